From an optimization exercise on the open Yosys and OpenROAD flow, aimed at small area and a short achievable clock period; shortcuts taken in it are not production practice.
In this exercise RTL edits were held to simulation tests only and were not proved equivalent to the original.
Runs are listed by start time; runs that overlapped did not see each other's results, and the first one shown may already differ from the original design.
Some runs may be left out. An edit can pass the tests and still lose a function that they never use.
Power and IR drop assume default switching activity.

`design/flow/run.sh`:
```
#!/bin/bash
# synth_recipe.tcl (not shown) runs the flow's synth.tcl, then flattens the netlist and writes it again
# the make line also repeats each setting of config.mk as NAME=value (left out here)
make -C /OpenROAD-flow-scripts/flow DESIGN_CONFIG=/design/flow/config.mk WORK_HOME=/design/flow/orfs CLKGATE_MAP_FILE= SYNTH_SCRIPT=/design/flow/synth_recipe.tcl finish
```
`design/flow/config.mk`:
```
export PLATFORM = sky130hd
export DESIGN_NAME = configurable_cache
export DESIGN_NICKNAME = configurable_cache
export VERILOG_FILES = /design/flow/design.v
export SDC_FILE = /design/flow/constraint.sdc
export NUM_CORES = 8
export LEC_CHECK = 0
export CAP_MARGIN = 20
export CORE_MARGIN = 2
export CORE_UTILIZATION = 40
export SLEW_MARGIN = 20
```
`design/flow/constraint.sdc`:
```
create_clock -name core_clock -period 12.0 [get_ports {clk}]
set_input_delay 2.4000 -clock core_clock [delete_from_list [all_inputs] [get_ports {clk}]]
set_output_delay 2.4000 -clock core_clock [all_outputs]
set_load 0.01 [all_outputs]
```
`design/flow/design.v`:
```
module configurable_cache #(
    parameter CACHE_SIZE = 8192,     
    parameter LINE_SIZE = 32,        
    parameter ASSOCIATIVITY = 4,     
    parameter NUM_LINES = CACHE_SIZE/LINE_SIZE,
    parameter NUM_SETS = NUM_LINES/ASSOCIATIVITY,
    parameter OFFSET_BITS = $clog2(LINE_SIZE),
    parameter SET_BITS = $clog2(NUM_SETS),
    parameter TAG_BITS = 32 - SET_BITS - OFFSET_BITS
)(
    input wire clk,
    input wire rst,
    input wire [32-1:0] addr,
    output reg hit,
    output reg miss,
    output reg [31:0] total_hits,
    output reg [31:0] total_misses,
    output wire [31:0] num_sets,
    output wire [31:0] tag_bits
);
    reg [TAG_BITS-1:0] tag_array [0:NUM_LINES-1];
    reg valid_array [0:NUM_LINES-1];
    reg [$clog2(ASSOCIATIVITY)-1:0] lru_counter [0:NUM_LINES-1];
    wire [TAG_BITS-1:0] addr_tag;
    wire [SET_BITS-1:0] set_index;
    wire [OFFSET_BITS-1:0] offset;
    assign num_sets = NUM_SETS;
    assign tag_bits = TAG_BITS;
    assign addr_tag = addr[32-1:32-TAG_BITS];
    assign set_index = addr[32-TAG_BITS-1:32-TAG_BITS-SET_BITS];
    assign offset = addr[OFFSET_BITS-1:0];
    reg [31:0] current_set_base;
    reg found_hit;
    reg [31:0] hit_way;
    reg [31:0] lru_way;
    reg [$clog2(ASSOCIATIVITY)-1:0] min_counter;
    integer i;
    always @(posedge clk or posedge rst) begin
        if (rst) begin
            for (i = 0; i < NUM_LINES; i = i + 1) begin
                valid_array[i] <= 0;
                tag_array[i] <= 0;
                lru_counter[i] <= i % ASSOCIATIVITY;
            end
            total_hits <= 0;
            total_misses <= 0;
            hit <= 0;
            miss <= 0;
        end else begin
            current_set_base = set_index * ASSOCIATIVITY;
            found_hit = 0;
            hit_way = 0;
            hit <= 0;
            miss <= 0;
            for (i = 0; i < ASSOCIATIVITY; i = i + 1) begin
                if (valid_array[current_set_base + i] && 
                    tag_array[current_set_base + i] == addr_tag) begin
                    found_hit = 1;
                    hit_way = i;
                end
            end
            if (found_hit) begin
                hit <= 1;
                total_hits <= total_hits + 1;
                for (i = 0; i < ASSOCIATIVITY; i = i + 1) begin
                    if (lru_counter[current_set_base + i] > 
                        lru_counter[current_set_base + hit_way]) begin
                        lru_counter[current_set_base + i] <= 
                            lru_counter[current_set_base + i] - 1;
                    end
                end
                lru_counter[current_set_base + hit_way] <= ASSOCIATIVITY - 1;
            end else begin
                miss <= 1;
                total_misses <= total_misses + 1;
                min_counter = ASSOCIATIVITY - 1;
                lru_way = 0;
                for (i = 0; i < ASSOCIATIVITY; i = i + 1) begin
                    if (lru_counter[current_set_base + i] < min_counter) begin
                        min_counter = lru_counter[current_set_base + i];
                        lru_way = i;
                    end
                end
                valid_array[current_set_base + lru_way] <= 1;
                tag_array[current_set_base + lru_way] <= addr_tag;
                for (i = 0; i < ASSOCIATIVITY; i = i + 1) begin
                    if (lru_counter[current_set_base + i] > 
                        lru_counter[current_set_base + lru_way]) begin
                        lru_counter[current_set_base + i] <= 
                            lru_counter[current_set_base + i] - 1;
                    end
                end
                lru_counter[current_set_base + lru_way] <= ASSOCIATIVITY - 1;
            end
        end
    end
endmodule
```
==> metrics.md, run 1 <==
| Metric | Value |
|---|---|
| Synth cell types | `101` |
| WL/cell | `41.7 um` |
| Die height | `848 um` |
| Num CTS Buffers | `668` |
| CP Buf/Inv Count | `6` |
| Chip width | `848 um` |
| Filler Cells Inserted | `64,300` |
| Number of synthesized register bits | `6,210` |
| Worst Tran Pin Value | `1.33 ns` |
| Worst skew pair latency | `1.21 ns` |
| Yosys warnings | `4` |
| CTS tree | `built` |
| Slew headroom | `10.5%` |
| Hold Buf Count CTS | `0` |
| Footprint of the multi-input gates | `121,000 um^2` |
| Initial Utilization | `40.1%` |
| 1st-pass router iterations | `6` |
| Final setup vio count | `0` |
| Synth top area share | `52.3%` |
| Ys flop type | `dfrtp_1` |
| Pwr/cell area | `215 nW/um^2` |
| Post_cts resized | `0` |
| LEAKAGE | `156 nW` |
| Vias in the first global route | `210,000` |
| Die ar. | `719,000 um^2` |
| Async set-reset flop share out of synthesis | `100%` |
| Clock sinks | `6,210` |
| WP data arrival | `11.49 ns` |
| Avg Cell Area, Syn | `12.6 um^2` |
| Highest clock rate | `95.7 MHz` |
| Hpwl dp | `717,000 um` |
| IO Pins | `164` |
| DRC viols | `0` |
| Period minus WS final | `10.45 ns` |
| Sequential-to-total area share from yosys stat | `54.6%` |
| Antenna violations before repair | `184` |
| Final worst-path cycle share | `87.1%` |
| Fin nets | `21,900` |
| Post-synthesis cell area | `285,000 um^2` |
| Worst Skew | `0.0706 ns` |
| Routed WL | `1,340,000 um` |
| CTS H-tree lvls | `6` |
| Clk slew on worst S/H paths | `0.06 ns` |
| Number of synthesized flops with an enable pin | `0` |
| Initial DRC Count | `40,200` |
| Setup Buffers After CTS | `0` |
| Most Frequent Cell on Critical Path | `ha_1` |
| DP Worst Slack | `0.766 ns` |
| Setup TNS | `0 ns` |
| Maximum VDD drop | `0.580 mV` |
| CP startpoint kind | `input port` |
| Status | `no timing/DRC/antenna violations` |
| Worst Hold Class | `reg -> reg` |
| Post-synthesis instance total | `22,600` |
| Root buf cell | `clkbuf_16` |
| CP top delay family | `simple AND/OR/NAND/NOR gates` |
| Worst Path Required | `13.05 ns` |
| Deepest clock path buffer count | `4` |
| PortBufs | `94` |
| RSZ-0062 raised after global routing | `no` |
| Synth area leader | `dfrtp_1` |
| Final WS setup | `1.55 ns` |
| Final Util | `45.2%` |
| Vias per cell | `7.06` |
| Worst hold slack | `0.459 ns` |
| Share of post-route cells with drive strength above 1 | `31.1%` |
| GP Congestion | `0.962` |
| Post-synth top cells | `dfrtp_1 (5,954), mux2_2 (4,015), and3_1 (2,005)` |
| Synthesis-to-layout area growth | `12.9%` |
| Tot Pwr | `69.1 mW` |
| Max-cap violations | `0` |
| Via count | `227,000` |
| Core area | `711,000 um^2` |
| Fin. Hold Viols | `0` |
| R2R Setup Slk | `3.91 ns` |
| Synth top area cells | `dfrtp_1 (52%), mux2_2 (16%), mux2_1 (6.6%)` |
| Max Slew Vio Count | `0` |
| Remaining Overflow, GRT | `0` |
| Critical path's slowest cell | `or4b_1` |
| Floorplan row count | `310` |
| Final ANT Viol Nets | `0` |
| All-Layer GR Usage | `36.0%` |
| Slowest stage delay, CP | `0.75 ns` |
| Register area | `156,000 um^2` |
| Pin count of the biggest net entering global routing | `182` |
| Most numerous cell in the Yosys netlist | `dfrtp_1` |
| Worst setup path category | `in -> reg` |
| First-pass GRT wire length | `1,810,000 um` |
| Worst setup EP type | `flop` |
| Worst Path Max Fanout | `48` |
## power breakdown
part | internal (mW) | switching [mW]
Clock | 11.9 | 9.10
Combinational | 6.90 | 9.54
Sequential | 28.1 | 3.58
Total | 46.9 | 22.2
## per-layer routing
layer  vias up  GRT usage (%)  share of wire, %
met4        26           22.8               7.2
li1      82700              -                 -
met3      5106           12.1                14
met2     20600           50.9                42
met5         -          0.159             0.019
met1    119000           47.3                37
## stage by stage
step / instance area [um^2] / instances
floorplan: 285000 / 22600
global route: 321000 / 31900
global placement: 299000 / 30700
finish: 322000 / 32200
CTS: 321000 / 31900
detailed placement: 299000 / 30700
## cell usage in the layout, fill, tap and decap left out, drive strengths merged, types with 256 or more instances in the layout
cell type	Yosys	layout
a221oi	271	271
a2111oi	624	624
nor2	425	425
a22oi	755	755
nand2	365	365
and3	2005	2005
clkbuf	1476	1050
mux2	5713	5713
or2	265	265
dfrtp	5954	5954
nand3	1028	1028
buf	1009	979
dfstp	256	256
nand4	618	618
## cell families after synthesis
group | count (synthesis) | synth area share, %
adders and majority gates | 23 | 0.0983
muxes | 5724 | 22.6
buffers and inverters | 2527 | 3.95
DFF | 6210 | 54.6
xor gates and xnor gates | 142 | 0.436
and+or+nand+nor | 5305 | 10.7
other | 2 | 0.00263
AOI/OAI and AO/OA | 2620 | 7.58
## final timing paths
| check | endpoint | depth (start not counted) | start |
|---|---|---|---|
| hold / removal | total_misses[31] | 1 | total_misses[31] |
| hold reg to reg | total_misses[31] | 1 | total_misses[31] |
| setup reg to reg | lru_counter[244][0] | 27 | lru_counter[216][1] |
| max in group asynchronous | tag_array[74][16] | 5 | rst |
| setup / recovery | lru_counter[244][0] | 31 | addr[8] |
| min in group asynchronous | tag_array[150][12] | 3 | rst |
## registers in the layout (all words and copies together), names as in the netlist
signal	cells
hit	1
lru_counter	512
miss	1
tag_array	5376
total_hits	32
total_misses	32
valid_array	256
## final cells by class
type	count	share of cell area, %
sequential	6210	48.4
multi-input combinational	13900	37.6
clock buffer	1036	6.20
tap	9516	3.70
timing repair buffer	1060	3.33
clock inverter	162	0.573
antenna	249	0.194
inverter	42	0.0502
==> inputs of run 2 (changes only) <==
==> design/flow/design.v (replaced) <==
module configurable_cache #(
    parameter CACHE_SIZE = 8192,     
    parameter LINE_SIZE = 32,        
    parameter ASSOCIATIVITY = 4,     
    parameter NUM_LINES = CACHE_SIZE/LINE_SIZE,
    parameter NUM_SETS = NUM_LINES/ASSOCIATIVITY,
    parameter OFFSET_BITS = $clog2(LINE_SIZE),
    parameter SET_BITS = $clog2(NUM_SETS),
    parameter TAG_BITS = 32 - SET_BITS - OFFSET_BITS
)(
    input wire clk,
    input wire rst,
    input wire [31:0] addr,
    output reg hit,
    output reg miss,
    output reg [31:0] total_hits,
    output reg [31:0] total_misses,
    output wire [31:0] num_sets,
    output wire [31:0] tag_bits
);
    localparam TB = TAG_BITS;
    assign num_sets = NUM_SETS;
    assign tag_bits = TAG_BITS;
    wire [TB-1:0]       a_tag = addr[31:32-TB];
    wire [SET_BITS-1:0] a_set = addr[32-TB-1:OFFSET_BITS];
    reg                p_v;      
    reg [SET_BITS-1:0] p_set;
    reg [TB-1:0]       p_tag;
    reg [3:1]          p_sh;     
    wire [3:0] rows [0:NUM_SETS-1];
    wire [NUM_SETS-1:0] anys;    
    wire [NUM_SETS-1:0] sel = {{(NUM_SETS-1){1'b0}}, 1'b1} << a_set;
    reg  [3:0] raw;
    integer k;
    always @* begin
        raw = 4'b0;
        for (k = 0; k < NUM_SETS; k = k + 1)
            raw = raw | ({4{sel[k]}} & rows[k]);
    end
    genvar s;
    generate
        for (s = 0; s < NUM_SETS; s = s + 1) begin : S
            reg [TB-1:0] t0, t1, t2, t3;
            reg [3:0]    v;
            wire we = p_v && (p_set == s);
            always @(posedge clk) begin
                if (we) begin
                    t0 <= p_tag;
                    if (p_sh[1]) t1 <= t0;
                    if (p_sh[2]) t2 <= t1;
                    if (p_sh[3]) t3 <= t2;
                end
            end
            always @(posedge clk or posedge rst) begin
                if (rst)
                    v <= 4'b0;
                else if (we) begin
                    v[0] <= 1'b1;
                    if (p_sh[1]) v[1] <= v[0];
                    if (p_sh[2]) v[2] <= v[1];
                    if (p_sh[3]) v[3] <= v[2];
                end
            end
            assign rows[s] = {v[3] && (t3 == a_tag), v[2] && (t2 == a_tag),
                              v[1] && (t1 == a_tag), v[0] && (t0 == a_tag)};
            wire evict3 = we && p_sh[3];
            assign anys[s] = rows[s][0] || rows[s][1] || rows[s][2] ||
                             (rows[s][3] && !evict3);
        end
    endgenerate
    wire same = p_v && (p_set == a_set);
    wire [3:0] em;
    assign em[0] = same ? (p_tag == a_tag) : raw[0];
    assign em[1] = (same && p_sh[1]) ? raw[0] : raw[1];
    assign em[2] = (same && p_sh[2]) ? raw[1] : raw[2];
    assign em[3] = (same && p_sh[3]) ? raw[2] : raw[3];
    wire found = (same && (p_tag == a_tag)) || |(sel & anys);
    always @(posedge clk) begin
        p_set <= a_set;
        p_tag <= a_tag;
        p_sh[1] <= !em[0];
        p_sh[2] <= !(em[0] || em[1]);
        p_sh[3] <= !(em[0] || em[1] || em[2]);
    end
    always @(posedge clk or posedge rst) begin
        if (rst) begin
            p_v <= 1'b0;
            hit <= 1'b0;
            miss <= 1'b0;
            total_hits <= 32'd0;
            total_misses <= 32'd0;
        end else begin
            p_v <= 1'b1;
            hit <= found;
            miss <= !found;
            if (found)
                total_hits <= total_hits + 32'd1;
            else
                total_misses <= total_misses + 32'd1;
        end
    end
endmodule
--- a/design/flow/config.mk
+++ b/design/flow/config.mk
@@ -9,3 +9,5 @@
 export CORE_MARGIN = 2
-export CORE_UTILIZATION = 40
+export CORE_UTILIZATION = 65
+export PLACE_DENSITY = 0.75
+export SETUP_SLACK_MARGIN = 5
 export SLEW_MARGIN = 20
==> run 2 against run 1 <==
  * Critical path type unchanged
  * Still clean on timing, DRC and antenna
  * Hold slack got worse by 0.024 ns
  * Sequential power fell by 31%
  * Largest cell class unchanged
  * Clock power fell by 15%
==> metrics.md, run 2 <==
| Metric | Value |
|---|---|
| Synth top area share | `67.0%` |
| DRC viols | `0` |
| Final setup vio count | `0` |
| CTS H-tree lvls | `6` |
| LEAKAGE | `82.0 nW` |
| Clk slew on worst S/H paths | `0.06 ns` |
| Filler Cells Inserted | `22,300` |
| Async set-reset flop share out of synthesis | `5.64%` |
| Clock sinks | `5,729` |
| Num CTS Buffers | `576` |
| CTS tree | `built` |
| Synthesis-to-layout area growth | `10.8%` |
| R2R Path Start | `p_set[1]` |
| Most numerous cell in the Yosys netlist | `edfxtp_1` |
| Synth area leader | `edfxtp_1` |
| Pwr/cell area | `157 nW/um^2` |
| Period minus WS final | `7.19 ns` |
| Routed WL | `668,000 um` |
| Reg2reg end | `total_misses[7]` |
| Post-synthesis instance total | `14,900` |
| Most Frequent Cell on Critical Path | `nand4_1` |
| WL/cell | `32.2 um` |
| Final WS setup | `4.81 ns` |
| Hpwl dp | `407,000 um` |
| DP Worst Slack | `3.19 ns` |
| GP Congestion | `0.968` |
| Die ar. | `375,000 um^2` |
| Via count | `134,000` |
| Chip width | `613 um` |
| Deepest clock path buffer count | `4` |
| Synth cell types | `62` |
| Worst Tran Pin Value | `1.26 ns` |
| CP startpoint kind | `input port` |
| Yosys warnings | `1` |
| Sequential-to-total area share from yosys stat | `70.6%` |
| Maximum VDD drop | `0.166 mV` |
| Antenna violations before repair | `59` |
| # placed instances | `19,600` |
| Highest clock rate | `139 MHz` |
| RSZ-0062 raised after global routing | `no` |
| Fin nets | `15,300` |
| Setup TNS | `0 ns` |
| Worst setup path endpoint | `total_misses[7]` |
| Floorplan row count | `223` |
| Pin count of the biggest net entering global routing | `87` |
| Core area | `369,000 um^2` |
| Slew headroom | `16.0%` |
| IO Pins | `164` |
| Fin cells | `20,700` |
| All-Layer GR Usage | `35.6%` |
| Most frequent cells in the layout | `edfxtp_1 (5,376), xnor2_1 (4,367), nand4_1 (1,233), xor2_1 (1,097), clkbuf_16 (597)` |
| Worst Skew | `0.0543 ns` |
| Worst Path Max Fanout | `66` |
| Slowest stage delay, CP | `0.93 ns` |
| Critical path's slowest cell | `dlygate4sd2_1` |
| Number of synthesized register bits | `5,729` |
| Synth top area cells | `edfxtp_1 (67%), xnor2_1 (16%), xor2_1 (4.0%)` |
| Final worst-path cycle share | `59.9%` |
| Initial DRC Count | `21,000` |
| Worst setup EP type | `flop` |
| Avg Cell Area, Syn | `16.2 um^2` |
| Root buf cell | `clkbuf_16` |
| Post-synth top cells | `edfxtp_1 (5,376), xnor2_1 (4,367), nand4_1 (1,233)` |
| Remaining Overflow, GRT | `0` |
| Post-synthesis cell area | `241,000 um^2` |
| Max Slew Vio Count | `0` |
| Share of post-route cells with drive strength above 1 | `10.1%` |
| 1st-pass router iterations | `7` |
| Worst setup path start | `addr[9]` |
| Worst Path Required | `12.94 ns` |
| PortBufs | `94` |
| Vias per cell | `6.45` |
| Max-cap violations | `0` |
| Initial Utilization | `65.3%` |
| Worst skew pair latency | `1.08 ns` |
| Commonest non-fill, non-tap cell in the layout | `edfxtp_1` |
| Die height | `613 um` |
| Fin. Hold Viols | `0` |
| WP data arrival | `8.13 ns` |
| R2R Setup Slk | `5.13 ns` |
| Worst setup path category | `in -> reg` |
| Worst Hold Class | `reg -> reg` |
| R2R depth | `13` |
| Worst path cell trace | `dlygate4sd2_1 -> nor4bb_2 -> nand2_1 -> nor4_1 -> a22oi_1 -> nand4_1 -> nor4_2 -> nand4_1 -> nor4_4 -> buf_6 -> nand4_1 -> xnor2_1` |
| Vias in the first global route | `131,000` |
| Final ANT Viol Nets | `0` |
| First-pass GRT wire length | `942,000 um` |
| Worst hold slack | `0.435 ns` |
| Status | `no timing/DRC/antenna violations` |
| Number of synthesized flops with an enable pin | `5,376` |
| Ys flop type | `edfxtp_1` |
## run 2: cell count changes after synthesis, sizes merged, moves of 715 or more
cell,before,now
a22oi,755,40
and3,2005,65
clkbuf,1476,50
dfrtp,5954,323
edfxtp,0,5376
mux2,5713,195
nand3,1028,46
xnor2,107,4367
xor2,35,1097
## run 2: per-stage QoR
| stage | utilization, % | power [mW] | instance area [um^2] |
|---|---|---|---|
| 6_report | 72.3 | 41.9 | 267000 |
| 5_1_grt | 72.3 | 42.7 | 267000 |
| 4_1_cts | 72.2 | 41.8 | 266000 |
| 3_5_place_dp | 67.2 | 24.4 | 248000 |
| 3_3_place_gp | 67.1 | 24.4 | 248000 |
| 2_1_floorplan | - | 23.6 | 241000 |
## run 2: what timing repair did
| item | in CTS | in global routing |
|---|---|---|
| hold buffers | 0 | 0 |
| gates resized for setup | 8 | 6 |
| endpoints found under the setup margin | 66 | 48 |
| cloned | 0 | 0 |
| setup buffers | 0 | 4 |
| pin swaps | 0 | 3 |
## run 2: per-layer routing
layer  wire, um  vias up  GRT usage, %
met4      36200       10          17.0
li1           -    55300             -
met5         68        -             0
met2     297000     9368          52.9
met3      86900     1749          8.31
met1     247000    67300          50.1
## run 2: cell type report
| type | instances | area [um^2] | share of cell area (%) |
|---|---|---|---|
| clock buffers | 795 | 16100 | 6.02 |
| repair buffers | 420 | 4140 | 1.55 |
| clock inverters | 262 | 2580 | 0.966 |
| multi-input cells | 8482 | 67500 | 25.3 |
| inverters | 14 | 56.3 | 0.0211 |
| well taps | 4950 | 6190 | 2.32 |
| flip-flops and latches | 5729 | 170000 | 63.8 |
| diodes | 71 | 178 | 0.0666 |
## run 2: worst max-delay path, delay by kind of cell
kind / cells / cell delay (ns)
AND/OR/NAND/NOR: 8 / 3.58
XOR/XNOR: 1 / 0.25
buffers and inverters: 2 / 1.35
AO/OA/AOI/OAI: 1 / 0.35
## run 2: logic make-up (layout without fill, tap and decap cells)
kind of cell / after synthesis / in the layout / synth area share (%)
flops: 5729 / 5729 / 70.6
xor+xnor: 5464 / 5464 / 19.9
simple gates: 2588 / 2588 / 6.37
buf+inv: 757 / 1491 / 1.70
mux: 197 / 197 / 0.920
compound gates: 166 / 166 / 0.499
fa+ha+maj: 2 / 2 / 0.0104
other cells: 2 / 136 / 0.00312
## run 2: worst min path at each step
stage | from | to | slack (ns) | depth (start not counted)
after floorplan | S[60].t1[15] | S[60].t2[15] | 0.43 | 0
after global placement | S[16].t0[0] | S[16].t1[0] | 0.45 | 0
after detailed placement | S[47].t0[11] | S[47].t1[11] | 0.45 | 0
after CTS | S[52].t0[14] | S[52].t1[14] | 0.44 | 0
after global routing | S[52].t0[14] | S[52].t1[14] | 0.46 | 0
final | S[52].t0[20] | S[52].t1[20] | 0.43 | 0
## run 2: power breakdown
group	switching [mW]	internal [mW]
clock network	7.54	10.3
registers	0.143	21.7
logic	1.47	0.728
total	9.16	32.7
==> inputs of run 3 (changes only) <==
--- a/design/flow/design.v
+++ b/design/flow/design.v
@@ -31,10 +31,3 @@
     wire [NUM_SETS-1:0] anys;    
-    wire [NUM_SETS-1:0] sel = {{(NUM_SETS-1){1'b0}}, 1'b1} << a_set;
-    reg  [3:0] raw;
-    integer k;
-    always @* begin
-        raw = 4'b0;
-        for (k = 0; k < NUM_SETS; k = k + 1)
-            raw = raw | ({4{sel[k]}} & rows[k]);
-    end
+    wire [3:0] raw = rows[a_set];
     genvar s;
@@ -71,3 +64,3 @@
     wire same = p_v && (p_set == a_set);
-    wire [3:0] em;
+    wire [2:0] em;
     assign em[0] = same ? (p_tag == a_tag) : raw[0];
@@ -75,4 +68,3 @@
     assign em[2] = (same && p_sh[2]) ? raw[1] : raw[2];
-    assign em[3] = (same && p_sh[3]) ? raw[2] : raw[3];
-    wire found = (same && (p_tag == a_tag)) || |(sel & anys);
+    wire found = (same && (p_tag == a_tag)) || anys[a_set];
     always @(posedge clk) begin
@@ -84,2 +76,4 @@
     end
+    wire [31:0] hits_inc = total_hits + 32'd1;
+    wire [31:0] misses_inc = total_misses + 32'd1;
     always @(posedge clk or posedge rst) begin
@@ -95,6 +89,4 @@
             miss <= !found;
-            if (found)
-                total_hits <= total_hits + 32'd1;
-            else
-                total_misses <= total_misses + 32'd1;
+            total_hits <= found ? hits_inc : total_hits;
+            total_misses <= found ? total_misses : misses_inc;
         end
==> design/flow/flow/run.sh (new file) <==
#!/bin/bash
# Layout flow: the standard ORFS flow (standard.sh, with config.mk's settings), except
# that repair_timing aims for 9 ns of setup slack rather than config.mk's 5 ns, repairs only
# the worst path each time, and may resize across cell footprints, so that the clock period
# the layout achieves keeps shrinking past the 7 ns point. The constraints
# (constraint.sdc) are the standard flow's, unchanged. Each ORFS step writes its full log under
# orfs/logs/; make's own output goes to standard_flow.log here.
set -euo pipefail
cd "$(dirname "$0")/.."
bash standard.sh SETUP_SLACK_MARGIN=9 TNS_END_PERCENT=0 MATCH_CELL_FOOTPRINT=0 finish > standard_flow.log 2>&1
==> design/flow/standard.sh (new file) <==
#!/bin/bash
# synth_recipe.tcl (not shown) runs the flow's synth.tcl, then flattens the netlist and writes it again
# the make line also repeats each setting of config.mk as NAME=value (left out here)
make -C /OpenROAD-flow-scripts/flow DESIGN_CONFIG=/design/flow/config.mk WORK_HOME=/design/flow/orfs CLKGATE_MAP_FILE= SYNTH_SCRIPT=/design/flow/synth_recipe.tcl "${@:-finish}"
--- a/design/flow/config.mk
+++ b/design/flow/config.mk
@@ -9,4 +9,6 @@
 export CORE_MARGIN = 2
-export CORE_UTILIZATION = 65
-export PLACE_DENSITY = 0.75
+export CORE_UTILIZATION = 70
+export CTS_CLUSTER_DIAMETER = 60
+export CTS_CLUSTER_SIZE = 25
+export PLACE_DENSITY = 0.8
 export SETUP_SLACK_MARGIN = 5
removed: design/flow/run.sh
==> run 3 against run 2 <==
  * Clock power is 21% lower
  * Critical endpoint is now p_sh[3]
  * Non-clock buffer count up 607
  * Power fell by 6.2%
  * First-iteration DRC count up 47%
  * The layout now fails its checks (antenna violations)
==> metrics.md, run 3 <==
| Metric | Value |
|---|---|
| Status | `finished with violations` |
| Layout Check Fails | `antenna violations` |
| 1st-pass router iterations | `17` |
| Synth area leader | `edfxtp_1` |
| Routed WL | `802,000 um` |
| Post-synth top cells | `edfxtp_1 (5,376), xnor2_1 (3,941), xor2_1 (1,522)` |
| Worst setup EP type | `flop` |
| Yosys warnings | `1` |
| IO Pins | `164` |
| All-Layer GR Usage | `45.2%` |
| Hold Buf Count CTS | `0` |
| Tot Pwr | `39.3 mW` |
| Slew headroom | `9.47%` |
| Most numerous cell in the Yosys netlist | `edfxtp_1` |
| Hpwl dp | `443,000 um` |
| Synth cell types | `85` |
| Initial Utilization | `70.1%` |
| Highest clock rate | `175 MHz` |
| Deepest clock path buffer count | `4` |
| Ys flop type | `edfxtp_1` |
| Synth top area cells | `edfxtp_1 (66%), xnor2_1 (14%), xor2_1 (5.5%)` |
| Fin. Hold Viols | `0` |
| Clk slew on worst S/H paths | `0.09 ns` |
| Vias in the first global route | `140,000` |
| Number of synthesized flops with an enable pin | `5,376` |
| Num CTS Buffers | `368` |
| GP Congestion | `0.997` |
| Number of synthesized register bits | `5,729` |
| Core area | `349,000 um^2` |
| Final Util | `78.6%` |
| WL/cell | `38.2 um` |
| Async set-reset flop share out of synthesis | `5.64%` |
| LEAKAGE | `85.8 nW` |
| Most frequent cells in the layout | `edfxtp_1 (5,376), xnor2_1 (3,935), xor2_1 (1,520), nand4_1 (1,167), buf_4 (533)` |
| Max-cap violations | `0` |
| Die height | `595 um` |
| Worst Skew | `0.0838 ns` |
| Period minus WS final | `5.70 ns` |
| Filler Cells Inserted | `18,400` |
| Sequential-to-total area share from yosys stat | `69.6%` |
| Maximum VDD drop | `0.213 mV` |
| Pin count of the biggest net entering global routing | `96` |
| Max Slew Vio Count | `0` |
| Clock sinks | `5,729` |
| Worst Path Max Fanout | `18` |
| WP data arrival | `6.56 ns` |
| CTS tree | `built` |
| Post-synthesis cell area | `244,000 um^2` |
| Worst setup path category | `in -> reg` |
| Setup TNS | `0 ns` |
| Final worst-path cycle share | `47.5%` |
| Vias per cell | `6.99` |
| Final ANT Viol Nets | `2` |
| Pwr/cell area | `143 nW/um^2` |
| Worst skew pair latency | `1.05 ns` |
| DP Worst Slack | `3.74 ns` |
| Worst Path Required | `12.86 ns` |
| Synthesis-to-layout area growth | `12.1%` |
| Final WS setup | `6.30 ns` |
| CTS H-tree lvls | `5` |
| Synth top area share | `66.0%` |
| Initial DRC Count | `30,800` |
| Commonest non-fill, non-tap cell in the layout | `edfxtp_1` |
| DRC viols | `0` |
| Via count | `147,000` |
| Fin nets | `16,000` |
| Antenna violations before repair | `76` |
| Post-synthesis instance total | `15,300` |
| Remaining Overflow, GRT | `0` |
| Worst Tran Pin Value | `1.36 ns` |
| Share of post-route cells with drive strength above 1 | `13.9%` |
| Floorplan row count | `217` |
| Root buf cell | `clkbuf_16` |
| PortBufs | `94` |
| Die ar. | `354,000 um^2` |
| CP startpoint kind | `input port` |
| Final setup vio count | `0` |
| RSZ-0062 raised after global routing | `yes` |
| Chip width | `595 um` |
| Worst Hold Class | `reg -> reg` |
| Avg Cell Area, Syn | `16.0 um^2` |
| First-pass GRT wire length | `1,100,000 um` |
-- run 3: repair_timing --
action | 4_1_cts | 5_1_grt
pin swaps | 145 | 16
buffers inserted | 333 | 33
resized for setup | 668 | 20
gates cloned | 127 | 1
setup endpoints to repair | 2370 | 2196
-- run 3: area by class of cell --
class	count	area, um^2	area share (%)
clock inverters	271	3550	1.29
multi-input cells	8816	70600	25.8
inverters	31	136	0.0498
diodes	133	333	0.121
clock buffers	415	9630	3.51
repair buffers	1027	13800	5.03
flip-flops and latches	5729	170000	62.1
well taps	4599	5750	2.10
-- run 3: per-stage QoR --
step                      area (um^2)  instances  hold WS, ns
final                          274000      21000        0.436
after global routing           274000      20900        0.451
after CTS                      273000      20800        0.437
after detailed placement       250000      19700        0.441
after global placement         250000      19700        0.440
after floorplan                245000      15300        0.426
-- run 3: metal layers --
| metal | GRT usage [%] | vias up | wire length (um) |
|---|---|---|---|
| met5 | 0 | - | 315 |
| met3 | 17.4 | 2858 | 147000 |
| met4 | 30.4 | 36 | 67700 |
| met1 | 59.1 | 72400 | 254000 |
| met2 | 63.2 | 14100 | 334000 |
| li1 | - | 57500 | - |
-- run 3: path summary, 6_finish.rpt --
kind | from | endpoint | slack, ns | depth (start not counted)
max | addr[7] | p_sh[3] | 6.30 | 13
min | S[5].t2[0] | S[5].t3[0] | 0.44 | 0
max reg2reg | p_set[3] | hit | 6.40 | 11
min reg2reg | S[5].t2[0] | S[5].t3[0] | 0.44 | 0
max in group asynchronous | rst | S[31].v[2] | 7.99 | 4
min in group asynchronous | rst | S[54].v[3] | 1.91 | 2
-- run 3: kinds of logic (layout without fill, tap and decap cells) --
group,after synthesis,in the layout,share of synthesized area (%)
compound gates,237,237,0.687
xor+xnor,5463,5463,19.6
fa+ha+maj,2,2,0.0102
buf+inv,795,1744,2.48
flops,5729,5729,69.6
mux,187,187,0.883
other cells,2,198,0.00307
simple gates,2862,2862,6.79
-- run 3: critical path, cell delays in order --
cell and delay [ns]:
buf_2 0.09, clkbuf_8 0.31, clkinvlp_4 0.41, buf_4 0.32
nor2_2 0.25, nand2_2 0.29, buf_4 0.35, o21ai_0 0.73
nor2_1 0.26, o21ai_2 0.53, o21ai_0 0.16, a222oi_1 0.30
nor4_1 0.09
-- run 3: power by group --
group | switching [mW] | internal, mW | leakage [nW]
Clock | 7.63 | 6.51 | 6.33
Combinational | 2.07 | 1.12 | 26.6
Sequential | 0.211 | 21.7 | 52.9
Total | 9.91 | 29.4 | 85.8
==> inputs of run 4 (changes only) <==
--- a/design/flow/design.v
+++ b/design/flow/design.v
@@ -30,4 +30,3 @@
     wire [3:0] rows [0:NUM_SETS-1];
-    wire [NUM_SETS-1:0] anys;    
-    wire [3:0] raw = rows[a_set];
+    wire [NUM_SETS-1:0] c1, c2, c3, c4;
     genvar s;
@@ -58,5 +57,7 @@
                               v[1] && (t1 == a_tag), v[0] && (t0 == a_tag)};
-            wire evict3 = we && p_sh[3];
-            assign anys[s] = rows[s][0] || rows[s][1] || rows[s][2] ||
-                             (rows[s][3] && !evict3);
+            wire [3:0] m = rows[s];
+            assign c1[s] = m[0] && !we;
+            assign c2[s] = m[0] || (m[1] && !(we && p_sh[2]));
+            assign c3[s] = m[0] || m[1] || (m[2] && !(we && p_sh[3]));
+            assign c4[s] = m[0] || m[1] || m[2] || (m[3] && !(we && p_sh[3]));
         end
@@ -64,7 +65,4 @@
     wire same = p_v && (p_set == a_set);
-    wire [2:0] em;
-    assign em[0] = same ? (p_tag == a_tag) : raw[0];
-    assign em[1] = (same && p_sh[1]) ? raw[0] : raw[1];
-    assign em[2] = (same && p_sh[2]) ? raw[1] : raw[2];
-    wire found = (same && (p_tag == a_tag)) || anys[a_set];
+    wire pend_hit = same && (p_tag == a_tag);
+    wire found = pend_hit || c4[a_set];
     always @(posedge clk) begin
@@ -72,5 +70,5 @@
         p_tag <= a_tag;
-        p_sh[1] <= !em[0];
-        p_sh[2] <= !(em[0] || em[1]);
-        p_sh[3] <= !(em[0] || em[1] || em[2]);
+        p_sh[1] <= !(pend_hit || c1[a_set]);
+        p_sh[2] <= !(pend_hit || c2[a_set]);
+        p_sh[3] <= !(pend_hit || c3[a_set]);
     end
==> design/flow/flow/run.sh (replaced) <==
#!/bin/bash
# Layout flow: the standard ORFS flow (standard.sh, with config.mk's settings), except
# that repair_timing aims for 9 ns of setup slack rather than config.mk's 5 ns, repairs only
# the worst path each time and may resize across cell footprints, so that the clock period
# the layout achieves keeps shrinking past the 7 ns point; and antennas left after detailed
# routing get up to 20 rounds of repair instead of 5. The constraints
# (constraint.sdc) are the standard flow's, unchanged. Each ORFS step writes its full log under
# orfs/logs/; make's own output goes to standard_flow.log here.
set -euo pipefail
cd "$(dirname "$0")/.."
bash standard.sh SETUP_SLACK_MARGIN=9 TNS_END_PERCENT=0 MATCH_CELL_FOOTPRINT=0 MAX_REPAIR_ANTENNAS_ITER_DRT=20 finish > standard_flow.log 2>&1
==> run 4 against run 3 <==
  * Now clean on timing, DRC and antenna
  * Power fell by 0.34%
  * Worst setup slack improved by 0.15 ns
  * Critical path depth grew 2
  * Final cell count down 0.93%
  * Hold slack gained 0.0058 ns
  * Clock skew grew 0.0017 ns
  * Utilization grew 0.21 points
  * Combinational power rose by 4%
==> metrics.md, run 4 <==
| Metric | Value |
|---|---|
| Core area | `346,000 um^2` |
| Period minus WS final | `5.56 ns` |
| Worst Path Required | `12.89 ns` |
| Post-synth top cells | `edfxtp_1 (5,376), xnor2_1 (3,786), xor2_1 (1,673)` |
| Worst setup path category | `in -> reg` |
| Final setup vio count | `0` |
| Vias per cell | `7.02` |
| R2R Setup Slk | `6.55 ns` |
| Post-synthesis cell area | `243,000 um^2` |
| Via count | `146,000` |
| Final ANT Viol Nets | `0` |
| IO Pins | `164` |
| Avg Cell Area, Syn | `15.9 um^2` |
| Pwr/cell area | `144 nW/um^2` |
| Final WS setup | `6.44 ns` |
| Deepest clock path buffer count | `4` |
| Share of post-route cells with drive strength above 1 | `12.1%` |
| Remaining Overflow, GRT | `0` |
| Grt met3 use | `15.4%` |
| DP Worst Slack | `3.90 ns` |
| Status | `no timing/DRC/antenna violations` |
| Synthesis-to-layout area growth | `12.2%` |
| Chip width | `593 um` |
| Clk slew on worst S/H paths | `0.09 ns` |
| Tot Pwr | `39.1 mW` |
| Routed WL | `790,000 um` |
| Worst Hold Class | `reg -> reg` |
| Synth area leader | `edfxtp_1` |
| Highest clock rate | `180 MHz` |
| Num CTS Buffers | `350` |
| Initial DRC Count | `28,800` |
| All-Layer GR Usage | `45.1%` |
| Most used routing layer in global routing | `met2` |
| Max-cap violations | `0` |
| Floorplan row count | `216` |
| Sequential-to-total area share from yosys stat | `70.1%` |
| CTS tree | `built` |
| GRT met2 Usage | `64.2%` |
| Vias in the first global route | `140,000` |
| Worst Path Max Fanout | `16` |
| 1st-pass router iterations | `8` |
| Synth top area cells | `edfxtp_1 (67%), xnor2_1 (14%), xor2_1 (6.0%)` |
| Die height | `593 um` |
| CTS H-tree lvls | `5` |
| DRC viols | `0` |
| Setup TNS | `0 ns` |
| Ys flop type | `edfxtp_1` |
| Hpwl dp | `391,000 um` |
| WL/cell | `37.9 um` |
| Number of synthesized register bits | `5,729` |
| Filler Cells Inserted | `17,800` |
| RSZ-0062 raised after global routing | `yes` |
| CP startpoint kind | `input port` |
| Commonest non-fill, non-tap cell in the layout | `edfxtp_1` |
| Die ar. | `352,000 um^2` |
| Initial Utilization | `70.2%` |
| WP data arrival | `6.45 ns` |
| Pin count of the biggest net entering global routing | `105` |
| Most numerous cell in the Yosys netlist | `edfxtp_1` |
| Number of synthesized flops with an enable pin | `5,376` |
| Fin nets | `15,800` |
| Root buf cell | `clkbuf_16` |
| Clock sinks | `5,729` |
| Yosys warnings | `1` |
| PortBufs | `94` |
| Slew headroom | `8.42%` |
| Met1 Use GR | `59.7%` |
| Most frequent cells in the layout | `edfxtp_1 (5,376), xnor2_1 (3,783), xor2_1 (1,673), nand4_1 (1,080), nor4_1 (525)` |
| Synth top area share | `66.5%` |
| Hold Buf Count CTS | `0` |
| First-pass GRT wire length | `1,080,000 um` |
| Worst Tran Pin Value | `1.37 ns` |
| Max Slew Vio Count | `0` |
| Footprint of the multi-input gates | `69,800 um^2` |
| LEAKAGE | `86.3 nW` |
| GP Congestion | `0.955` |
| Worst setup EP type | `flop` |
| Register area | `170,000 um^2` |
| Synth cell types | `76` |
| Post-synthesis instance total | `15,300` |
| Worst skew pair latency | `1.05 ns` |
| Worst Skew | `0.0855 ns` |
| Maximum VDD drop | `0.178 mV` |
| Final worst-path cycle share | `46.3%` |
| Async set-reset flop share out of synthesis | `5.64%` |
| Fin. Hold Viols | `0` |
| Antenna violations before repair | `51` |
[run 4: changes by cell type after synthesis, sizes merged, moves of 17 or more]
| cell | change |
|---|---|
| xnor2 | -155 |
| xor2 | +151 |
| nand4 | -88 |
| o211ai | +41 |
| o21ai | +40 |
| and2 | +36 |
| inv | +27 |
| mux2 | -25 |
| a21oi | +22 |
| nor3 | -20 |
| a31oi | +18 |
| o22ai | -17 |
[run 4: power breakdown]
part	total, mW	switching [mW]	internal, mW	leakage, nW
Combinational	3.33	2.17	1.16	27.3
Sequential	22.0	0.216	21.7	52.9
Clock	13.8	7.42	6.43	6.10
Total	39.1	9.81	29.3	86.3
[run 4: cells by family after synthesis]
logic type                 share of synthesized area [%]
muxes                                              0.848
other                                            0.00309
buffers and inverters                               1.84
and+or+nand+nor                                     6.50
DFF                                                 70.1
AOI/OAI and AO/OA                                   1.01
adders and majority gates                         0.0103
xor gates and xnor gates                            19.7
[run 4: critical path: stages]
cell and delay, ns:
buf_16 0.26, buf_4 0.24, clkbuf_16 0.29, buf_12 0.16, xnor2_1 0.11, nand4_1 0.10, nor4_1 0.33, nand4_1 0.31
o211ai_1 0.31, o21ai_1 0.22, mux4_2 0.66, nor2_4 0.22, a31oi_1 0.08, mux2_2 0.41, o211a_1 0.24
[run 4: layer usage]
layer,vias up,share of wire [%]
met2,14200,42
li1,57000,-
met1,72000,32
met3,2943,18
met4,16,8.1
met5,-,0.019
[run 4: stage by stage]
stage	hold slack [ns]	std cells	instance area [um^2]	util [%]
6_report	0.441	20800	272000	78.8
3_5_place_dp	0.455	19600	249000	72.1
2_1_floorplan	0.426	15400	243000	-
3_3_place_gp	0.449	19600	249000	72.1
4_1_cts	0.446	20700	272000	78.6
5_1_grt	0.444	20700	272000	78.7
[run 4: area by class of cell]
type | count | share of cell area [%]
Sequential cell | 5729 | 62.5
Antenna cell | 134 | 0.123
Inverter | 56 | 0.0864
Multi-Input combinational cell | 8800 | 25.6
Tap cell | 4578 | 2.10
Clock inverter | 254 | 1.29
Clock buffer | 400 | 3.35
Timing Repair Buffer | 875 | 4.93
[run 4: worst paths after layout]
| kind | start | end | depth (start not counted) |
|---|---|---|---|
| max | addr[17] | p_sh[2] | 15 |
| min | S[55].t2[9] | S[55].t3[9] | 0 |
| max reg2reg | p_set[3] | p_sh[2] | 12 |
| min reg2reg | S[55].t2[9] | S[55].t3[9] | 0 |
| max in group asynchronous | rst | S[13].v[0] | 4 |
| min in group asynchronous | rst | S[21].v[2] | 2 |
[run 4: timing repair]
item                       in CTS  in global routing
pin swaps                      73                 11
buffers inserted              250                 16
gates cloned                  188                  0
setup endpoints to repair    3104               3272
resized for setup             556                  9
==> inputs of run 5 (changes only) <==
--- a/design/flow/config.mk
+++ b/design/flow/config.mk
@@ -7,2 +7,3 @@
 export LEC_CHECK = 0
+export ABC_AREA = 1
 export CAP_MARGIN = 20
==> run 5 against run 4 <==
  * Still clean
  * Final cell count increased by 50%
  * Clock skew increased by 0.023 ns
  * Hold slack got worse by 0.013 ns
  * Critical endpoint is now p_sh[1]
  * Largest power group unchanged
  * Final area increased by 6.9%
  * Non-clock buffer count increased by 18
  * Global-route usage increased by 9.9 points
  * Synthesized cell count increased by 65%
==> metrics.md, run 5 <==
| Metric | Value |
|---|---|
| Status | `no timing/DRC/antenna violations` |
| Worst setup path start | `addr[26]` |
| IO Pins | `164` |
| Worst path cell trace | `buf_16 -> clkinv_16 -> buf_4 -> buf_16 -> nand2_1 -> nand2_1 -> nor2_1 -> nand2_1 -> nor2_1 -> nand3_1 -> o221ai_1 -> nand3_1 -> nand3_1 -> nand3_1 -> nand3_1 -> a21boi_0` |
| Deepest clock path buffer count | `4` |
| Fin. Hold Viols | `0` |
| Initial Utilization | `70.2%` |
| Synth top area share | `62.4%` |
| Worst Skew | `0.109 ns` |
| Max Slew Vio Count | `0` |
| Worst Path Required | `12.96 ns` |
| CP top delay family | `simple AND/OR/NAND/NOR gates` |
| CTS tree | `built` |
| Period minus WS final | `5.13 ns` |
| Sequential-to-total area share from yosys stat | `65.7%` |
| Number of synthesized flops with an enable pin | `5,376` |
| Fin nets | `25,500` |
| Worst Hold Class | `reg -> reg` |
| DRC viols | `0` |
| Die ar. | `375,000 um^2` |
| Post-synthesis instance total | `25,300` |
| WL/cell | `33.6 um` |
| Worst skew pair latency | `1.10 ns` |
| First-pass GRT wire length | `1,420,000 um` |
| Hold Buf Count CTS | `0` |
| Share of post-route cells with drive strength above 1 | `7.93%` |
| Slowest stage delay, CP | `0.57 ns` |
| Hpwl dp | `499,000 um` |
| Vias in the first global route | `193,000` |
| Final ANT Viol Nets | `0` |
| Worst Tran Pin Value | `1.35 ns` |
| Synthesis-to-layout area growth | `12.5%` |
| Most frequent cells in the layout | `nand2_1 (7,231), edfxtp_1 (5,376), nor2_1 (3,345), o21ai_0 (2,774), inv_1 (1,660)` |
| Worst setup path endpoint | `p_sh[1]` |
| Pin count of the biggest net entering global routing | `104` |
| Worst setup path category | `in -> reg` |
| Initial DRC Count | `51,900` |
| Most numerous cell in the Yosys netlist | `nand2_1` |
| Antenna violations before repair | `137` |
| Reg2reg end | `p_sh[2]` |
| Via count | `217,000` |
| R2R Setup Slk | `7.05 ns` |
| Most Frequent Cell on Critical Path | `nand3_1` |
| Slew headroom | `9.91%` |
| Avg Cell Area, Syn | `10.2 um^2` |
| Commonest non-fill, non-tap cell in the layout | `nand2_1` |
| Vias per cell | `6.95` |
| CP startpoint kind | `input port` |
| Floorplan row count | `223` |
| All-Layer GR Usage | `55.0%` |
| PortBufs | `94` |
| Routed WL | `1,050,000 um` |
| LEAKAGE | `109 nW` |
| GP Congestion | `0.968` |
| Clock sinks | `5,729` |
| Post-synthesis cell area | `259,000 um^2` |
| Core area | `369,000 um^2` |
| Worst Path Max Fanout | `41` |
| Root buf cell | `clkbuf_16` |
| Remaining Overflow, GRT | `0` |
| Yosys warnings | `1` |
| Synth area leader | `edfxtp_1` |
| Maximum VDD drop | `0.156 mV` |
| R2R Path Start | `p_set[0]` |
| Highest clock rate | `195 MHz` |
| RSZ-0062 raised after global routing | `yes` |
| Ys flop type | `edfxtp_1` |
| Synth top area cells | `edfxtp_1 (62%), nand2_1 (11%), o21ai_0 (5.4%)` |
| Worst setup EP type | `flop` |
| Chip width | `612 um` |
| Post-synth top cells | `nand2_1 (7,251), edfxtp_1 (5,376), nor2_1 (3,524)` |
| Tot Pwr | `41.2 mW` |
| Final worst-path cycle share | `42.8%` |
| R2R depth | `19` |
| Max-cap violations | `0` |
| Final setup vio count | `0` |
| CTS H-tree lvls | `5` |
| WP data arrival | `6.09 ns` |
| Clk slew on worst S/H paths | `0.09 ns` |
| Critical path's slowest cell | `nand3_1` |
| Async set-reset flop share out of synthesis | `5.64%` |
| WP depth | `16` |
| Setup TNS | `0 ns` |
| 1st-pass router iterations | `22` |
| Die height | `612 um` |
| Synth cell types | `52` |
| CP Buf/Inv Count | `4` |
| Num CTS Buffers | `393` |
| Number of synthesized register bits | `5,729` |
| Pwr/cell area | `142 nW/um^2` |
## run 5: cell count changes after synthesis, moves of 481 or more
cell / before / now
inv_1: 55 / 1669
nand2_1: 225 / 7251
nand3_1: 142 / 623
nand4_1: 1080 / 102
nor2_1: 265 / 3524
nor4_1: 583 / 15
o21ai_0: 87 / 2787
xnor2_1: 3786 / 577
xor2_1: 1673 / 776
## run 5: power by group
group	internal, mW	total [mW]	switching [mW]
combinational	1.00	3.98	2.98
clock	7.14	15.3	8.16
sequential	21.7	21.9	0.196
## run 5: cell type report
cell class / count / area [um^2]
inverter: 1691 / 6940
clock buffer: 435 / 10400
tap: 4950 / 6190
clock inverter: 307 / 4090
fill: 21400 / 77400
timing repair inverter: 56 / 667
antenna: 482 / 1210
sequential: 5729 / 170000
multi-input combinational: 16700 / 78000
timing repair buffer: 893 / 13400
## run 5: stage by stage
step                      cells  worst slack [ns]  utilization (%)  hold slack, ns  area (um^2)
after floorplan           25300              5.29                -           0.426       259000
after global placement    29500              3.85             71.8           0.430       265000
after detailed placement  29500              3.83             71.8           0.432       265000
after CTS                 30700              7.43             78.5           0.434       289000
after global routing      30800              7.03             78.7           0.446       290000
final                     31200              6.87             79.0           0.428       291000
## run 5: cells by family (layout without fill, tap and decap cells)
family,after synthesis,after routing,synth area share (%)
AND/OR/NAND/NOR,11700,11700,17.6
AO/OA/AOI/OAI,3546,3546,7.31
buffers and inverters,2890,3382,4.74
XOR/XNOR,1353,1353,4.58
other,2,547,0.00290
adder cells (fa/ha/maj),2,2,0.00967
flip-flops,5729,5729,65.7
## run 5: worst min path at each step
| stage | start | endpoint | slack (ns) | cells after the start |
|---|---|---|---|---|
| 6_report | S[2].t0[20] | S[2].t1[20] | 0.43 | 0 |
| 5_1_grt | S[2].t0[20] | S[2].t1[20] | 0.45 | 0 |
| 4_1_cts | S[2].t0[20] | S[2].t1[20] | 0.43 | 0 |
| 3_5_place_dp | S[60].t2[2] | S[60].t3[2] | 0.43 | 0 |
| 3_3_place_gp | S[32].t0[1] | S[32].t1[1] | 0.43 | 0 |
| 2_1_floorplan | S[0].t0[19] | S[0].t1[19] | 0.43 | 0 |
## run 5: per-layer routing
layer	share of wire [%]	GRT usage [%]	vias to the layer above
met5	0.11	1.74	-
met4	12	49.5	49
met3	21	27.9	7495
met2	39	72.1	26500
met1	28	65.6	97800
li1	-	-	85400
## run 5: timing repair
item                        CTS  global route
setup endpoints to repair  2916          3318
setup buffers               209            22
cloned                      229            11
gates resized for setup     815            53
pin swaps                    17            11
==> inputs of run 6 (changes only) <==
==> design/flow/flow/run.sh (replaced) <==
#!/bin/bash
# Layout flow: the standard ORFS flow (standard.sh, with config.mk's settings), except
# that repair_timing aims for 7.6 ns of setup slack rather than config.mk's 5 ns on every path below it,
# and may resize across cell footprints, so that the clock period
# the layout achieves keeps shrinking past the 7 ns point; and antennas left after detailed
# routing get up to 20 rounds of repair instead of 5. The constraints
# (constraint.sdc) are the standard flow's, unchanged. Each ORFS step writes its full log under
# orfs/logs/; make's own output goes to standard_flow.log here.
set -euo pipefail
cd "$(dirname "$0")/.."
bash standard.sh SETUP_SLACK_MARGIN=7.6 TNS_END_PERCENT=100 MATCH_CELL_FOOTPRINT=0 MAX_REPAIR_ANTENNAS_ITER_DRT=20 finish > standard_flow.log 2>&1
--- a/design/flow/config.mk
+++ b/design/flow/config.mk
@@ -7,3 +7,2 @@
 export LEC_CHECK = 0
-export ABC_AREA = 1
 export CAP_MARGIN = 20
==> run 6 against run 5 <==
  * Final area is 6.4% lower
  * Largest cell class unchanged
  * Count of clock-buffer cells in the layout is 24 lower
  * Critical path depth is 1 higher
  * Worst setup slack worse by 0.49 ns
  * Non-clock buffer count is 29 higher
  * The layout now fails its checks (max-slew violations)
==> metrics.md, run 6 <==
| Metric | Value |
|---|---|
| Most frequent cells in the layout | `edfxtp_1 (5,376), xnor2_1 (3,770), xor2_1 (1,672), nand4_1 (1,080), clkbuf_16 (505)` |
| Register area | `170,000 um^2` |
| RSZ-0062 raised after global routing | `yes` |
| Async set-reset flop share out of synthesis | `5.64%` |
| Die ar. | `352,000 um^2` |
| Hold Buf Count CTS | `0` |
| Routed WL | `774,000 um` |
| First-pass GRT wire length | `1,050,000 um` |
| Post-synth top cells | `edfxtp_1 (5,376), xnor2_1 (3,786), xor2_1 (1,673)` |
| Slew headroom | `-9.88%` |
| Final worst-path cycle share | `46.9%` |
| Root buf cell | `clkbuf_16` |
| Via count | `145,000` |
| Synth top area cells | `edfxtp_1 (67%), xnor2_1 (14%), xor2_1 (6.0%)` |
| Final WS setup | `6.37 ns` |
| WL/cell | `37.1 um` |
| CTS H-tree lvls | `5` |
| Floorplan row count | `216` |
| Synth cell types | `76` |
| Commonest non-fill, non-tap cell in the layout | `edfxtp_1` |
| Final setup vio count | `0` |
| Post-synthesis instance total | `15,300` |
| Initial Utilization | `70.2%` |
| LEAKAGE | `86.5 nW` |
| Vias per cell | `6.95` |
| Worst Path Required | `12.89 ns` |
| Sequential-to-total area share from yosys stat | `70.1%` |
| Clk slew on worst S/H paths | `0.10 ns` |
| DP Worst Slack | `3.37 ns` |
| Worst skew pair latency | `1.06 ns` |
| Most numerous cell in the Yosys netlist | `edfxtp_1` |
| 1st-pass router iterations | `9` |
| Max-cap violations | `0` |
| CP startpoint kind | `input port` |
| Fin. Hold Viols | `0` |
| Die height | `593 um` |
| Synth area leader | `edfxtp_1` |
| Number of synthesized register bits | `5,729` |
| Synth top area share | `66.5%` |
| Antenna violations before repair | `68` |
| Yosys warnings | `1` |
| Status | `finished with violations` |
| PortBufs | `94` |
| Vias in the first global route | `138,000` |
| GP Congestion | `0.925` |
| Worst Path Max Fanout | `11` |
| Post-synthesis cell area | `243,000 um^2` |
| Avg Cell Area, Syn | `15.9 um^2` |
| All-Layer GR Usage | `43.3%` |
| Maximum VDD drop | `0.190 mV` |
| Number of synthesized flops with an enable pin | `5,376` |
| Worst Tran Pin Value | `1.65 ns` |
| Core area | `346,000 um^2` |
| Layout Check Fails | `max-slew violations` |
| Clock sinks | `5,729` |
| Worst setup EP type | `flop` |
| Num CTS Buffers | `353` |
| CTS tree | `built` |
| Synthesis-to-layout area growth | `12.3%` |
| Share of post-route cells with drive strength above 1 | `13.1%` |
| Worst Hold Class | `reg -> reg` |
| Max Slew Vio Count | `52` |
| Pwr/cell area | `143 nW/um^2` |
| Pin count of the biggest net entering global routing | `119` |
| Initial DRC Count | `29,100` |
| Worst setup path category | `in -> reg` |
| Deepest clock path buffer count | `4` |
| WP data arrival | `6.52 ns` |
| DRC viols | `0` |
| Highest clock rate | `178 MHz` |
| Filler Cells Inserted | `17,800` |
| Ys flop type | `edfxtp_1` |
| Worst Skew | `0.0806 ns` |
| IO Pins | `164` |
| Period minus WS final | `5.63 ns` |
| Hpwl dp | `392,000 um` |
| Chip width | `593 um` |
| Remaining Overflow, GRT | `0` |
| Footprint of the multi-input gates | `70,600 um^2` |
| Setup TNS | `0 ns` |
| Fin nets | `15,900` |
| Final ANT Viol Nets | `0` |
[run 6: changes by cell type after synthesis, sizes merged, moves of 484 or more]
cell,delta
inv,-1633
nand2,-7026
nand3,-484
nand4,+977
nor2,-3259
nor4,+568
o21ai,-2708
xnor2,+3209
xor2,+897
[run 6: path summary, 6_finish.rpt]
check	startpoint	endpoint	slack (ns)	cells after the start
hold / removal	S[22].t0[5]	S[22].t1[5]	0.45	0
setup / recovery	addr[27]	total_hits[8]	6.37	17
setup reg to reg	p_set[1]	p_sh[2]	6.49	11
max in group asynchronous	rst	S[15].v[0]	7.38	4
min in group asynchronous	rst	S[30].v[2]	1.84	2
hold reg to reg	S[22].t0[5]	S[22].t1[5]	0.45	0
[run 6: per-stage QoR]
step                util [%]  hold slack, ns  instance area, um^2  total power [mW]  std cells
floorplan                  -           0.426               247000              24.0      15400
global placement        72.3           0.439               250000              24.9      19600
detailed placement      72.3           0.448               250000              24.9      19600
CTS                     78.0           0.457               270000              38.4      20600
global route            78.7           0.459               272000              39.5      20800
finish                  78.8           0.453               273000              38.9      20900
[run 6: worst max-delay path, cell delays in order]
cell and delay [ns]:
buf_16 0.27, buf_16 0.20, buf_4 0.24, xnor2_1 0.16, nand4_1 0.13, nor4_1 0.47, a21oi_1 0.23, nand4_1 0.16
o211ai_1 0.17, a22oi_2 0.58, o31ai_4 0.15, o41ai_4 0.40, buf_6 0.18, clkbuf_16 0.20, clkbuf_16 0.18, nand4_1 0.12
xnor2_1 0.15
[run 6: timing repair]
| action | CTS | global route |
|---|---|---|
| endpoints found under the hold margin | 0 | 0 |
| endpoints found under the setup margin | 133 | 70 |
| cloned | 148 | 20 |
| gates resized for setup | 451 | 142 |
| setup buffers | 177 | 123 |
| pin swaps | 74 | 63 |
[run 6: power breakdown]
part | internal [mW] | switching, mW
Combinational | 1.18 | 2.16
Clock | 6.15 | 7.46
Sequential | 21.7 | 0.200
[run 6: area by class of cell]
type,instances,area share [%]
Antenna cell,131,0.120
Clock buffer,411,3.38
Clock inverter,249,1.16
Inverter,56,0.0849
Multi-Input combinational cell,8801,25.9
Sequential cell,5729,62.5
Tap cell,4578,2.10
Timing Repair Buffer,922,4.79
[run 6: per-layer routing]
| metal | global-route usage [%] | wire length [um] |
|---|---|---|
| met2 | 63.1 | 336000 |
| met1 | 57.2 | 243000 |
| met5 | 0 | 302 |
| met3 | 12.3 | 131000 |
| met4 | 29.5 | 62400 |
[run 6: cells by family (layout without fill, tap and decap cells)]
group | Yosys count | count (layout) | share of synthesized area (%)
buffers and inverters | 828 | 1638 | 1.84
adders and majority gates | 2 | 2 | 0.0103
muxes | 169 | 169 | 0.848
DFF | 5729 | 5729 | 70.1
xor gates and xnor gates | 5459 | 5459 | 19.7
and+or+nand+nor | 2744 | 2745 | 6.50
other | 2 | 196 | 0.00309
AOI/OAI and AO/OA | 361 | 361 | 1.01
==> inputs of run 7 (changes only) <==
==> design/flow/flow/run.sh (replaced) <==
#!/bin/bash
# Layout flow: the standard ORFS flow (standard.sh, with config.mk's settings), except
# that repair_timing aims for 9 ns of setup slack rather than config.mk's 5 ns, repairs only
# the worst path each time and may resize across cell footprints, so that the clock period
# the layout achieves keeps shrinking past the 7 ns point; and antennas left after detailed
# routing get up to 20 rounds of repair instead of 5. The constraints
# (constraint.sdc) are the standard flow's, unchanged. Each ORFS step writes its full log under
# orfs/logs/; make's own output goes to standard_flow.log here.
set -euo pipefail
cd "$(dirname "$0")/.."
bash standard.sh SETUP_SLACK_MARGIN=9 TNS_END_PERCENT=0 MATCH_CELL_FOOTPRINT=0 MAX_REPAIR_ANTENNAS_ITER_DRT=20 finish > standard_flow.log 2>&1
--- a/design/flow/config.mk
+++ b/design/flow/config.mk
@@ -9,6 +9,6 @@
 export CORE_MARGIN = 2
-export CORE_UTILIZATION = 70
+export CORE_UTILIZATION = 65
 export CTS_CLUSTER_DIAMETER = 60
 export CTS_CLUSTER_SIZE = 25
-export PLACE_DENSITY = 0.8
+export PLACE_DENSITY = 0.75
 export SETUP_SLACK_MARGIN = 5
==> run 7 against run 6 <==
  * Final area down 0.43%
  * Count of clock-buffer cells in the layout up 11
  * Clock skew down 0.012 ns
  * The run now finishes clean
  * Register-to-register slack worse by 0.03 ns
  * Non-clock buffer count down 176
  * Hold slack worse by 0.0094 ns
  * Via count down 2.6%
  * Highest routed layer unchanged
  * Critical path depth down 2
  * Utilization down 5.9 points
  * Maximum frequency down 0.27%
  * Synthesized cell count unchanged
  * Critical path type unchanged
==> metrics.md, run 7 <==
| Metric | Value |
|---|---|
| Fin nets | `15,700` |
| Via count | `141,000` |
| Part of the power in registers | `55.4%` |
| Tot Pwr | `39.6 mW` |
| WL/cell | `35.5 um` |
| WP data arrival | `6.53 ns` |
| Floorplan row count | `224` |
| Sequential-to-total area share from yosys stat | `70.1%` |
| Final worst-path cycle share | `47.0%` |
| 1st-pass router iterations | `7` |
| Core area | `372,000 um^2` |
| Vias in the first global route | `134,000` |
| Switching power | `9.92 mW` |
| LEAKAGE | `85.7 nW` |
| CTS tree | `built` |
| Initial DRC Count | `27,200` |
| Int Power | `29.7 mW` |
| Clk slew on worst S/H paths | `0.09 ns` |
| Combinational share of power | `7.8%` |
| Yosys warnings | `1` |
| Max Slew Vio Count | `0` |
| Most numerous cell in the Yosys netlist | `edfxtp_1` |
| Post-synthesis instance total | `15,300` |
| Remaining Overflow, GRT | `0` |
| Worst Skew | `0.0689 ns` |
| Worst Path Max Fanout | `57` |
| Fin. Hold Viols | `0` |
| Pwr/cell area | `146 nW/um^2` |
| Synth top area share | `66.5%` |
| Number of synthesized register bits | `5,729` |
| Root buf cell | `clkbuf_16` |
| Number of synthesized flops with an enable pin | `5,376` |
| IO Pins | `164` |
| Final setup vio count | `0` |
| DRC viols | `0` |
| RSZ-0062 raised after global routing | `yes` |
| Post-synthesis cell area | `243,000 um^2` |
| Share of post-route cells with drive strength above 1 | `11.7%` |
| Initial Utilization | `65.3%` |
| Worst skew pair latency | `1.04 ns` |
| Commonest non-fill, non-tap cell in the layout | `edfxtp_1` |
| First-pass GRT wire length | `988,000 um` |
| Vias per cell | `6.70` |
| Worst setup EP type | `flop` |
| Maximum VDD drop | `0.172 mV` |
| Period minus WS final | `5.64 ns` |
| Clock sinks | `5,729` |
| Synthesis-to-layout area growth | `11.8%` |
| Ys flop type | `edfxtp_1` |
| Post-synth top cells | `edfxtp_1 (5,376), xnor2_1 (3,786), xor2_1 (1,673)` |
| Hold depth | `0` |
| Pin count of the biggest net entering global routing | `92` |
| Antenna violations before repair | `66` |
| Most frequent cells in the layout | `edfxtp_1 (5,376), xnor2_1 (3,786), xor2_1 (1,672), nand4_1 (1,080), nor4_1 (534)` |
| Deepest clock path buffer count | `4` |
| Worst Tran Pin Value | `1.34 ns` |
| Die ar. | `378,000 um^2` |
| CTS H-tree lvls | `5` |
| GP Congestion | `0.931` |
| Synth cell types | `76` |
| Routed WL | `749,000 um` |
| Worst Hold Class | `reg -> reg` |
| Worst Path Required | `12.89 ns` |
| Sw Share | `25.0%` |
| Async set-reset flop share out of synthesis | `5.64%` |
| Num CTS Buffers | `378` |
| Worst setup path category | `in -> reg` |
| Slew headroom | `9.70%` |
| Setup TNS | `0 ns` |
| Synth area leader | `edfxtp_1` |
| CP startpoint kind | `input port` |
| Filler Cells Inserted | `22,300` |
| Max-cap violations | `0` |
| Status | `no timing/DRC/antenna violations` |
| Clock Power Share | `36.8%` |
| Die height | `615 um` |
| Avg Cell Area, Syn | `15.9 um^2` |
| R2R depth | `15` |
| PortBufs | `94` |
| Final ANT Viol Nets | `0` |
| All-Layer GR Usage | `37.1%` |
| Highest clock rate | `177 MHz` |
| Hpwl dp | `406,000 um` |
| Chip width | `615 um` |
| Synth top area cells | `edfxtp_1 (67%), xnor2_1 (14%), xor2_1 (6.0%)` |
## run 7: per-stage QoR
stage | cells | utilization, % | hold slack, ns | area [um^2] | setup slack [ns]
6_report | 21100 | 73.0 | 0.443 | 271000 | 6.36
5_1_grt | 21000 | 72.9 | 0.462 | 271000 | 6.46
4_1_cts | 20800 | 71.8 | 0.445 | 267000 | 6.28
3_5_place_dp | 20000 | 67.2 | 0.454 | 250000 | 3.93
3_3_place_gp | 20000 | 67.2 | 0.447 | 250000 | 3.97
2_1_floorplan | 15400 | - | 0.426 | 243000 | 5.29
## run 7: routing by layer
metal  vias to the layer above  GRT usage [%]  share of wire, %
met3                      2059           8.77                16
met4                        22           17.5               6.1
met5                         -              0             0.025
met1                     70300           51.9                34
met2                     12100           55.5                44
li1                      56800              -                 -
## run 7: worst max-delay path: stages
cell and delay [ns]:
buf_16 0.16, buf_16 0.20, xor2_1 0.37, nor4_1 0.37, nand4_1 0.19, o22ai_2 0.28, nor3b_1 0.13, a311o_2 0.53
a22oi_2 0.25, a21oi_4 0.13, o41ai_4 0.37, buf_6 0.18, clkbuf_16 0.21, and4b_1 0.23, xor2_1 0.14
## run 7: final timing paths
kind	startpoint	end	slack, ns
max in group asynchronous	rst	S[30].v[0]	7.99
min in group asynchronous	rst	total_hits[9]	1.98
hold / removal	S[23].t0[13]	S[23].t1[13]	0.44
setup / recovery	addr[12]	total_misses[22]	6.36
setup reg to reg	p_sh[3]	total_misses[25]	6.46
hold reg to reg	S[23].t0[13]	S[23].t1[13]	0.44
## run 7: cells by family after synthesis
logic type / count (synthesis) / share of synthesized area [%]
compound gates: 361 / 1.01
buf+inv: 828 / 1.84
other cells: 2 / 0.00309
flops: 5729 / 70.1
fa+ha+maj: 2 / 0.0103
xor+xnor: 5459 / 19.7
mux: 169 / 0.848
simple gates: 2744 / 6.50
## run 7: repair_timing
item,4_1_cts,5_1_grt
gates resized for setup,257,281
hold buffers,0,0
setup endpoints to repair,3859,3999
buffers inserted,58,106
gates cloned,59,63
pin swaps,12,42
## run 7: cell type report
class / instances / area (um^2) / area share (%)
tap: 4972 / 6220 / 2.29
sequential: 5729 / 170000 / 62.7
clock buffer: 422 / 9980 / 3.68
inverter: 56 / 228 / 0.0839
multi-input combinational: 8800 / 69700 / 25.7
antenna: 84 / 210 / 0.0775
clock inverter: 286 / 3830 / 1.41
timing repair buffer: 746 / 11000 / 4.04
## run 7: power groups by stage
stage          registers [mW]  clock network (mW)  logic, mW
6_report                 21.9                14.6       3.10
5_1_grt                  22.0                15.2       3.14
4_1_cts                  21.9                14.5       2.78
3_5_place_dp             22.4                   0       2.54
3_3_place_gp             22.4                   0       2.50
2_1_floorplan            22.3                   0       1.51
==> inputs of run 8 (changes only) <==
--- a/design/flow/config.mk
+++ b/design/flow/config.mk
@@ -7,8 +7,9 @@
 export LEC_CHECK = 0
+export ABC_AREA = 1
 export CAP_MARGIN = 20
 export CORE_MARGIN = 2
-export CORE_UTILIZATION = 65
+export CORE_UTILIZATION = 55
 export CTS_CLUSTER_DIAMETER = 60
 export CTS_CLUSTER_SIZE = 25
-export PLACE_DENSITY = 0.75
+export PLACE_DENSITY = 0.7
 export SETUP_SLACK_MARGIN = 5
==> run 8 against run 7 <==
  * Largest cell class unchanged
  * Count of clock-buffer cells in the layout up 21
  * Routed wire length up 48%
  * Combinational power up 37%
  * Critical path depth up 4
  * Hold slack worse by 0.012 ns
  * Clock power up 9%
  * Maximum frequency up 13%
  * Largest power group unchanged
  * Sequential cell count unchanged
==> metrics.md, run 8 <==
| Metric | Value |
|---|---|
| Routed WL | `1,110,000 um` |
| Worst skew pair latency | `1.12 ns` |
| Initial DRC Count | `52,200` |
| Most numerous cell in the Yosys netlist | `nand2_1` |
| Die height | `690 um` |
| Combinational share of power | `10.1%` |
| Sw Share | `28.1%` |
| IO Pins | `164` |
| Worst Skew | `0.0687 ns` |
| Final worst-path cycle share | `41.4%` |
| WP data arrival | `5.96 ns` |
| Chip width | `690 um` |
| First-pass GRT wire length | `1,280,000 um` |
| Synth area leader | `edfxtp_1` |
| Antenna violations before repair | `158` |
| Sequential-to-total area share from yosys stat | `65.7%` |
| Async set-reset flop share out of synthesis | `5.64%` |
| Max Slew Vio Count | `0` |
| Clk slew on worst S/H paths | `0.09 ns` |
| Hpwl dp | `514,000 um` |
| Worst setup EP type | `flop` |
| Num CTS Buffers | `418` |
| Synth top area cells | `edfxtp_1 (62%), nand2_1 (11%), o21ai_0 (5.4%)` |
| Number of synthesized register bits | `5,729` |
| Floorplan row count | `251` |
| RSZ-0062 raised after global routing | `yes` |
| Setup TNS | `0 ns` |
| Switching power | `11.8 mW` |
| Part of the power in registers | `52.1%` |
| Max-cap violations | `0` |
| Synth cell types | `52` |
| Worst Path Required | `12.99 ns` |
| Synth top area share | `62.4%` |
| PortBufs | `94` |
| Post-synthesis instance total | `25,300` |
| CP startpoint kind | `input port` |
| Root buf cell | `clkbuf_16` |
| Highest clock rate | `201 MHz` |
| Most frequent cells in the layout | `nand2_1 (7,188), edfxtp_1 (5,376), nor2_1 (3,239), o21ai_0 (2,751), inv_1 (1,653)` |
| All-Layer GR Usage | `38.0%` |
| DRC viols | `0` |
| GP Congestion | `0.958` |
| Pin count of the biggest net entering global routing | `109` |
| Fin. Hold Viols | `0` |
| Placed Area | `266,000 um^2` |
| Fin nets | `25,800` |
| CTS tree | `built` |
| Worst Tran Pin Value | `1.39 ns` |
| Design Area, Final | `299,000 um^2` |
| Share of post-route cells with drive strength above 1 | `9.90%` |
| Worst Path Max Fanout | `8` |
| Tot Pwr | `42.1 mW` |
| Die ar. | `476,000 um^2` |
| CTS H-tree lvls | `5` |
| Via count | `215,000` |
| Initial Utilization | `55.3%` |
| Worst hold slack | `0.431 ns` |
| Post-synthesis cell area | `259,000 um^2` |
| Slew headroom | `7.49%` |
| Filler Cells Inserted | `34,900` |
| Final ANT Viol Nets | `0` |
| Int Power | `30.3 mW` |
| LEAKAGE | `111 nW` |
| WL/cell | `34.0 um` |
| Yosys warnings | `1` |
| Ys flop type | `edfxtp_1` |
| Avg Cell Area, Syn | `10.2 um^2` |
| Worst Hold Class | `reg -> reg` |
| Maximum VDD drop | `0.161 mV` |
| Commonest non-fill, non-tap cell in the layout | `nand2_1` |
| Post-synth top cells | `nand2_1 (7,251), edfxtp_1 (5,376), nor2_1 (3,524)` |
| Synthesis-to-layout area growth | `15.4%` |
| Status | `no timing/DRC/antenna violations` |
| Period minus WS final | `4.97 ns` |
| Core area | `468,000 um^2` |
| Hold Buf Count CTS | `0` |
| Remaining Overflow, GRT | `0` |
| Worst setup path category | `in -> reg` |
| Vias per cell | `6.58` |
| Clock sinks | `5,729` |
| Number of synthesized flops with an enable pin | `5,376` |
| Final setup vio count | `0` |
| Clock Power Share | `37.8%` |
| Vias in the first global route | `178,000` |
| Deepest clock path buffer count | `4` |
| 1st-pass router iterations | `17` |
| Pwr/cell area | `141 nW/um^2` |
## run 8: cell families after synthesis
logic type               Yosys count  synth area share (%)
other                              2               0.00290
buffers and inverters           2890                  4.74
AO/OA/AOI/OAI                   3546                  7.31
XOR/XNOR                        1353                  4.58
AND/OR/NAND/NOR                11700                  17.6
flip-flops                      5729                  65.7
adder cells (fa/ha/maj)            2               0.00967
## run 8: worst paths after layout
path                              start        endpoint  slack, ns  cells after the start
setup / recovery               addr[16]         p_sh[2]       7.03                     19
hold / removal             S[40].t1[11]    S[40].t2[11]       0.43                      0
setup reg to reg                p_sh[3]  total_hits[20]       7.07                     21
hold reg to reg            S[40].t1[11]    S[40].t2[11]       0.43                      0
max in group asynchronous           rst      S[41].v[2]       7.76                      6
min in group asynchronous           rst       S[3].v[1]       1.70                      2
## run 8: power by group through the flow
stage,clock network [mW],registers [mW],logic (mW)
global route,16.4,21.9,4.15
CTS,15.7,21.9,3.06
finish,15.9,21.9,4.26
detailed placement,0,22.4,2.85
global placement,0,22.4,2.81
floorplan,0,22.3,1.54
## run 8: timing repair
action,4_1_cts,5_1_grt
setup endpoints to repair,3532,3831
cloned,52,261
resized for setup,321,958
pin swaps,5,173
buffers inserted,10,424
## run 8: layer usage
layer  track usage (%)  vias to the layer above  share of wire [%]
met5                 0                        -               0.13
met4              22.7                       70                9.6
met3              10.1                     5742                 21
met2              55.4                    24000                 40
met1              51.4                    99400                 30
li1                  -                    85900                  -
## run 8: worst max-delay path, stage by stage
cell and delay, ns:
buf_16 0.16, clkinv_16 0.10, buf_16 0.19, buf_16 0.19
buf_12 0.17, nand2_1 0.06, o21ai_0 0.09, nor2_1 0.12
nand2_1 0.07, nor2_1 0.14, nand3_2 0.12, o211ai_1 0.58
nand3_1 0.28, a21oi_2 0.30, o21ai_0 0.14, nand2_2 0.27
nand2_1 0.12, nand3_2 0.22, a21boi_2 0.16
## run 8: per-stage QoR
step                cells  worst slack [ns]  util (%)
floorplan           25300              5.29         -
global placement    30800              3.42      56.9
detailed placement  30800              3.31      56.9
CTS                 31600              6.59      60.7
global route        32400              7.27      63.6
finish              32700              7.03      63.8
## run 8: layout make-up
| class | instances | area (um^2) | area share [%] |
|---|---|---|---|
| well taps | 6198 | 7750 | 2.60 |
| repair buffers | 1148 | 17300 | 5.80 |
| clock inverters | 349 | 4740 | 1.59 |
| repair inverters | 55 | 805 | 0.269 |
| flip-flops and latches | 5729 | 170000 | 57.0 |
| multi-input cells | 16700 | 79100 | 26.5 |
| diodes | 363 | 908 | 0.304 |
| inverters | 1691 | 6990 | 2.34 |
| clock buffers | 443 | 10700 | 3.59 |

[re-timing with driven ports]
Ports are ideal in the flow. The routed layouts listed here were re-timed in OpenROAD.
Step 1: set_driving_cell puts a clkbuf_16 on clk and a buf_2 on each other input, an assumption about the parent block.
Step 2 times the ports against the registers' clock, not the clock port: input delays grow and output delays shrink by t, the midpoint of the rising clock arrivals with the driver on.
Three values: no drivers, after step 1, after step 2; two values: the first two.
run | shift t [ns] | setup slack, ns | hold WS [ns] | clock arrival spread, ns
run 1 | 1.308 | 1.552 / 1.452 / 0.143 | 0.459 / 0.459 / 0.459 | 0.070 / 0.071
run 2 | 1.157 | 4.809 / 4.815 / 3.658 | 0.435 / 0.435 / 0.435 | 0.058 / 0.058
run 3 | 1.127 | 6.295 / 6.029 / 4.902 | 0.436 / 0.436 / 0.436 | 0.086 / 0.087
run 4 | 1.137 | 6.441 / 6.049 / 4.912 | 0.441 / 0.441 / 0.441 | 0.104 / 0.104
run 5 | 1.163 | 6.869 / 6.468 / 5.304 | 0.428 / 0.428 / 0.428 | 0.109 / 0.109
run 6 | 1.136 | 6.375 / 5.976 / 4.840 | 0.453 / 0.453 / 0.453 | 0.082 / 0.082
run 7 | 1.119 | 6.360 / 6.021 / 4.902 | 0.443 / 0.443 / 0.443 | 0.074 / 0.074
run 8 | 1.219 | 7.027 / 6.780 / 5.562 | 0.431 / 0.431 / 0.431 | 0.074 / 0.074
The setup slack of run 5, which loses most, moves by -0.401 ns with the drivers and by -1.565 ns with both steps.
